What follows belongs to an exercise in optimizing a design on an open flow for small area; a production flow would make more cautious choices. At most, simulation tests tie the RTL to the original design; equivalence was not proved. Runs are listed by start time; runs that overlapped did not see each other's results, and the first one shown may already differ from the original design. The series may have gaps, and a smaller design here may also do less where the tests do not look. The RTL of runs 1 to 5 was laid out without a check of its function. In runs 9 and 10 the design's own scripts or RTL, not TritonCTS, make the clock network. The flow treats the clock pin as an ideal source. Dropping or thinning the clock tree relies on that and would not hold on a real chip.

===== flow/run.sh =====
#!/bin/bash
# synth_recipe.tcl (not shown) runs the flow's synth.tcl, then flattens the netlist and writes it again
# the make line also repeats each setting of config.mk as NAME=value (left out here)
make -C /OpenROAD-flow-scripts/flow DESIGN_CONFIG=/design/flow/config.mk WORK_HOME=/design/flow/orfs CLKGATE_MAP_FILE= SYNTH_SCRIPT=/design/flow/synth_recipe.tcl finish

===== flow/config.mk =====
export PLATFORM = sky130hd
export DESIGN_NAME = pmod_step_interface
export DESIGN_NICKNAME = pmod_step_interface
export VERILOG_FILES = /design/flow/design.v
export SDC_FILE = /design/flow/constraint.sdc
export NUM_CORES = 4
export LEC_CHECK = 0
export CAP_MARGIN = 20
export CORE_MARGIN = 2
export CORE_UTILIZATION = 40
export SLEW_MARGIN = 20

===== flow/constraint.sdc =====
create_clock -name core_clock -period 10.0 [get_ports {clk}]
set_input_delay 2.0000 -clock core_clock [delete_from_list [all_inputs] [get_ports {clk}]]
set_output_delay 2.0000 -clock core_clock [all_outputs]
set_load 0.01 [all_outputs]

===== flow/design.v =====
`timescale 1ns / 1ps
module clock_div(
    input clk,
    input rst,
    output reg new_clk,
    output tick
    );
    localparam define_speed = 26'd5000;
    reg [25:0] count;
    assign tick = (count == define_speed) && (new_clk == 1'b0);
    always @ (posedge(clk),posedge(rst))
    begin
        if (rst == 1'b1)
        begin 
            count <= 26'b0;   
            new_clk <= 1'b0;            
        end
        else if (count == define_speed)
        begin
            count <= 26'b0;
            new_clk <= ~new_clk;
        end
        else
        begin
            count <= count + 1'b1;
            new_clk <= new_clk;
        end
    end
endmodule
`timescale 1ns / 1ps
module debounceplz(
    input wire clk,
    input wire reset,
    input wire sw,
    output reg db
    );
    localparam [2:0]
        zero = 3'b000,
        wait1_1 = 3'b001,
        wait1_2 = 3'b010,
        wait1_3 = 3'b011,
        one = 3'b100,
        wait0_1 = 3'b101,
        wait0_2 = 3'b110,
        wait0_3 = 3'b111;
        localparam N=10;  
        reg[N-1:0] q_reg;
        wire [N-1:0] q_next;
        wire m_tick;
        reg [2:0] state_reg, state_next;
        always @(posedge clk, posedge reset)
            if (reset)
                q_reg <= 0;
            else
                q_reg <= q_next;
        assign q_next = q_reg + 1;
        assign m_tick = (q_reg==0) ? 1'b1 : 1'b0;
        always @(posedge clk, posedge reset)
            if (reset)
                state_reg <= zero;
            else
                state_reg <= state_next;
        always @*
            begin
                state_next = state_reg;  
                db = 1'b0;  
                case (state_reg)
                    zero:
                        if(sw)
                            state_next = wait1_1;
                    wait1_1:
                        if(~sw)
                            state_next = zero;
                        else
                            if(m_tick)
                                state_next = wait1_2;
                        wait1_2:
                            if(~sw)
                                state_next = zero;
                            else
                                if(m_tick)
                                    state_next = wait1_3;
                        wait1_3:
                            if(~sw)
                                state_next = zero;
                            else
                                if(m_tick)
                                    state_next = one;
                        one:
                            begin
                                db = 1'b1;
                                if(~sw)
                                    state_next = wait0_1;
                            end
                        wait0_1:
                            begin
                                db = 1'b1;
                                if(sw)
                                    state_next = one;
                                else
                                    if(m_tick)
                                        state_next = wait0_2;
                            end
                        wait0_2:
                            begin
                                db = 1'b1;
                                if(sw)
                                    state_next = one;
                                else
                                    if(m_tick)
                                        state_next = wait0_3;
                            end
                        wait0_3:
                            begin
                                db = 1'b1;
                                if(sw)
                                    state_next = one;
                                else
                                    if(m_tick)
                                        state_next = zero;
                            end
                        default: state_next = zero;
                    endcase
                end
endmodule
`timescale 1ns / 1ps
module pmod_step_driver(
    input clk,
    input rst,
    input limit,
    input tick,
    input dir,
    input en,
    output reg [3:0] signal,
    output [2:0] LEDz
    );
    localparam sig4 = 3'b001;
    localparam sig3 = 3'b011;
    localparam sig2 = 3'b010;
    localparam sig1 = 3'b110;
    localparam sig0 = 3'b000;
    reg [2:0] present_state, next_state;
    reg dirT;
    reg enT;
    reg dirQ;
    reg enQ;
    reg [1:0] LEDzr;
    assign LEDz = {1'b0, LEDzr};
    always @(posedge clk, posedge rst)
    begin
        if (rst == 1'b1)
            begin
            dirQ <= 1'b0;
            enQ <= 1'b0;
            dirT <= 1'b0;
            enT <= 1'b0;
            LEDzr <= 2'b00;
            end
        else
            begin
            dirQ <= dir;
            enQ <= en;
            if(dir == 1'b1 && dirQ == 1'b0 && dirT == 1'b0)
                begin
                dirT <= 1'b1;
                LEDzr[1] <= 1'b1;
                end
            else if(dir == 1'b1 && dirQ == 1'b0 && dirT == 1'b1)
                begin
                dirT <= 1'b0;
                LEDzr[1] <= 1'b0;
                end
            if(en == 1'b1 && enQ == 1'b0 && enT == 1'b0)
                begin
                enT <= 1'b1;
                LEDzr[0] <= 1'b1;
                end
            else if(en == 1'b1 && enQ == 1'b0 && enT == 1'b1)
                begin
                enT <= 1'b0;
                LEDzr[0] <= 1'b0;
                end
            end
    end
    always @(present_state, dirT, enT)
    begin
        case(present_state)
        sig4:
        begin
            if (dirT == 1'b0 && enT == 1'b1)
                next_state = sig3;
            else if (dirT == 1'b1 && enT == 1'b1)
                next_state = sig1;
            else 
                next_state = sig0;
         end
         sig3:
         begin
            if (dirT == 1'b0 && enT == 1'b1)
                next_state = sig2;
            else if (dirT == 1'b1 && enT == 1'b1)
                next_state = sig4;
            else
                next_state = sig0;
         end
         sig2:
         begin
            if (dirT == 1'b0 && enT == 1'b1)
                 next_state = sig1;
             else if (dirT == 1'b1 && enT == 1'b1)
                 next_state = sig3;
             else
                 next_state = sig0;
        end
        sig1:
        begin
            if (dirT == 1'b0 && enT == 1'b1)
               next_state = sig4;
            else if (dirT == 1'b1 && enT == 1'b1)
               next_state = sig2;
            else
               next_state = sig0;
        end
        sig0:
        begin
            if (enT == 1'b1)
                next_state = sig1;
            else
                next_state = sig0;
        end
        default:
            next_state = sig0;
        endcase
    end
    always @(posedge clk, posedge rst)
    begin
        if (rst == 1'b1)
            present_state <= sig0;
        else if (limit == 1'b1)
            present_state <= sig0;
        else if (tick == 1'b1)
            present_state <= next_state;
    end
    always @(posedge clk, posedge rst)
    begin
        if (rst == 1'b1)
            signal <= 4'b0000;
        else if (tick == 1'b1)
        begin
        if (present_state == sig4)
            begin
            signal <= 4'b1000;
            end
        else if (present_state == sig3)
            begin
            signal <= 4'b0100;
            end
        else if (present_state == sig2)
            begin
            signal <= 4'b0010;
            end
        else if (present_state == sig1)
            begin
            signal <= 4'b0001;
            end
        else 
            begin
            signal <= 4'b0000;
            end
        end
     end
endmodule
`timescale 1ns / 1ps
module pmod_second_driver(
    input clk,
    input rst,
    input limit,
    input tick,
    input dir,
    input en,
    output reg [3:0] signal,
    output [2:0] LED2z
    );
    localparam sig4 = 3'b001;
    localparam sig3 = 3'b011;
    localparam sig2 = 3'b010;
    localparam sig1 = 3'b110;
    localparam sig0 = 3'b000;
    reg [2:0] present_state, next_state;
    reg dirT;
    reg enT;
    reg dirQ;
    reg enQ;
    reg [1:0] LED2zr;
    assign LED2z = {1'b0, LED2zr};
    always @(posedge clk, posedge rst)
    begin
        if (rst == 1'b1)
            begin
            dirQ <= 1'b0;
            enQ <= 1'b0;
            dirT <= 1'b0;
            enT <= 1'b0;
            LED2zr <= 2'b00;
            end
        else
            begin
            dirQ <= dir;
            enQ <= en;
            if(dir == 1'b1 && dirQ == 1'b0 && dirT == 1'b0)
                begin
                dirT <= 1'b1;
                LED2zr[1] <= 1'b1;
                end
            else if(dir == 1'b1 && dirQ == 1'b0 && dirT == 1'b1)
                begin
                dirT <= 1'b0;
                LED2zr[1] <= 1'b0;
                end
            if(en == 1'b1 && enQ == 1'b0 && enT == 1'b0)
                begin
                enT <= 1'b1;
                LED2zr[0] <= 1'b1;
                end
            else if(en == 1'b1 && enQ == 1'b0 && enT == 1'b1)
                begin
                enT <= 1'b0;
                LED2zr[0] <= 1'b0;
                end
            end
    end
    always @(present_state, dirT, enT)
    begin
        case(present_state)
        sig4:
        begin
            if (dirT == 1'b0 && enT == 1'b1)
                next_state = sig3;
            else if (dirT == 1'b1 && enT == 1'b1)
                next_state = sig1;
            else 
                next_state = sig0;
         end
         sig3:
         begin
            if (dirT == 1'b0 && enT == 1'b1)
                next_state = sig2;
            else if (dirT == 1'b1 && enT == 1'b1)
                next_state = sig4;
            else
                next_state = sig0;
         end
         sig2:
         begin
            if (dirT == 1'b0 && enT == 1'b1)
                 next_state = sig1;
             else if (dirT == 1'b1 && enT == 1'b1)
                 next_state = sig3;
             else
                 next_state = sig0;
        end
        sig1:
        begin
            if (dirT == 1'b0 && enT == 1'b1)
               next_state = sig4;
            else if (dirT == 1'b1 && enT == 1'b1)
               next_state = sig2;
            else
               next_state = sig0;
        end
        sig0:
        begin
            if (enT == 1'b1)
                next_state = sig1;
            else
                next_state = sig0;
        end
        default:
            next_state = sig0;
        endcase
    end
    always @(posedge clk, posedge rst)
    begin
        if (rst == 1'b1)
            present_state <= sig0;
        else if (limit == 1'b1)
            present_state <= sig0;
        else if (tick == 1'b1)
            present_state <= next_state;
    end
    always @(posedge clk, posedge rst)
    begin
        if (rst == 1'b1)
            signal <= 4'b0000;
        else if (tick == 1'b1)
        begin
        if (present_state == sig4)
            begin
            signal <= 4'b1000;
            end
        else if (present_state == sig3)
            begin
            signal <= 4'b0100;
            end
        else if (present_state == sig2)
            begin
            signal <= 4'b0010;
            end
        else if (present_state == sig1)
            begin
            signal <= 4'b0001;
            end
        else 
            begin
            signal <= 4'b0000;
            end
        end
     end
endmodule
`timescale 1ns / 1ps
module pmod_step_interface(
    input clk,
    input rst,
    input [3:0] rf_input,
    input [1:0] limit_switches,
    output [3:0] signal_out,
    output [3:0] second_signal,
    output [5:0] LED
    );
    wire new_clk_net;
    wire step_tick;
    wire [3:0] rf_bounced;
    wire [1:0] limit_bounced;
    clock_div clock_Div(
        .clk(clk),
        .rst(rst),
        .new_clk(new_clk_net),
        .tick(step_tick)
        );
    debounceplz debounce_button0(
        .clk(clk),
        .reset(rst),
        .sw(rf_input[0]),
        .db(rf_bounced[0])
        );
    debounceplz debounce_button1(
        .clk(clk),
        .reset(rst),
        .sw(rf_input[1]),
        .db(rf_bounced[1])
        );
    debounceplz debounce_button2(
            .clk(clk),
            .reset(rst),
            .sw(rf_input[2]),
            .db(rf_bounced[2])
            );
    debounceplz debounce_button3(
            .clk(clk),
            .reset(rst),
            .sw(rf_input[3]),
            .db(rf_bounced[3])
            );
    pmod_step_driver control(
        .clk(clk),
        .rst(rst),
        .limit(limit_switches[0]),
        .tick(step_tick),
        .dir(rf_bounced[0]),
        .en(rf_bounced[1]),
        .signal(signal_out),
        .LEDz(LED[2:0])
        );
    pmod_second_driver second_control(
        .clk(clk),
        .rst(rst),
        .limit(limit_switches[1]),
        .tick(step_tick),
        .dir(rf_bounced[2]),
        .en(rf_bounced[3]),
        .signal(second_signal),
        .LED2z(LED[5:3])
        );
endmodule

==> metrics.md, run 1 <==
| Metric | Value |
|---|---|
| Pins Over Slew Limit | 0 |
| Final wirelength | 7.893 mm |
| Setup_tns | 0 ps |
| Non-filler cells, final | 579 |
| DPL Wire Length | 5.392 mm |
| Die area | 12820 sq um |
| Multi-input logic area | 2093 sq um |
| Die X-Extent | 113.2 um |
| Initial DRC count | 112 |
| CTS tree | yes |
| CTS buffer count | 9 |
| DR vias | 2967 |
| Worst clock skew | 8.965 ps |
| Synth Instances | 413 |
| Least-Margin Pin Slew | 766.9 ps |
| CP endpoint kind | primary output |
| Post-route clock period utilization | 33.97% |
| Nets | 449 |
| Synth Flop Type | dfrtp_1 |
| Peak Freq | 294.4 MHz |
| Cell Rows | 39 |
| Largest net degree at the start of global routing | 87 |
| Synth cell types | 46 |
| Slowest cell on crit path | clkdlybuf4s50_1 |
| Dpl cell area | 5075 sq um |
| Design Area, Final | 5443 sq um |
| EDFF count, synth | 0 |
| Gp weighted congestion | 0.7598 |
| Synthesis Warnings | 4 |
| GRT overflow | 0 |
| Fillers | 1077 |
| Buf+Inv Stages, Crit Path | 1 |
| CP max stage delay | 600 ps |
| Synth Register Bits | 101 |
| Required time of the critical path | 8000 ps |
| Crit-path cells | clkdlybuf4s50_1 |
| Mean cell area of the mapped netlist | 11.56 sq um |
| Antenna-violating nets left | 0 |
| Hold Buf Count CTS | 0 |
| Crit path DAT | 1400 ps |
| Maxcap violations | 0 |
| DRC | 0 |
| Fin. Hold Viols | 0 |
| Wirelength per Cell | 13.63 um |
| Crit path max fanout | 6 |
| Synthesis-to-layout area growth | 14.02% |
| Util after Layout | 47.26% |
| Register area share after synthesis | 52.95% |
| CTS Sinks | 101 |
| PortBufs | 19 |
| DR pass1 iterations | 17 |
| GRT Resource Usage Total | 13.59% |
| Register area | 2527 sq um |
| Rel. slew slack | 48.87% |
| Die H | 113.2 um |
| Inserted Diodes | 0 |
| Worst-Skew Late Latency | 340 ps |
| Startpoint Class | register |
| Min cycle time layout | 3397 ps |
| Largest Register | clock_Div.count |
| Asr flop ratio synth | 100.0% |
| Core Footprint | 11520 sq um |
| Root Buffer | clkbuf_16 |
| # IOs | 22 |
| Hold Path Class | register to register |
| Post-CTS resize count | 0 |
| Vias/cell | 5.124 |
| Maximum clock insertion buffer count | 2 |
| Unrepaired setup endpoints after global routing | false |
| H-tree Lvls | 3 |
| Post-CTS setup buffer count | 0 |
| Starting density of the core | 41.45% |
| First-pass GRT wire length | 14.03 mm |
| Status | timing/DRC/antenna clean |
| Initial antenna violation count | 0 |
| Layout cells sized above 1 | 8.716% |
| Placed cells | 563 |
| CP delay by family, top | buffers and inverters |
| Post-Syn Area | 4773 sq um |
| # setup viols final | 0 |
| Flop2flop setup slack | 7940 ps |
| Worst-path clk slew | 70 ps |
| Number of flip-flops in the largest register | 26 |
| Vias in the first global route | 3039 |
| Kind of critical path | register to primary output |
logic make-up after synthesis:
logic type                 count (synthesis)  synth area share [%]
and+or+nand+nor                          162                 22.28
other                                      1               0.07856
AOI/OAI and AO/OA                         25                 3.355
adders and majority gates                 10                 2.621
xor gates and xnor gates                  65                 11.93
muxes                                     15                 3.512
buffers and inverters                     34                 3.277
DFF                                      101                 52.95
path summary, 6_finish.rpt:
check / startpoint / endpoint / cells after the start
worst min register to register: debounce_button3.state_reg[2] / second_control.enQ / 0
min in group asynchronous: rst / debounce_button0.q_reg[7] / 2
worst min-delay path: debounce_button3.state_reg[2] / second_control.enQ / 0
worst max register to register: clock_Div.count[15] / control.signal[3] / 4
max in group asynchronous: rst / second_control.signal[0] / 3
worst max-delay path: control.dirT / LED[1] / 1
cell type report:
class | count | share of cell area [%]
clock buffers | 10 | 4.207
clock inverters | 6 | 2.483
inverters | 20 | 1.425
multi-input cells | 279 | 38.46
flip-flops and latches | 101 | 46.44
well taps | 143 | 3.287
repair buffers | 20 | 3.701
Yosys cell counts (2+ instances only):
library cell  instances  area share [%]
and3b_1               4            0.73
nor2_1               22             1.7
buf_2                 2            0.21
and4_1                6             1.1
clkbuf_1              5            0.39
a21oi_1              10             1.0
nor3_1               10             1.0
and4b_1               5             1.0
or4b_1                2            0.42
and2_1                2            0.26
xor2_1               17             3.1
mux2_1                9             2.1
a211oi_1              4            0.63
nand3b_1              6            0.94
nand2b_1              3            0.39
xnor2_1              48             8.8
mux2_2                5             1.2
nor4_2                5             1.3
and3_1                8             1.0
a21bo_2               4            0.84
buf_4                 7             1.1
nand3_1              30             3.1
nand4b_1              2            0.37
dfrtp_1             101              53
o21ai_0               5            0.52
nor4b_4               2             1.0
nand2_1              18             1.4
inv_1                20             1.6
ha_1                 10             2.6
nor4b_1               4            0.73
nor3b_1               8             1.3
or4_1                 3            0.47
nor2b_1               5            0.66
nand4_1               9             1.2
routing by layer:
| metal | global-route usage, % | wire (um) | vias up |
|---|---|---|---|
| li1 | - | - | 1464 |
| met1 | 18.13 | 3921 | 1454 |
| met2 | 21.60 | 3608 | 44 |
| met3 | 3.374 | 261 | 5 |
| met4 | 4.959 | 101 | 0 |
| met5 | 0 | 0 | - |
cells in the final DEF, fill, tap and decap left out, types with 3 or more instances in the layout:
master	n
nand3_1	30
mux2_2	5
a21bo_2	4
nor2b_1	5
nand2b_1	3
nor3_1	10
or4_1	3
nor4b_1	4
and3b_1	4
xnor2_1	48
clkdlybuf4s50_1	19
bufinv_16	4
ha_1	10
inv_1	19
o21ai_0	5
nor4_2	5
clkbuf_16	9
a21oi_1	10
and3_1	8
dfrtp_1	101
and4b_1	5
xor2_1	17
nand4_1	9
mux2_1	9
nor2_1	22
a211oi_1	4
nand2_1	18
nor3b_1	8
and4_1	6
nand3b_1	6
per-stage QoR:
step | hold WS, ps | worst slack, ps
after floorplan | 441.9 | 5353
after detailed placement | 423.1 | 6284
after CTS | 438.8 | 6559
after global placement | 412.4 | 6323
final | 435.2 | 6603
after global routing | 452.7 | 6533
Power of run 1 is not shown: the default activity estimate is doubtful for this run.
==> run 2: changes to the inputs <==
==> flow/design.v (replaced) <==
`timescale 1ns / 1ps
module clock_div(
    input clk,
    input rst,
    output tick,
    output m_tick
    );
    reg [9:0] q;
    reg [13:0] r;
    wire q_low0 = (q[8:0] == 9'd0);
    assign m_tick = q_low0 & ~q[9];
    assign tick = ((r & 14'h32ff) == 14'h2298);
    always @(posedge clk, posedge rst)
        if (rst) begin
            q <= 10'd0;
            r <= 14'd1480;
        end else begin
            q <= {q[8:0], q[9] ^ q[6] ^ q_low0};
            r <= {r[12:0], r[13] ^ (~r[3] | r[4]) ^ tick};
        end
endmodule
`timescale 1ns / 1ps
module debounceplz(
    input wire clk,
    input wire reset,
    input wire sw,
    input wire m_tick,
    output reg tog
    );
    reg db;
    reg [1:0] c;
    reg db_q;    
    wire x = sw ^ db;                        
    wire flip = x & m_tick & (c == 2'b10);   
    always @(posedge clk, posedge reset)
        if (reset) begin
            db <= 1'b0;
            c <= 2'b00;
            tog <= 1'b0;
        end else begin
            db <= db ^ flip;
            c[0] <= x & (~c[1] | (c[0] & ~m_tick));
            c[1] <= x & (c[0] ? (c[1] | m_tick) : (c[1] & ~m_tick));
            tog <= tog ^ (db & ~db_q);
        end
    always @(posedge clk)
        db_q <= db;
endmodule
`timescale 1ns / 1ps
module pmod_step_driver(
    input clk,
    input rst,
    input limit,
    input tick,
    input dirT,
    input enT,
    output [3:0] signal
    );
    reg v;
    reg [1:0] ph;
    reg a;
    reg d;    
    assign signal = {v & ph[1] & ph[0], v & ph[1] & ~ph[0], v & ~ph[1] & ph[0], v & ~ph[1] & ~ph[0]};
    always @(posedge clk, posedge rst)
        if (rst) begin
            v <= 1'b0;
            ph <= 2'b00;
            a <= 1'b0;
        end else begin
            a <= ~limit & (tick ? enT : a);
            if (tick) begin
                v <= a;
                ph <= v ? (d ? ph + 2'd1 : ph - 2'd1) : 2'd0;
            end
        end
    always @(posedge clk)
        if (tick)
            d <= dirT;
endmodule
`timescale 1ns / 1ps
`timescale 1ns / 1ps
module pmod_step_interface(
    input clk,
    input rst,
    input [3:0] rf_input,
    input [1:0] limit_switches,
    output [3:0] signal_out,
    output [3:0] second_signal,
    output [5:0] LED
    );
    wire step_tick;
    wire db_tick;
    wire [3:0] tog;    
    clock_div clock_Div(
        .clk(clk),
        .rst(rst),
        .tick(step_tick),
        .m_tick(db_tick)
        );
    genvar i;
    generate
        for (i = 0; i < 4; i = i + 1) begin : debounce
            debounceplz db_i(
                .clk(clk),
                .reset(rst),
                .sw(rf_input[i]),
                .m_tick(db_tick),
                .tog(tog[i])
                );
        end
    endgenerate
    pmod_step_driver control(
        .clk(clk),
        .rst(rst),
        .limit(limit_switches[0]),
        .tick(step_tick),
        .dirT(tog[0]),
        .enT(tog[1]),
        .signal(signal_out)
        );
    pmod_step_driver second_control(
        .clk(clk),
        .rst(rst),
        .limit(limit_switches[1]),
        .tick(step_tick),
        .dirT(tog[2]),
        .enT(tog[3]),
        .signal(second_signal)
        );
    assign LED = {1'b0, tog[2], tog[3], 1'b0, tog[0], tog[1]};
endmodule
--- a/flow/config.mk
+++ b/flow/config.mk
@@ -7,2 +7,3 @@
 export LEC_CHECK = 0
+export ABC_AREA = 1
 export CAP_MARGIN = 20
==> run 2 against run 1 <==
Final cell count down 43%. Clock skew down 4.2 ps. First-iteration DRC count down 72%. Synthesized area down 53%. Critical path type unchanged. Global-route usage down 0.59 points. Die area down 52%. Non-clock buffer count unchanged. Largest cell class unchanged. Design area down 53%. Count of clock-buffer cells in the layout down 5. Via count down 52%. Wire length down 56%. Hold slack worse by 77 ps.
==> metrics.md, run 2 <==
| Metric | Value |
|---|---|
| Status | timing/DRC/antenna clean |
| Hold Buf Count CTS | 0 |
| Reg2reg start | clock_Div.r[3] |
| Die X-Extent | 78.54 um |
| Synthesis-to-layout area growth | 14.92% |
| Initial antenna violation count | 0 |
| Largest Register | clock_Div.r |
| Post-synth top area share | 48.42% |
| Unrepaired setup endpoints after global routing | false |
| Worst Hold Launch | clock_Div.r[11] |
| Post-synth top cells | 45 x inv_1, 43 x dfrtp_1, 39 x nand2_1 |
| Post-Syn Area | 2222 sq um |
| Pins Over Slew Limit | 0 |
| Core Footprint | 5439 sq um |
| DPL Wire Length | 2.464 mm |
| Multi-input logic area | 636.9 sq um |
| Final wirelength | 3.441 mm |
| Root Buffer | clkbuf_8 |
| CTS buffer count | 5 |
| Layout cells sized above 1 | 8.494% |
| Worst-Skew Late Latency | 300 ps |
| Kind of critical path | register to primary output |
| R2r worst-path depth | 4 |
| Gp weighted congestion | 0.7682 |
| Min cycle time layout | 3547 ps |
| Vias/cell | 4.308 |
| Synth Register Bits | 54 |
| Peak Freq | 281.9 MHz |
| WHS Path Cells | 0 |
| Antenna-violating nets left | 0 |
| Crit path max fanout | 6 |
| Largest cells by area after synthesis | dfrtp_1 48%, inv_1 7.6%, nand2_1 6.6%, dfstp_2 5.9%, nor2_1 5.9% |
| # setup viols final | 0 |
| GRT overflow | 0 |
| Vias in the first global route | 1333 |
| Mean cell area of the mapped netlist | 9.337 sq um |
| Leading cell type in the layout, fill and taps excluded | inv_1 |
| Wirelength per Cell | 10.40 um |
| Register area share after synthesis | 60.64% |
| Number of flip-flops in the largest register | 14 |
| Non-filler cells, final | 331 |
| Most frequent cells in the layout | 44 x inv_1, 43 x dfrtp_1, 39 x nand2_1 |
| Initial DRC count | 31 |
| Synth cell types | 26 |
| Die H | 78.54 um |
| Maximum clock insertion buffer count | 2 |
| Post-CTS resize count | 0 |
| Hold Path Class | register to register |
| Maxcap violations | 0 |
| # IOs | 22 |
| Nets | 266 |
| Synth Flop Type | dfrtp_1 |
| DR vias | 1426 |
| Inserted Diodes | 0 |
| Worst clock skew | 4.781 ps |
| Largest regs | clock_Div.r (14), clock_Div.q (10), debounce.db_i.c (8) |
| Starting density of the core | 40.86% |
| Asr flop ratio synth | 88.89% |
| Dpl cell area | 2445 sq um |
| Cell Rows | 27 |
| CP endpoint kind | primary output |
| Crit path DAT | 1550 ps |
| Synthesis Warnings | 3 |
| Required time of the critical path | 8000 ps |
| PortBufs | 19 |
| First-pass GRT wire length | 6.147 mm |
| Cell with the most instances after synthesis | inv_1 |
| Placed cells | 322 |
| Area leader, netlist | dfrtp_1 |
| Register area | 1348 sq um |
| Synth Instances | 238 |
| Fillers | 541 |
| DRC | 0 |
| Startpoint Class | register |
| Fin. Hold Viols | 0 |
| Largest net degree at the start of global routing | 49 |
| Post-CTS setup buffer count | 0 |
| CTS Sinks | 54 |
| DR pass1 iterations | 4 |
| EDFF count, synth | 2 |
| Design Area, Final | 2554 sq um |
| Post-route clock period utilization | 35.47% |
| CTS tree | yes |
| Die area | 6168 sq um |
| Worst-path clk slew | 90 ps |
| H-tree Lvls | 2 |
| Setup crit start | second_control.ph[1] |
| Setup_tns | 0 ps |
| GRT Resource Usage Total | 13.00% |
==> run 2: metrics by stage <==
stage	hold WS (ps)	utilization [%]	setup WS [ps]
after floorplan	331.2	-	6864
after global placement	346.7	44.95	6742
after detailed placement	344.3	44.95	6745
after CTS	365.1	46.58	6432
after global routing	376.7	46.95	6271
final	358.0	46.95	6453
==> run 2: worst paths after layout <==
check	to	slack, ps
min reg2reg	clock_Div.r[12]	360
min	clock_Div.r[12]	360
max in group asynchronous	clock_Div.r[6]	7520
max reg2reg	control.d	8540
min in group asynchronous	clock_Div.r[9]	1960
max	second_signal[3]	6450
==> run 2: cells by family after synthesis <==
| kind of cell | after synthesis | synth area share, % |
|---|---|---|
| xor+xnor | 13 | 5.124 |
| other cells | 1 | 0.1688 |
| buf+inv | 56 | 10.87 |
| flops | 54 | 60.64 |
| compound gates | 10 | 2.252 |
| simple gates | 104 | 20.95 |
==> run 2: area by class of cell <==
type	count	share of cell area, %
clock inverter	3	0.7839
tap	72	3.528
clock buffer	5	2.695
sequential	54	52.77
timing repair buffer	20	8.231
multi-input combinational	129	24.94
inverter	48	7.055
==> run 2: per-layer routing <==
metal	wire [um]	part of all wire, %	vias up	track usage [%]
li1	-	-	750	-
met1	1714	50	643	18.04
met2	1529	44	25	18.63
met3	124	3.6	8	3.793
met4	73	2.1	0	6.316
met5	0	0	-	0
==> run 2: critical path: stages, from the launching register on <==
cell and delay [ps]:
dfrtp_1 470, inv_1 80, nor3_1 130, clkdlybuf4s50_1 560
Power of run 2 is not shown: the default activity estimate is doubtful for this run.
==> run 3: changes to the inputs <==
--- a/flow/config.mk
+++ b/flow/config.mk
@@ -7,3 +7,2 @@
 export LEC_CHECK = 0
-export ABC_AREA = 1
 export CAP_MARGIN = 20
==> run 3 against run 2 <==
Highest routed layer unchanged. Largest cell class unchanged. Via count decreased by 19%. Die area decreased by 5.9%. Critical path type unchanged. Still clean. First-iteration DRC count increased by 65%.
==> metrics.md, run 3 <==
| Metric | Value |
|---|---|
| Die area | 5801 sq um |
| Die H | 76.17 um |
| Post-route clock period utilization | 35.96% |
| Layout cells sized above 1 | 13.33% |
| Least-Margin Pin Slew | 901.9 ps |
| Synth Flop Type | dfrtp_1 |
| Synthesis-to-layout area growth | 15.98% |
| Non-filler cells, final | 250 |
| Met3 routed WL | 95 um |
| Startpoint Class | register |
| Synth cell types | 32 |
| R2R Path End | second_control.ph[0] |
| Antenna-violating nets left | 0 |
| DR vias | 1153 |
| Gp weighted congestion | 0.7746 |
| # setup viols final | 0 |
| WHS Endpoint | clock_Div.r[7] |
| Initial antenna violation count | 0 |
| Synth Instances | 157 |
| Rel. slew slack | 39.32% |
| Worst clock skew | 11.30 ps |
| DPL Wire Length | 2.262 mm |
| Cell Rows | 26 |
| PnR worst setup slack | 6404 ps |
| Die X-Extent | 76.17 um |
| Worst Hold Launch | clock_Div.r[6] |
| Largest net degree at the start of global routing | 49 |
| WHS Path Cells | 0 |
| Crit path max fanout | 6 |
| Largest Register | clock_Div.r |
| Hold Path Class | register to register |
| CTS Sinks | 54 |
| Area leader, netlist | dfrtp_1 |
| Synthesis Warnings | 3 |
| CTS tree | yes |
| Register area share after synthesis | 64.68% |
| Cell with the most instances after synthesis | dfrtp_1 |
| Largest cells by area after synthesis | dfrtp_1 52%, dfstp_2 6.3%, dfxtp_1 3.8%, mux2i_1 3.8%, nand2b_1 3.0% |
| Required time of the critical path | 8000 ps |
| Nets | 187 |
| Peak Freq | 278.1 MHz |
| GRT overflow | 0 |
| Flop2flop setup slack | 7980 ps |
| Maximum clock insertion buffer count | 2 |
| Final wirelength | 3.204 mm |
| Post-CTS resize count | 0 |
| Worst-path clk slew | 90 ps |
| Mean cell area of the mapped netlist | 13.27 sq um |
| Wire length on met1 | 1.460 mm |
| Inserted Diodes | 0 |
| Vias/cell | 4.612 |
| R2r worst-path depth | 3 |
| Setup_tns | 0 ps |
| Hold Buf Count CTS | 0 |
| Most frequent cells in the layout | 43 x dfrtp_1, 19 x clkdlybuf4s50_1, 13 x nand2_1 |
| DR pass1 iterations | 3 |
| Reg2reg start | clock_Div.r[7] |
| Root Buffer | clkbuf_8 |
| Pre-CTS worst setup slack | 6711 ps |
| PortBufs | 19 |
| First-pass GRT wire length | 5.423 mm |
| Highest metal used | met4 |
| Crit path DAT | 1600 ps |
| Asr flop ratio synth | 88.89% |
| Status | timing/DRC/antenna clean |
| Post-synth top cells | 43 x dfrtp_1, 13 x nand2_1, 10 x nand2b_1 |
| Worst-Skew Late Latency | 290 ps |
| Starting density of the core | 41.05% |
| # IOs | 22 |
| Met2 wire len | 1.615 mm |
| Post-CTS setup buffer count | 0 |
| EDFF count, synth | 2 |
| Kind of critical path | register to primary output |
| Pins Over Slew Limit | 0 |
| Worst hold slack | 369.6 ps |
| CTS buffer count | 5 |
| CP endpoint kind | primary output |
| GRT Resource Usage Total | 11.87% |
| Number of flip-flops in the largest register | 14 |
| DRC | 0 |
| Fin. Hold Viols | 0 |
| Maxcap violations | 0 |
| Leading cell type in the layout, fill and taps excluded | dfrtp_1 |
| Post-Syn Area | 2083 sq um |
| H-tree Lvls | 2 |
| Vias in the first global route | 1213 |
| Min cycle time layout | 3596 ps |
| Wirelength per Cell | 12.82 um |
| Core Footprint | 5075 sq um |
| Initial DRC count | 51 |
| Largest regs | clock_Div.r (14), clock_Div.q (10), debounce.db_i.c (8) |
| Synth Register Bits | 54 |
| Placed cells | 241 |
| Unrepaired setup endpoints after global routing | false |
| Post-synth top area share | 51.65% |
-- run 3: cells by family after synthesis --
logic type	synth area share, %
AO/OA/AOI/OAI	2.523
XOR/XNOR	5.045
buffers and inverters	3.784
flip-flops	64.69
multiplexers	8.889
other	0.1800
AND/OR/NAND/NOR	14.90
-- run 3: worst max-delay path by stage --
stage / from / endpoint / slack [ps] / cells past startpoint
CTS: second_control.v / second_signal[0] / 6370 / 3
detailed placement: second_control.v / second_signal[0] / 6710 / 3
global placement: second_control.ph[0] / second_signal[0] / 6770 / 3
floorplan: rst / clock_Div.q[0] / 6860 / 1
global route: second_control.v / second_signal[0] / 6260 / 3
finish: second_control.v / second_signal[0] / 6400 / 3
-- run 3: final cells by class --
cell class,instances,area [sq um]
Multi-Input combinational cell,91,660.6
Fill cell,474,2659
Tap cell,70,87.58
Sequential cell,54,1348
Clock buffer,8,80.08
Inverter,6,22.52
Timing Repair Buffer,21,217.7
-- run 3: through the flow --
stage / cell area (sq um) / utilization (%)
after CTS: 2396 / 47.21
after floorplan: 2087 / -
after detailed placement: 2316 / 45.64
after global placement: 2316 / 45.64
final: 2416 / 47.61
after global routing: 2416 / 47.61
-- run 3: metal layers --
layer / vias to the layer above / GRT usage (%)
met5: - / 0
met4: 0 / 4.182
met3: 5 / 4.028
met2: 17 / 19.73
met1: 569 / 14.50
li1: 562 / -
-- run 3: worst max-delay path, cell delays in order (launching register included) --
cell and delay (ps):
dfrtp_1 410, nor2b_1 200, nor2b_1 150, clkdlybuf4s50_1 540
Power of run 3 is not shown: the default activity estimate is doubtful for this run.
==> run 4: changes to the inputs <==
--- a/flow/design.v
+++ b/flow/design.v
@@ -59,5 +59,5 @@
     reg v;
+    reg a;
     reg [1:0] ph;
-    reg a;
-    reg d;    
+    reg d;
     assign signal = {v & ph[1] & ph[0], v & ph[1] & ~ph[0], v & ~ph[1] & ph[0], v & ~ph[1] & ~ph[0]};
@@ -66,3 +66,2 @@
             v <= 1'b0;
-            ph <= 2'b00;
             a <= 1'b0;
@@ -70,10 +69,10 @@
             a <= ~limit & (tick ? enT : a);
-            if (tick) begin
+            if (tick)
                 v <= a;
-                ph <= v ? (d ? ph + 2'd1 : ph - 2'd1) : 2'd0;
-            end
         end
     always @(posedge clk)
-        if (tick)
+        if (tick) begin
+            ph <= v ? (d ? ph + 2'd1 : ph - 2'd1) : 2'd0;
             d <= dirT;
+        end
 endmodule
==> flow/flow/run.sh (new file) <==
#!/bin/bash
# Own layout flow: the standard synthesis, then the combinational logic between
# the standard synthesis's registers is re-mapped by ABC for area (registers,
# their names and cell types are kept as they are), then the standard ORFS
# layout with small port buffers and a small clock tree.
set -euo pipefail
W=$(pwd)
R=$W/orfs/results/$FLOW_PLATFORM/pmod_step_interface/base
LOGS=$W/orfs/logs/$FLOW_PLATFORM/pmod_step_interface/base
LIB=$FLOW_HOME/platforms/$FLOW_PLATFORM/lib/sky130_fd_sc_hd__tt_025C_1v80.lib

# 1. standard synthesis (netlist only)
bash standard.sh "$R/1_2_yosys.v" > $W/log_1_synth.txt 2>&1
cp "$R/1_2_yosys.v" $W/synth_standard.v

# 2. area re-mapping of the combinational logic
DU=$(grep -o -- "-dont_use [^ ]*" $LOGS/1_2_yosys.log | sort -u | tr '\n' ' ')
sed -e "s#@LIB@#$LIB#g" -e "s#@DU@#$DU#g" -e "s#@IN@#$W/synth_standard.v#g" \
    -e "s#@OUT@#$R/1_2_yosys.v#g" -e "s#@TOP@#$FLOW_TOP#g" flow/reabc.ys > $W/reabc.ys
yosys -s $W/reabc.ys > $W/log_2_reabc.txt 2>&1

# 3. the rest of the standard layout
source flow/knobs.sh
bash standard.sh "${KNOBS[@]}" finish > $W/log_3_layout.txt 2>&1
==> flow/flow/knobs.sh (new file) <==
KNOBS=(
  "BUFFER_PORTS_ARGS=-buffer_cell sky130_fd_sc_hd__buf_1"
)
==> flow/flow/reabc.ys (new file) <==
read_liberty -ignore_miss_func @LIB@
read_verilog -defer @IN@
hierarchy -top @TOP@
setattr -mod -set keep_hierarchy 1 sky130_fd_sc_hd__df* sky130_fd_sc_hd__edf* sky130_fd_sc_hd__sdf* sky130_fd_sc_hd__conb_1
flatten
opt_clean
abc -liberty @LIB@ @DU@ -script "+strash;&get -n;&st;&deepsyn -T 20;&dch;&nf -a;&put"
opt_clean -purge
rename -enumerate
tee -o reabc_stat.txt stat -liberty @LIB@
select @TOP@
write_verilog -noattr -nohex -nodec -selected @OUT@
==> flow/standard.sh (new file) <==
#!/bin/bash
# synth_recipe.tcl (not shown) runs the flow's synth.tcl, then flattens the netlist and writes it again
# the make line also repeats each setting of config.mk as NAME=value (left out here)
make -C /OpenROAD-flow-scripts/flow DESIGN_CONFIG=/design/flow/config.mk WORK_HOME=/design/flow/orfs CLKGATE_MAP_FILE= SYNTH_SCRIPT=/design/flow/synth_recipe.tcl "${@:-finish}"
removed: flow/run.sh
==> run 4 against run 3 <==
Register-to-register slack lost 200 ps. Global-route usage up 0.64 points. Highest routed layer unchanged. Non-clock buffer count fell by 1. Worst setup slack gained 320 ps. Still clean. Hold slack got worse by 12 ps.
==> metrics.md, run 4 <==
| Metric | Value |
|---|---|
| Die area | 5259 sq um |
| First-pass GRT wire length | 4.926 mm |
| Crit path max fanout | 4 |
| Number of flip-flops in the largest register | 14 |
| Layout cells sized above 1 | 6.875% |
| Hold Path Class | register to register |
| Min cycle time layout | 3272 ps |
| GRT Resource Usage Total | 12.50% |
| Pins Over Slew Limit | 0 |
| CTS buffer count | 5 |
| Kind of critical path | register to primary output |
| Setup_tns | 0 ps |
| Unrepaired setup endpoints after global routing | false |
| Peak Freq | 305.6 MHz |
| Cell mode on critical path | nor2b_1 |
| Flop2flop setup slack | 7780 ps |
| Core Footprint | 4444 sq um |
| CTS tree | yes |
| Crit path DAT | 1270 ps |
| H-tree Lvls | 2 |
| DRC | 0 |
| Cell Rows | 24 |
| Vias/cell | 4.774 |
| GRT overflow | 0 |
| Buf+Inv Stages, Crit Path | 1 |
| Synth Instances | 131 |
| Hold Buf Count CTS | 0 |
| Nets | 167 |
| Slowest cell on crit path | edfxtp_1 |
| Starting density of the core | 42.26% |
| Rel. slew slack | 58.69% |
| CP delay by family, top | flip-flops |
| Largest regs | clock_Div.r (14), clock_Div.q (10), debounce.db_i.c (8) |
| Post-CTS setup buffer count | 0 |
| Worst-Skew Late Latency | 300 ps |
| Leading cell type in the layout, fill and taps excluded | dfrtp_1 |
| Initial antenna violation count | 0 |
| Startpoint Class | register |
| # IOs | 22 |
| Post-CTS resize count | 0 |
| Largest net degree at the start of global routing | 45 |
| Largest Register | clock_Div.r |
| Maximum clock insertion buffer count | 2 |
| Antenna-violating nets left | 0 |
| CTS Sinks | 54 |
| Maxcap violations | 0 |
| DR vias | 1012 |
| Worst-path clk slew | 80 ps |
| Post-route clock period utilization | 32.72% |
| Crit-path cells | nor2b_1 > nor2b_1 > buf_1 |
| # setup viols final | 0 |
| Vias in the first global route | 1053 |
| Synthesis-to-layout area growth | 12.13% |
| DR pass1 iterations | 4 |
| Wirelength per Cell | 13.39 um |
| Gp weighted congestion | 0.7658 |
| Most frequent cells in the layout | 39 x dfrtp_1, 19 x buf_1, 12 x xnor2_1 |
| Status | timing/DRC/antenna clean |
| Inserted Diodes | 0 |
| Initial DRC count | 42 |
| Final wirelength | 2.839 mm |
| CP max stage delay | 410 ps |
| DPL Wire Length | 2.055 mm |
| Die H | 72.52 um |
| PortBufs | 19 |
| Post-Syn Area | 1878 sq um |
| Root Buffer | clkbuf_8 |
| CP endpoint kind | primary output |
| Required time of the critical path | 8000 ps |
| Synthesis Warnings | 3 |
| Worst clock skew | 8.771 ps |
| Mean cell area of the mapped netlist | 14.34 sq um |
| Fin. Hold Viols | 0 |
| Least-Margin Pin Slew | 616.1 ps |
| Die X-Extent | 72.52 um |
## run 4: per-stage QoR
step	cells	area, sq um	hold slack, ps	utilization [%]	setup slack, ps
global placement	204	2026	338.5	45.58	7123
global route	212	2106	369.6	47.38	6644
finish	212	2106	357.1	47.38	6728
CTS	212	2106	358.2	47.38	6706
floorplan	132	1882	331.2	-	7212
detailed placement	204	2026	338.1	45.58	7042
## run 4: worst reg2reg max path, cell delays in order (launching register included)
cell and delay (ps):
dfrtp_1 400, nor4_1 350, nand4bb_1 560, nor3b_1 440
mux2_1 370
## run 4: worst paths after layout
kind,cells after the start,to,startpoint
max,3,signal_out[0],control.ph[0]
min,0,clock_Div.r[12],clock_Div.r[11]
max reg2reg,4,debounce[0].db_i.db,clock_Div.q[5]
min reg2reg,0,clock_Div.r[12],clock_Div.r[11]
max in group asynchronous,3,clock_Div.r[10],rst
min in group asynchronous,3,debounce[0].db_i.tog,rst
## run 4: routing by layer
metal	up-vias	global-route usage (%)	share of wire, %	wire, um
li1	496	-	-	-
met1	494	15.46	44	1255
met2	17	20.61	51	1443
met3	5	3.333	3.4	96
met4	0	5.556	1.5	43
met5	-	0	0	0
## run 4: area by class of cell
cell class	instances	area [sq um]
timing repair buffer	20	78.83
clock buffer	8	80.08
inverter	2	7.507
sequential	54	1368
tap	52	65.06
fill	413	2338
multi-input combinational	76	506.7
Power of run 4 is not shown: the default activity estimate is doubtful for this run.
==> run 5: changes to the inputs <==
==> flow/run.sh (new file) <==
#!/bin/bash
# synth_recipe.tcl (not shown) runs the flow's synth.tcl, then flattens the netlist and writes it again
# the make line also repeats each setting of config.mk as NAME=value (left out here)
make -C /OpenROAD-flow-scripts/flow DESIGN_CONFIG=/design/flow/config.mk WORK_HOME=/design/flow/orfs CLKGATE_MAP_FILE= SYNTH_SCRIPT=/design/flow/synth_recipe.tcl finish
removed: flow/flow/run.sh
removed: flow/flow/knobs.sh
removed: flow/flow/reabc.ys
removed: flow/standard.sh
==> run 5 against run 4 <==
Core utilization is essentially flat. Design area is 13% higher. Worst setup slack lost 370 ps.
==> metrics.md, run 5 <==
| Metric | Value |
|---|---|
| Pins Over Slew Limit | 0 |
| CTS tree | yes |
| Met1 Usage GRT | 15.28% |
| Crit-path cells | nor2b_1 > nor2b_1 > clkdlybuf4s50_1 |
| Root Buffer | clkbuf_8 |
| Largest cells by area after synthesis | dfrtp_1 48%, edfxtp_1 8.8%, dfstp_2 6.4%, dfxtp_1 3.9%, xnor2_1 3.4% |
| Cell mode on critical path | nor2b_1 |
| Synth Instances | 148 |
| CTS Sinks | 54 |
| Hold Path Class | register to register |
| Fin. Hold Viols | 0 |
| Least-Margin Pin Slew | 529.9 ps |
| Gp weighted congestion | 0.6759 |
| Setup crit start | control.ph[0] |
| Wirelength per Cell | 12.21 um |
| Vias/cell | 4.533 |
| GRT overflow | 0 |
| Layout cells sized above 1 | 11.76% |
| Cell Rows | 26 |
| DR pass1 iterations | 4 |
| Fillers | 460 |
| Worst clock skew | 7.286 ps |
| Rel. slew slack | 64.67% |
| Worst-path clk slew | 90 ps |
| Synthesis-to-layout area growth | 16.30% |
| Most frequent cells in the layout | 39 x dfrtp_1, 19 x clkdlybuf4s50_1, 10 x nand2b_1, 10 x nand2_1 |
| Starting density of the core | 40.76% |
| Die area | 5693 sq um |
| Die X-Extent | 75.45 um |
| First-pass GRT wire length | 4.740 mm |
| Reg2reg start | clock_Div.r[3] |
| PortBufs | 19 |
| Mean cell area of the mapped netlist | 13.80 sq um |
| Maximum clock insertion buffer count | 2 |
| CP max stage delay | 540 ps |
| Kind of critical path | register to primary output |
| Slowest cell on crit path | clkdlybuf4s50_1 |
| # setup viols final | 0 |
| Register area | 1368 sq um |
| Initial antenna violation count | 0 |
| Cell with the most instances after synthesis | dfrtp_1 |
| Setup_tns | 0 ps |
| Asr flop ratio synth | 81.48% |
| EDFF count, synth | 6 |
| GRT Resource Usage Total | 11.18% |
| Register area share after synthesis | 66.97% |
| Core Footprint | 5010 sq um |
| Crit path max fanout | 4 |
| Initial DRC count | 42 |
| Post-CTS resize count | 0 |
| Multi-input logic area | 609.3 sq um |
| Antenna-violating nets left | 0 |
| Largest net degree at the start of global routing | 45 |
| Synth Register Bits | 54 |
| Crit path DAT | 1640 ps |
| Die H | 75.45 um |
| Worst-Skew Late Latency | 300 ps |
| Post-Syn Area | 2042 sq um |
| Gr busiest metal | met2 |
| CP endpoint kind | primary output |
| Post-synth top cells | 39 x dfrtp_1, 10 x nand2_1, 10 x nand2b_1 |
| Largest Register | clock_Div.r |
| Final wirelength | 2.930 mm |
| # IOs | 22 |
| Met3 Use GR | 3.836% |
| Hold Buf Count CTS | 0 |
| DR vias | 1088 |
| Synth Flop Type | dfrtp_1 |
| DRC | 0 |
| Peak Freq | 274.4 MHz |
| Unrepaired setup endpoints after global routing | false |
| Leading cell type in the layout, fill and taps excluded | dfrtp_1 |
| Required time of the critical path | 8000 ps |
| Area leader, netlist | dfrtp_1 |
| Vias in the first global route | 1057 |
| Inserted Diodes | 0 |
| Worst Hold Launch | clock_Div.r[11] |
| Number of flip-flops in the largest register | 14 |
| Synthesis Warnings | 3 |
| Status | timing/DRC/antenna clean |
| DPL Wire Length | 2.025 mm |
| Post-route clock period utilization | 36.45% |
| Startpoint Class | register |
| Post-CTS setup buffer count | 0 |
| Post-synth top area share | 47.79% |
| Largest regs | clock_Div.r (14), clock_Div.q (10), debounce.db_i.c (8) |
| Met2 Usage GRT | 16.04% |
| Min cycle time layout | 3645 ps |
| H-tree Lvls | 2 |
| CTS buffer count | 5 |
| Maxcap violations | 0 |
| Synth cell types | 27 |
| Nets | 177 |
run 5: through the flow:
stage	hold slack (ps)	area [sq um]	cells	setup WS, ps	util [%]
global placement	333.2	2281	232	6739	45.53
finish	355.4	2375	240	6355	47.40
global route	359.7	2375	240	6249	47.40
floorplan	331.2	2046	149	6977	-
CTS	357.0	2375	240	6302	47.40
detailed placement	335.5	2281	232	6646	45.53
run 5: worst paths after layout:
check | end | slack [ps] | cells past startpoint
max in group asynchronous | clock_Div.r[8] | 7500 | 3
setup / recovery | signal_out[0] | 6360 | 3
min in group asynchronous | debounce[2].db_i.db | 2130 | 3
hold / removal | clock_Div.r[12] | 360 | 0
setup reg to reg | control.v | 8100 | 3
hold reg to reg | clock_Div.r[12] | 360 | 0
run 5: critical path, delay by kind of cell (launching register included):
family | cells | cell delay, ps
buffers and inverters | 1 | 540
DFF | 1 | 440
and+or+nand+nor | 2 | 370
run 5: area by class of cell:
cell class                 instances  area share, %
clock buffer                       6          3.477
tap                               70          3.688
sequential                        54          57.59
timing repair buffer              20          8.325
clock inverter                     2         0.4742
inverter                           5         0.7903
multi-input combinational         83          25.66
run 5: logic make-up after synthesis:
group | share of synthesized area [%]
flip-flops | 66.97
AND/OR/NAND/NOR | 15.69
XOR/XNOR | 6.005
multiplexers | 6.250
buffers and inverters | 3.370
AO/OA/AOI/OAI | 1.532
other | 0.1836
run 5: routing by layer:
metal	part of all wire, %	up-vias	wire, um
met1	48	533	1413
met2	46	21	1348
met3	4.5	5	132
met4	1.2	0	36
met5	0	-	0
li1	-	529	-
Power of run 5 is not shown: the default activity estimate is doubtful for this run.
==> run 6: changes to the inputs <==
--- a/flow/design.v
+++ b/flow/design.v
@@ -7,14 +7,18 @@
     );
-    reg [9:0] q;
-    reg [13:0] r;
-    wire q_low0 = (q[8:0] == 9'd0);
-    assign m_tick = q_low0 & ~q[9];
-    assign tick = ((r & 14'h32ff) == 14'h2298);
+    reg p;
+    reg [8:0] s;
+    reg [12:0] r;
+    wire s_low0 = (s[7:0] == 8'd0);
+    assign m_tick = s_low0 & ~s[8] & ~p;
+    wire r_end = ((r & 13'h0bfd) == 13'h00cd);
+    assign tick = r_end & ~p;
     always @(posedge clk, posedge rst)
         if (rst) begin
-            q <= 10'd0;
-            r <= 14'd1480;
+            p <= 1'b0;
+            s <= 9'd0;
+            r <= 13'd414;
         end else begin
-            q <= {q[8:0], q[9] ^ q[6] ^ q_low0};
-            r <= {r[12:0], r[13] ^ (~r[3] | r[4]) ^ tick};
+            p <= ~p;
+            s <= {s[7:0], s[8] ^ s[3] ^ (s_low0 & p)};
+            r <= {r[11:0], ~(r[12] ^ r[0]) ^ r_end};
         end
==> flow/flow/run.sh (new file) <==
#!/bin/bash
# Own layout flow: the standard synthesis, then the combinational logic between
# the standard synthesis's registers is re-mapped by ABC for area (registers,
# their names and cell types are kept as they are), then the standard ORFS
# layout with small port buffers and a small clock tree.
set -euo pipefail
W=$(pwd)
R=$W/orfs/results/$FLOW_PLATFORM/pmod_step_interface/base
LOGS=$W/orfs/logs/$FLOW_PLATFORM/pmod_step_interface/base
LIB=$FLOW_HOME/platforms/$FLOW_PLATFORM/lib/sky130_fd_sc_hd__tt_025C_1v80.lib

# 1. standard synthesis (netlist only)
bash standard.sh "$R/1_2_yosys.v" > $W/log_1_synth.txt 2>&1
cp "$R/1_2_yosys.v" $W/synth_standard.v

# 2. area re-mapping of the combinational logic
DU=$(grep -o -- "-dont_use [^ ]*" $LOGS/1_2_yosys.log | sort -u | tr '\n' ' ')
sed -e "s#@LIB@#$LIB#g" -e "s#@DU@#$DU#g" -e "s#@IN@#$W/synth_standard.v#g" \
    -e "s#@OUT@#$R/1_2_yosys.v#g" -e "s#@TOP@#$FLOW_TOP#g" flow/reabc.ys > $W/reabc.ys
yosys -s $W/reabc.ys > $W/log_2_reabc.txt 2>&1

# 3. the rest of the standard layout
source flow/knobs.sh
bash standard.sh "${KNOBS[@]}" finish > $W/log_3_layout.txt 2>&1
==> flow/flow/knobs.sh (new file) <==
KNOBS=(
  "BUFFER_PORTS_ARGS=-buffer_cell sky130_fd_sc_hd__buf_1"
  "CTS_ARGS=-repair_clock_nets -dont_use_dummy_load -root_buf sky130_fd_sc_hd__clkbuf_16 -buf_list sky130_fd_sc_hd__clkbuf_16"
)
==> flow/flow/reabc.ys (new file) <==
read_liberty -ignore_miss_func @LIB@
read_verilog -defer @IN@
hierarchy -top @TOP@
setattr -mod -set keep_hierarchy 1 sky130_fd_sc_hd__df* sky130_fd_sc_hd__edf* sky130_fd_sc_hd__sdf* sky130_fd_sc_hd__conb_1
flatten
opt_clean
abc -liberty @LIB@ @DU@ -script "+strash;&get -n;&st;&deepsyn -T 20;&dch;&nf -a;&put"
opt_clean -purge
rename -enumerate
tee -o reabc_stat.txt stat -liberty @LIB@
select @TOP@
write_verilog -noattr -nohex -nodec -selected @OUT@
==> flow/standard.sh (new file) <==
#!/bin/bash
# synth_recipe.tcl (not shown) runs the flow's synth.tcl, then flattens the netlist and writes it again
# the make line also repeats each setting of config.mk as NAME=value (left out here)
make -C /OpenROAD-flow-scripts/flow DESIGN_CONFIG=/design/flow/config.mk WORK_HOME=/design/flow/orfs CLKGATE_MAP_FILE= SYNTH_SCRIPT=/design/flow/synth_recipe.tcl "${@:-finish}"
removed: flow/run.sh
==> run 6 against run 5 <==
Still clean on timing, DRC and antenna. Core utilization up 1.0 points. Non-clock buffer count is the same. Count of clock-buffer cells in the layout decreased by 1. Synthesized cell count decreased by 8.8%. Design area is 10% lower. Register-to-register slack got worse by 580 ps. Worst setup slack improved by 430 ps. Sequential cell count decreased by 1. Clock skew shrank 1.6 ps. Hold slack better by 1.7 ps. First-iteration DRC count up 43%. Sequential share of layout area is 5.3 points higher. Critical endpoint unchanged.
==> metrics.md, run 6 <==
| Metric | Value |
|---|---|
| Inserted Diodes | 0 |
| Worst-path clk slew | 60 ps |
| Peak Freq | 310.9 MHz |
| Multi-input logic area | 505.5 sq um |
| GRT Resource Usage Total | 11.43% |
| DR vias | 996 |
| Startpoint Class | register |
| Most frequent cells in the layout | 37 x dfrtp_1, 19 x buf_1, 11 x nand2_1 |
| Fin. Hold Viols | 0 |
| Initial DRC count | 60 |
| Worst-Skew Late Latency | 280 ps |
| CP delay by family, top | flip-flops |
| Vias/cell | 4.676 |
| First-pass GRT wire length | 4.485 mm |
| Starting density of the core | 42.23% |
| DPL Wire Length | 1.857 mm |
| Hold Path Class | register to register |
| Cell mode on critical path | nor2b_1 |
| Mean cell area of the mapped netlist | 13.81 sq um |
| Crit-path cells | nor2b_1 > nor2b_1 > buf_1 |
| Crit path DAT | 1220 ps |
| Largest Register | clock_Div.r |
| DRC | 0 |
| CP endpoint kind | primary output |
| Crit path max fanout | 4 |
| Unrepaired setup endpoints after global routing | false |
| Maxcap violations | 0 |
| Gp weighted congestion | 0.7601 |
| Status | timing/DRC/antenna clean |
| Core Footprint | 4414 sq um |
| Hold Buf Count CTS | 0 |
| Die X-Extent | 72.27 um |
| Initial antenna violation count | 0 |
| Maximum clock insertion buffer count | 2 |
| Least-Margin Pin Slew | 505.8 ps |
| Post-CTS setup buffer count | 0 |
| Post-Syn Area | 1864 sq um |
| CP max stage delay | 410 ps |
| Post-route clock period utilization | 32.17% |
| CTS tree | yes |
| Fillers | 401 |
| Pins Over Slew Limit | 0 |
| Number of flip-flops in the largest register | 13 |
| Kind of critical path | register to primary output |
| GRT overflow | 0 |
| Largest net degree at the start of global routing | 44 |
| Wirelength per Cell | 12.39 um |
| Worst clock skew | 5.720 ps |
| Slowest cell on crit path | edfxtp_1 |
| Rel. slew slack | 66.28% |
| Min cycle time layout | 3217 ps |
| Buf+Inv Stages, Crit Path | 1 |
| # setup viols final | 0 |
| # IOs | 22 |
| PortBufs | 19 |
| Synthesis-to-layout area growth | 14.63% |
| Synth Instances | 135 |
| Leading cell type in the layout, fill and taps excluded | dfrtp_1 |
| Final wirelength | 2.640 mm |
| Die H | 72.27 um |
| Synthesis Warnings | 3 |
| Required time of the critical path | 8000 ps |
| Vias in the first global route | 1024 |
| Die area | 5223 sq um |
| DR pass1 iterations | 4 |
| CTS Sinks | 53 |
| Register area | 1344 sq um |
| CTS buffer count | 5 |
| Setup_tns | 0 ps |
| Cell Rows | 24 |
| Nets | 171 |
| Antenna-violating nets left | 0 |
| Root Buffer | clkbuf_16 |
| H-tree Lvls | 2 |
| Layout cells sized above 1 | 7.453% |
| Largest regs | clock_Div.r (13), clock_Div.s (9), debounce.db_i.c (8) |
| Post-CTS resize count | 0 |
run 6: path summary, 6_finish.rpt:
kind,start,cells after the start,slack [ps],end
min,clock_Div.r[1],0,360,clock_Div.r[2]
min reg2reg,clock_Div.r[1],0,360,clock_Div.r[2]
max reg2reg,clock_Div.s[0],4,7520,debounce[1].db_i.db
max,control.ph[0],3,6780,signal_out[0]
min in group asynchronous,rst,3,1810,debounce[1].db_i.c[1]
max in group asynchronous,rst,3,7830,clock_Div.r[4]
run 6: routing by layer:
layer	track usage, %	routed length, um
met5	0	0
met4	4.403	12
met3	5.139	131
met2	17.33	1248
met1	14.43	1247
run 6: cell type report:
cell class | count | area share (%)
clock buffer | 5 | 5.855
multi-input combinational | 78 | 23.65
sequential | 53 | 62.88
tap | 52 | 3.044
timing repair buffer | 20 | 3.689
inverter | 5 | 0.8782
run 6: through the flow:
stage | hold slack, ps | util, % | cell area, sq um | instances | worst slack [ps]
3_5_place_dp | 337.1 | 45.58 | 2012 | 208 | 7068
3_3_place_gp | 333.6 | 45.58 | 2012 | 208 | 7121
2_1_floorplan | 331.2 | - | 1868 | 136 | 7212
6_report | 357.1 | 48.41 | 2137 | 213 | 6783
4_1_cts | 358.4 | 48.41 | 2137 | 213 | 6762
5_1_grt | 364.7 | 48.41 | 2137 | 213 | 6654
Power of run 6 is not shown: the default activity estimate is doubtful for this run.
==> run 7: changes to the inputs <==
==> flow/flow/cts_pre.tcl (new file) <==
# Clock tree of a single buffer: replaces clock_tree_synthesis for this small
# design. The clock port drives one clock buffer placed at the centre of the
# registers, and that buffer drives every register's clock pin, so all
# registers see the same clock arrival.
rename clock_tree_synthesis orfs_clock_tree_synthesis
proc clock_tree_synthesis {args} {
  set cell $::env(ONE_CLKBUF_CELL)
  set block [ord::get_db_block]
  set net [$block findNet clk]
  set n 0
  set sx 0
  set sy 0
  foreach it [$net getITerms] {
    set inst [$it getInst]
    set loc [$inst getLocation]
    set sx [expr {$sx + [lindex $loc 0]}]
    set sy [expr {$sy + [lindex $loc 1]}]
    incr n
  }
  set dbu [$block getDbUnitsPerMicron]
  set x [expr {double($sx) / $n / $dbu}]
  set y [expr {double($sy) / $n / $dbu}]
  puts "one clock buffer $cell for $n clock pins at ($x, $y)"
  insert_buffer -buffer_cell $cell -net clk -location [list $x $y] \
    -buffer_name clkbuf_0_clk -net_name clknet_0_clk
  [$block findNet clknet_0_clk] setSigType CLOCK
  [$block findNet clk] setSigType CLOCK
  set_propagated_clock [all_clocks]
}
==> flow/flow/knobs.sh (replaced) <==
export ONE_CLKBUF_CELL=sky130_fd_sc_hd__clkbuf_16
KNOBS=(
  "BUFFER_PORTS_ARGS=-buffer_cell sky130_fd_sc_hd__buf_1"
  "PRE_CTS_TCL=$W/flow/cts_pre.tcl"
)
==> run 7 against run 6 <==
The run now fails in 4_1_cts. Synthesized cell count is the same. Synthesized area unchanged.
==> metrics.md, run 7 <==
| Metric | Value |
|---|---|
| Status | stopped before the end |
| Failed at | 4_1_cts |
| Error Message | Error: cts.tcl, 36 invalid command name "NULL" |
| DPL Wire Length | 1.857 mm |
| Pre-CTS worst setup slack | 7068 ps |
| Starting density of the core | 42.23% |
| Die H | 72.27 um |
| Dpl cell area | 2012 sq um |
| Synth Instances | 135 |
| PortBufs | 19 |
| Post-Syn Area | 1864 sq um |
| Mean cell area of the mapped netlist | 13.81 sq um |
| Die X-Extent | 72.27 um |
| # IOs | 22 |
| Synthesis Warnings | 3 |
| Gp weighted congestion | 0.7601 |
| Cell Rows | 24 |
## run 7: worst max-delay path by stage
stage                   from            end  cells after the start
2_1_floorplan  control.ph[0]  signal_out[0]                      2
3_3_place_gp   control.ph[0]  signal_out[0]                      3
3_5_place_dp   control.ph[0]  signal_out[0]                      3
## run 7: through the flow
step	utilization [%]	std cells	hold slack [ps]
2_1_floorplan	-	136	331.2
3_3_place_gp	45.58	208	333.6
3_5_place_dp	45.58	208	337.1
==> run 8: changes to the inputs <==
==> flow/flow/knobs.sh (replaced) <==
export ONE_CLKBUF_CELL=sky130_fd_sc_hd__clkbuf_8
KNOBS=(
  "BUFFER_PORTS_ARGS=-buffer_cell sky130_fd_sc_hd__buf_1"
  "PRE_CTS_TCL=$W/flow/cts_pre.tcl"
)
==> run 8 against run 7 <==
The flow again stops in 4_1_cts. Synthesized cell count did not move. Synthesized area did not move.
==> metrics.md, run 8 <==
| Metric | Value |
|---|---|
| Status | stopped before the end |
| Failed at | 4_1_cts |
| Error Message | Error: cts.tcl, 36 invalid command name "NULL" |
| DPL Wire Length | 1.857 mm |
| Gp weighted congestion | 0.7601 |
| PortBufs | 19 |
| Synth Instances | 135 |
| Pre-CTS worst setup slack | 7068 ps |
| Post-Syn Area | 1864 sq um |
| Starting density of the core | 42.23% |
| Die H | 72.27 um |
| Die X-Extent | 72.27 um |
| Synthesis Warnings | 3 |
| # IOs | 22 |
| Cell Rows | 24 |
| Mean cell area of the mapped netlist | 13.81 sq um |
[run 8: how the worst min path moves through the flow]
stage | slack (ps) | end
3_5_place_dp | 340 | clock_Div.r[11]
3_3_place_gp | 330 | clock_Div.r[11]
2_1_floorplan | 330 | clock_Div.r[11]
[run 8: metrics by stage]
step                      util, %  hold slack (ps)  area [sq um]  instances
after global placement      45.58            333.6          2012        208
after floorplan                 -            331.2          1868        136
after detailed placement    45.58            337.1          2012        208
==> run 9: changes to the inputs <==
==> flow/flow/cts_pre.tcl (replaced) <==
# Small clock tree for this small design, in place of clock_tree_synthesis:
# the clock pins are split into ONE_CLKBUF_GROUPS groups by position
# (k-means), and each group gets one clock buffer at its centre, driven
# straight from the clock port (which then feeds only those few buffers).
rename clock_tree_synthesis orfs_clock_tree_synthesis
proc clock_tree_synthesis {args} {
  set cell $::env(ONE_CLKBUF_CELL)
  set k $::env(ONE_CLKBUF_GROUPS)
  set block [ord::get_db_block]
  set dbu [$block getDbUnitsPerMicron]
  set net [$block findNet clk]
  set pins {}
  set xs {}
  set ys {}
  foreach it [$net getITerms] {
    set inst [$it getInst]
    set bb [$inst getBBox]
    lappend pins "[$inst getName]/[[$it getMTerm] getName]"
    lappend xs [expr {([$bb xMin] + [$bb xMax]) / 2.0 / $dbu}]
    lappend ys [expr {([$bb yMin] + [$bb yMax]) / 2.0 / $dbu}]
  }
  set n [llength $pins]
  # k-means, seeded with pins spread along the sorted x order
  set order [lsort -indices -real $xs]
  set cx {}
  set cy {}
  for {set j 0} {$j < $k} {incr j} {
    set i [lindex $order [expr {int(($j + 0.5) * $n / $k)}]]
    lappend cx [lindex $xs $i]
    lappend cy [lindex $ys $i]
  }
  for {set iter 0} {$iter < 50} {incr iter} {
    set asg {}
    for {set i 0} {$i < $n} {incr i} {
      set best 0
      set bd 1e30
      for {set j 0} {$j < $k} {incr j} {
        set d [expr {pow([lindex $xs $i] - [lindex $cx $j], 2) + pow([lindex $ys $i] - [lindex $cy $j], 2)}]
        if {$d < $bd} { set bd $d; set best $j }
      }
      lappend asg $best
    }
    for {set j 0} {$j < $k} {incr j} {
      set sx 0.0; set sy 0.0; set c 0
      for {set i 0} {$i < $n} {incr i} {
        if {[lindex $asg $i] == $j} {
          set sx [expr {$sx + [lindex $xs $i]}]
          set sy [expr {$sy + [lindex $ys $i]}]
          incr c
        }
      }
      if {$c > 0} {
        lset cx $j [expr {$sx / $c}]
        lset cy $j [expr {$sy / $c}]
      }
    }
  }
  for {set j 0} {$j < $k} {incr j} {
    set loads {}
    for {set i 0} {$i < $n} {incr i} {
      if {[lindex $asg $i] == $j} { lappend loads [get_pins [lindex $pins $i]] }
    }
    if {[llength $loads] == 0} { continue }
    puts "clock buffer $j: $cell for [llength $loads] clock pins at ([lindex $cx $j], [lindex $cy $j])"
    insert_buffer -buffer_cell $cell -net clk -load_pins $loads \
      -location [list [lindex $cx $j] [lindex $cy $j]] \
      -buffer_name clkbuf_$j -net_name clknet_$j
  }
  $net setSigType CLOCK
  foreach it [$net getITerms] {
    foreach ot [[$it getInst] getITerms] {
      if {[$ot isOutputSignal]} {
        [$ot getNet] setSigType CLOCK
        puts "clock buffer [[$it getInst] getName] drives [[$ot getNet] getName]"
      }
    }
  }
  set_propagated_clock [all_clocks]
}
==> flow/flow/knobs.sh (replaced) <==
export ONE_CLKBUF_CELL=${ONE_CLKBUF_CELL:-sky130_fd_sc_hd__clkbuf_8}
export ONE_CLKBUF_GROUPS=${ONE_CLKBUF_GROUPS:-3}
KNOBS=(
  "BUFFER_PORTS_ARGS=-buffer_cell sky130_fd_sc_hd__buf_1"
  "PRE_CTS_TCL=$W/flow/cts_pre.tcl"
)
==> run 9 against run 8 <==
The run now finishes clean. Synthesized area stayed put. Synthesized cell count stayed put.
==> metrics.md, run 9 <==
| Metric | Value |
|---|---|
| Post-Syn Area | 1864 sq um |
| DPL Wire Length | 1.857 mm |
| Core Footprint | 4414 sq um |
| Inserted Diodes | 0 |
| Least-Margin Pin Slew | 503.9 ps |
| Hold Buf Count CTS | 0 |
| DR vias | 992 |
| Initial antenna violation count | 0 |
| First-pass GRT wire length | 4.402 mm |
| Vias/cell | 4.701 |
| Pins Over Slew Limit | 0 |
| Crit path max fanout | 4 |
| Die H | 72.27 um |
| Rel. slew slack | 66.41% |
| Largest net degree at the start of global routing | 44 |
| Post-CTS setup buffer count | 0 |
| # IOs | 22 |
| Synth Instances | 135 |
| Kind of critical path | register to primary output |
| Worst-path clk slew | 90 ps |
| Gp weighted congestion | 0.7601 |
| Die area | 5223 sq um |
| Crit path DAT | 1100 ps |
| Starting density of the core | 42.23% |
| # setup viols final | 0 |
| CP max stage delay | 430 ps |
| Worst-Skew Late Latency | 170 ps |
| Synthesis-to-layout area growth | 10.13% |
| Layout cells sized above 1 | 6.289% |
| Vias in the first global route | 1003 |
| Flop2flop setup slack | 7500 ps |
| Final wirelength | 2.532 mm |
| PortBufs | 19 |
| GRT overflow | 0 |
| Leading cell type in the layout, fill and taps excluded | dfrtp_1 |
| Initial DRC count | 60 |
| Cell mode on critical path | nor2b_1 |
| Startpoint Class | register |
| Crit-path cells | nor2b_1 > nor2b_1 > buf_1 |
| Peak Freq | 322.5 MHz |
| Cell Rows | 24 |
| Die X-Extent | 72.27 um |
| Status | timing/DRC/antenna clean |
| Maxcap violations | 0 |
| Worst clock skew | 16.55 ps |
| Fin. Hold Viols | 0 |
| Mean cell area of the mapped netlist | 13.81 sq um |
| Nets | 169 |
| Synthesis Warnings | 3 |
| Antenna-violating nets left | 0 |
| DRC | 0 |
| Min cycle time layout | 3100 ps |
| CP endpoint kind | primary output |
| Unrepaired setup endpoints after global routing | false |
| Number of flip-flops in the largest register | 13 |
| GRT Resource Usage Total | 10.09% |
| DR pass1 iterations | 4 |
| Largest regs | clock_Div.r (13), clock_Div.s (9), debounce.db_i.c (8) |
| Required time of the critical path | 8000 ps |
| Post-route clock period utilization | 31.00% |
| Hold Path Class | register to register |
| Setup_tns | 0 ps |
| Wirelength per Cell | 12.00 um |
| Most frequent cells in the layout | 37 x dfrtp_1, 19 x buf_1, 11 x nand2_1 |
| Post-CTS resize count | 0 |
| Largest Register | clock_Div.r |
| Slowest cell on crit path | edfxtp_1 |
## run 9: area by class of cell, without the clock buffers
| class | count | area (sq um) |
|---|---|---|
| multi-input combinational | 78 | 505.5 |
| tap | 52 | 65.06 |
| timing repair buffer | 20 | 78.83 |
| fill | 408 | 2361 |
| inverter | 5 | 18.77 |
| sequential | 53 | 1344 |
## run 9: path summary, 6_finish.rpt
| check | start | endpoint | depth (start not counted) |
|---|---|---|---|
| worst max-delay path | control.ph[0] | signal_out[0] | 3 |
| worst min-delay path | clock_Div.r[1] | clock_Div.r[2] | 0 |
| worst max register to register | clock_Div.s[0] | debounce[0].db_i.db | 4 |
| worst min register to register | clock_Div.r[1] | clock_Div.r[2] | 0 |
| max in group asynchronous | rst | clock_Div.r[4] | 3 |
| min in group asynchronous | rst | debounce[3].db_i.c[0] | 3 |
## run 9: critical path, delay by kind of cell (launching register included)
| kind | cells | cell delay, ps |
|---|---|---|
| buffers and inverters | 1 | 150 |
| flip-flops | 1 | 430 |
| AND/OR/NAND/NOR | 2 | 370 |
## run 9: stage by stage
step	std cells	hold slack (ps)	setup slack (ps)	util, %	area [sq um]
floorplan	136	331.2	7212	-	1868
global placement	208	333.6	7121	45.58	2012
detailed placement	208	337.1	7068	45.58	2012
CTS	211	362.7	6888	46.51	2053
global route	211	369.5	6775	46.51	2053
finish	211	361.3	6900	46.51	2053
## run 9: metal layers
layer	vias up	wire [um]	global-route usage [%]
li1	495	-	-
met1	475	1204	13.98
met2	19	1159	17.53
met3	3	143	1.667
met4	0	25	0.8386
met5	-	0	0
Power of run 9 is not shown: the default activity estimate is doubtful for this run.
==> run 10: changes to the inputs <==
==> flow/flow/run.sh (replaced) <==
#!/bin/bash
# Own layout flow: the standard synthesis; then the combinational logic
# between the standard synthesis's registers is re-mapped by ABC for area
# with a few scripts, keeping the smallest result (registers, their names and
# cell types stay as the standard synthesis made them); then the standard
# ORFS layout with small port buffers and a small clock tree (cts_pre.tcl).
set -euo pipefail
W=$(pwd)
R=$W/orfs/results/$FLOW_PLATFORM/pmod_step_interface/base
LOGS=$W/orfs/logs/$FLOW_PLATFORM/pmod_step_interface/base
LIB=$FLOW_HOME/platforms/$FLOW_PLATFORM/lib/sky130_fd_sc_hd__tt_025C_1v80.lib

# 1. standard synthesis (netlist only)
bash standard.sh "$R/1_2_yosys.v" > $W/log_1_synth.txt 2>&1
cp "$R/1_2_yosys.v" $W/synth_standard.v

# 2. area re-mapping of the combinational logic, several ABC scripts in parallel
DU=$(grep -o -- "-dont_use [^ ]*" $LOGS/1_2_yosys.log | sort -u | tr '\n' ' ')
i=0
while IFS= read -r S; do
  i=$((i+1))
  S=$(printf '%s' "$S" | sed 's/[&#\\]/\\&/g')
  sed -e "s#@LIB@#$LIB#g" -e "s#@DU@#$DU#g" -e "s#@IN@#$W/synth_standard.v#g" \
      -e "s#@OUT@#$W/reabc_$i.v#g" -e "s#@TOP@#$FLOW_TOP#g" -e "s#@STAT@#$W/reabc_stat_$i.txt#g" \
      -e "s#@SCRIPT@#$S#g" flow/reabc.ys > $W/reabc_$i.ys
  (timeout 600 yosys -s $W/reabc_$i.ys > $W/log_2_reabc_$i.txt 2>&1 || true) &
done < flow/scripts.txt
wait
best=""
bestA=""
for j in $(seq 1 $i); do
  A=$(grep "Chip area for top module" $W/reabc_stat_$j.txt 2>/dev/null | awk '{print $NF}' || true)
  [[ -n "$A" && -s $W/reabc_$j.v ]] || continue
  echo "script $j: area $A" >> $W/reabc_choice.txt
  if [[ -z "$bestA" ]] || awk -v a=$A -v b=$bestA 'BEGIN{exit !(a<b)}'; then best=$j; bestA=$A; fi
done
if [[ -n "$best" ]]; then
  echo "chosen: script $best" >> $W/reabc_choice.txt
  cp $W/reabc_$best.v "$R/1_2_yosys.v"
fi

# 3. the rest of the standard layout
source flow/knobs.sh
bash standard.sh "${KNOBS[@]}" finish > $W/log_3_layout.txt 2>&1
--- a/flow/flow/reabc.ys
+++ b/flow/flow/reabc.ys
@@ -6,6 +6,6 @@
 opt_clean
-abc -liberty @LIB@ @DU@ -script "+strash;&get -n;&st;&deepsyn -T 20;&dch;&nf -a;&put"
+abc -liberty @LIB@ @DU@ -script "@SCRIPT@"
 opt_clean -purge
 rename -enumerate
-tee -o reabc_stat.txt stat -liberty @LIB@
+tee -o @STAT@ stat -liberty @LIB@
 select @TOP@
==> flow/flow/scripts.txt (new file) <==
+strash;&get -n;&st;&deepsyn -T 20;&dch;&nf -a;&put
+strash;&get -n;&st;&deepsyn -T 20;&dch;&put;amap;strash;dch;amap
+strash;&get -n;&st;&deepsyn -T 20;&put;dch;map -a
+strash;&get -n;&st;&deepsyn -T 20;&put;dch;amap
==> run 10 against run 9 <==
Synthesized cell count rose by 19%. Sequential cell count unchanged. Global-route usage increased by 1.5 points. Largest cell class unchanged. Fmax down 2.7%. Wire length rose by 12%. Highest routed layer unchanged. Clock skew decreased by 0.71 ps. Via count grew 15%. First-iteration DRC count increased by 13%.
==> metrics.md, run 10 <==
| Metric | Value |
|---|---|
| Status | timing/DRC/antenna clean |
| Maxcap violations | 0 |
| Min cycle time layout | 3187 ps |
| Antenna-violating nets left | 0 |
| Nets | 194 |
| Post-CTS setup buffer count | 0 |
| # IOs | 22 |
| Kind of critical path | register to primary output |
| DRC | 0 |
| Worst-Skew Late Latency | 160 ps |
| Setup_tns | 0 ps |
| DR pass1 iterations | 4 |
| Number of flip-flops in the largest register | 13 |
| Final wirelength | 2.828 mm |
| Startpoint Class | register |
| Mean cell area of the mapped netlist | 11.39 sq um |
| Design Area, Final | 2012 sq um |
| Wirelength per Cell | 11.98 um |
| Synthesis-to-layout area growth | 10.36% |
| Core Footprint | 4384 sq um |
| Die X-Extent | 71.51 um |
| Most frequent cells in the layout | 37 x dfrtp_1, 27 x nor2_1, 20 x nand2_1 |
| PortBufs | 19 |
| Required time of the critical path | 8000 ps |
| Hold Path Class | register to register |
| First-pass GRT wire length | 4.974 mm |
| Inserted Diodes | 0 |
| Least-Margin Pin Slew | 518.2 ps |
| Vias/cell | 4.852 |
| Peak Freq | 313.8 MHz |
| Vias in the first global route | 1109 |
| Dpl cell area | 1971 sq um |
| Leading cell type in the layout, fill and taps excluded | dfrtp_1 |
| Unrepaired setup endpoints after global routing | false |
| GRT overflow | 0 |
| Worst clock skew | 15.84 ps |
| Post-route clock period utilization | 31.87% |
| Synth Instances | 160 |
| Worst-path clk slew | 110 ps |
| Pins Over Slew Limit | 0 |
| Layout cells sized above 1 | 5.435% |
| DR vias | 1145 |
| Largest net degree at the start of global routing | 44 |
| Gp weighted congestion | 0.7274 |
| Largest Register | clock_Div.r |
| Synthesis Warnings | 3 |
| Post-Syn Area | 1823 sq um |
| Crit path DAT | 1190 ps |
| Die H | 71.51 um |
| Fin. Hold Viols | 0 |
| Met1 Usage GRT | 17.48% |
| CP endpoint kind | primary output |
| DPL Wire Length | 2.044 mm |
| Util after Layout | 45.89% |
| Initial antenna violation count | 0 |
| Initial DRC count | 68 |
| Gr busiest metal | met2 |
| Post-CTS resize count | 0 |
| Largest regs | clock_Div.r (13), clock_Div.s (9), debounce.db_i.c (8) |
| Met2 Usage GRT | 19.24% |
| GRT Resource Usage Total | 11.62% |
| Hold Buf Count CTS | 0 |
| Rel. slew slack | 65.45% |
| Crit path max fanout | 3 |
| Die area | 5114 sq um |
| Met3 Use GR | 1.125% |
| Starting density of the core | 41.58% |
| # setup viols final | 0 |
| Cell Rows | 24 |
## run 10: cell types whose count changed in the layout (fill, tap and decap cells not counted), moves of 5 or more
cell,change
clkinv_1,+11
nand2_1,+9
o21ai_0,+9
xnor2_1,-10
a21oi_1,+7
nor2_1,+19
nor3b_1,-5
## run 10: worst paths after layout
check                           startpoint              end  slack (ps)  depth (start not counted)
setup / recovery                 control.v    signal_out[0]        6810                          5
hold / removal             clock_Div.r[10]  clock_Div.r[11]         360                          0
setup reg to reg            clock_Div.r[4]    control.ph[0]        8100                          5
hold reg to reg            clock_Div.r[10]  clock_Div.r[11]         360                          0
max in group asynchronous              rst        control.v        7720                          3
min in group asynchronous              rst   clock_Div.r[5]        1910                          3
## run 10: critical path, stage by stage (launching register included)
cell,delay [ps]
dfrtp_1,360
clkinv_1,80
nor2_1,180
clkinv_1,130
nor2_1,120
buf_1,190
## run 10: metrics by stage
step                      instances  hold slack, ps  setup slack, ps
after floorplan                 161           331.2             7200
after global placement          233           336.3             7112
after detailed placement        233           341.8             7015
after CTS                       236           365.3             6825
after global routing            236           376.2             6723
final                           236           361.3             6813
## run 10: layer usage
layer	vias to the layer above	routed length, um
li1	578	-
met3	4	96
met4	0	25
met5	-	0
met2	21	1279
met1	542	1427
## run 10: area by class of cell, without the clock buffers
| cell class | instances | area, sq um |
|---|---|---|
| inverter | 16 | 60.06 |
| sequential | 53 | 1344 |
| timing repair buffer | 20 | 78.83 |
| multi-input combinational | 92 | 422.9 |
| fill | 415 | 2372 |
| tap | 52 | 65.06 |
Power of run 10 is not shown: the default activity estimate is doubtful for this run.

-- re-timing with driven ports --
In the flow no input, the clock included, has a driving cell. The finished layouts below were timed again as built, in two steps. Step 1 assumes that a clkbuf_16 drives the clock port and a buf_2 every other input. Step 2 also shifts input and output timing later by t, the mid clock arrival at the registers, as if the neighbouring blocks saw the same clock. Slacks: no drivers / after step 1 / after step 2; pairs: no drivers / after step 1.
run	t (ns)	setup WS [ns]	slew at the worst register clock pin (ns)
run 1	0.374	6.603 / 6.563 / 6.716	0.07 / 0.07
run 2	0.330	6.453 / 6.424 / 6.754	0.09 / 0.09
run 3	0.314	6.404 / 6.379 / 6.693	0.09 / 0.09
run 4	0.320	6.728 / 6.704 / 7.023	0.09 / 0.09
run 5	0.322	6.355 / 6.328 / 6.650	0.09 / 0.09
run 6	0.306	6.783 / 6.753 / 7.059	0.06 / 0.06
run 9	0.205	6.900 / 6.852 / 7.057	0.11 / 0.11
run 10	0.196	6.813 / 6.771 / 6.967	0.11 / 0.11
After both steps every run listed still meets setup and hold. The worst setup slack also covers recovery checks on asynchronous resets.
